What follows belongs to an exercise in optimizing a design on an open flow for small area; a production flow would make more cautious choices.
RTL that was checked went through simulation tests only; none was proved equivalent to the original.
Order is by start time. A run may have started before the one above it ended, and the first run may already hold edits.
Not every run is shown, and edits may drop behaviour that the tests do not exercise.
Function not checked in runs 1 to 5: the RTL went through the layout flow alone.
Power is estimated from default activity; no workload was simulated. The flow treats the clock pin as an ideal source, which a real chip does not have.

## design.v

```verilog
`timescale 1ns / 1ps
module ring_bank #(parameter L = 16, parameter RH = 120, parameter IB = 7) (
    input           clk,
    input  [7:0]    wdata,
    input  [IB-1:0] wr_idx,
    input           wr_hi,
    input  [IB-1:0] rd_idx,
    output [7:0]    mux_a,
    output [7:0]    mux_b
);
    wire [7:0] port_a [0:RH-1];
    wire [7:0] port_b [0:RH-1];
    genvar i;
    generate
        for (i = 0; i < RH; i = i + 1) begin : g_ring
            reg [8*L-1:0] ra, rb;
            wire we_a = !wr_hi && wr_idx == i;
            wire we_b =  wr_hi && wr_idx == i;
            always @(posedge clk) begin
                ra <= {we_a ? wdata : ra[7:0], ra[8*L-1:8]};
                rb <= {we_b ? wdata : rb[7:0], rb[8*L-1:8]};
            end
            assign port_a[i] = ra[7:0];
            assign port_b[i] = rb[7:0];
        end
    endgenerate
    assign mux_a = port_a[rd_idx];
    assign mux_b = port_b[rd_idx];
endmodule
`timescale 1ns / 1ps
module rgb2grey (
    input  [23:0] rgb,
    output [7:0]  grey
);
    wire [9:0] sum = rgb[23:16] + rgb[15:8] + rgb[7:0];
    assign grey = sum / 2'd3;
endmodule
`timescale 1ns / 1ps
module sobel (
    input         aclk,
    input         aresetn,
    input         v,
    input  [7:0]  p0,
    input  [7:0]  l1,
    input  [7:0]  l2,
    input         tuser,
    input         tlast,
    input  [31:0] threshold,
    output reg    m_axis_tvalid,
    output [23:0] m_axis_tdata,
    output reg    m_axis_tuser,
    output reg    m_axis_tlast
);
    reg [7:0] a0, a1, a2;    
    reg [7:0] b0, b1, b2;    
    reg [7:0] c0, c1, c2;    
    always @(posedge aclk) begin
        if (!aresetn) begin
            a0 <= 0; a1 <= 0; a2 <= 0;
            b0 <= 0; b1 <= 0; b2 <= 0;
            c0 <= 0; c1 <= 0; c2 <= 0;
        end else if (v) begin
            a0 <= p0; a1 <= a0; a2 <= a1;
            b0 <= l1; b1 <= b0; b2 <= b1;
            c0 <= l2; c1 <= c0; c2 <= c1;
        end
    end
    always @(posedge aclk) begin
        m_axis_tvalid <= v;
        m_axis_tuser  <= tuser;
        m_axis_tlast  <= tlast;
    end
    wire [9:0] hv0 = a0 + {a1, 1'b0} + a2;
    wire [9:0] hv1 = c0 + {c1, 1'b0} + c2;
    wire [9:0] hh0 = a0 + {b0, 1'b0} + c0;
    wire [9:0] hh1 = a2 + {b2, 1'b0} + c2;
    wire [9:0] t10 = threshold[9:0];
    wire big = |threshold[30:10];
    wire [10:0] dv = (hv0 > hv1) ? hv0 - hv1 : hv1 - hv0;
    wire [10:0] dh = (hh0 > hh1) ? hh0 - hh1 : hh1 - hh0;
    wire edge_v = dv > t10;
    wire edge_h = dh > t10;
    wire is_edge = threshold[31] | (~big & (edge_v | edge_h));
    assign m_axis_tdata = {24{is_edge}};
endmodule
`timescale 1ns / 1ps
module edge_detect (
    input         aclk,
    input         aresetn,
    input  [23:0] s_axis_tdata,
    input         s_axis_tvalid,
    output        s_axis_tready,
    input         s_axis_tuser,
    input         s_axis_tlast,
    output        m_axis_tvalid,
    output [23:0] m_axis_tdata,
    input         m_axis_tready,
    output        m_axis_tuser,
    output        m_axis_tlast,
    input  [31:0] threshold
);
    localparam LB = 4;                  
    localparam L  = 1 << LB;            
    localparam R  = 3840 / L;           
    localparam RH = R / 2;              
    localparam IB = $clog2(RH);
    assign s_axis_tready = m_axis_tready;
    wire       v = s_axis_tvalid;
    wire [7:0] grey;
    rgb2grey u_grey (.rgb(s_axis_tdata), .grey(grey));
    reg [LB-1:0] n_lo;
    reg [IB-1:0] n_idx;
    reg          n_hi;
    reg [LB-1:0] dlt;
    reg          f1, f2;                
    always @(posedge aclk) begin
        if (!aresetn) begin
            n_lo <= 0; n_idx <= 0; n_hi <= 1'b0; dlt <= 0;
            f1 <= 1'b0; f2 <= 1'b0;
        end else if (v) begin
            n_lo <= n_lo + 1'b1;
            if (&n_lo) begin
                if (n_idx == RH - 1) begin
                    n_idx <= 0;
                    n_hi  <= ~n_hi;
                    if (n_hi) f2 <= 1'b1; else f1 <= 1'b1;
                end else
                    n_idx <= n_idx + 1'b1;
            end
        end else
            dlt <= dlt + 1'b1;
    end
    wire [LB:0]  ph_sum = {1'b0, n_lo} + {1'b0, dlt};
    wire [LB-1:0] ph = ph_sum[LB-1:0];
    wire         cb = ph_sum[LB];
    wire [IB-1:0] rb_idx = (cb && n_idx == RH - 1) ? {IB{1'b0}} : n_idx + cb;
    wire          rb_hi  = (cb && n_idx == RH - 1) ? ~n_hi : n_hi;
    wire [IB-1:0] wr_idx = (rb_idx == 0) ? RH - 1 : rb_idx - 1'b1;
    wire          wr_hi  = (rb_idx == 0) ? ~rb_hi : rb_hi;
    reg [7:0] wbuf [0:L-1];
    genvar k;
    generate
        for (k = 0; k < L; k = k + 1) begin : g_wb
            always @(posedge aclk)
                if (v && n_lo == k) wbuf[k] <= grey;
        end
    endgenerate
    wire [7:0] wdata = wbuf[ph];
    wire [7:0] mux_a, mux_b;
    ring_bank #(.L(L), .RH(RH), .IB(IB)) u_bank (
        .clk(aclk), .wdata(wdata), .wr_idx(wr_idx), .wr_hi(wr_hi),
        .rd_idx(rb_idx), .mux_a(mux_a), .mux_b(mux_b));
    wire [7:0] port1 = rb_hi ? mux_a : mux_b;    
    wire [7:0] port2 = rb_hi ? mux_b : mux_a;    
    reg [7:0] pf1 [0:L-2];
    reg [7:0] pf2 [0:L-2];
    integer j;
    always @(posedge aclk) begin
        pf1[0] <= port1;
        pf2[0] <= port2;
        for (j = 1; j < L - 1; j = j + 1) begin
            pf1[j] <= pf1[j-1];
            pf2[j] <= pf2[j-1];
        end
    end
    wire [LB-1:0] dm1 = dlt - 1'b1;
    wire [7:0] line1 = (dlt == 0) ? port1 : pf1[dm1];
    wire [7:0] line2 = (dlt == 0) ? port2 : pf2[dm1];
    sobel u_sobel (
        .aclk(aclk), .aresetn(aresetn), .v(v),
        .p0(grey), .l1(f1 ? line1 : 8'd0), .l2(f2 ? line2 : 8'd0),
        .tuser(s_axis_tuser), .tlast(s_axis_tlast), .threshold(threshold),
        .m_axis_tvalid(m_axis_tvalid), .m_axis_tdata(m_axis_tdata),
        .m_axis_tuser(m_axis_tuser), .m_axis_tlast(m_axis_tlast));
endmodule
```

## run.sh

```bash
#!/bin/bash
# synth_recipe.tcl (not shown) runs the flow's synth.tcl, then flattens the netlist and writes it again
# the make line also repeats each setting of config.mk as NAME=value (left out here)
make -C /OpenROAD-flow-scripts/flow DESIGN_CONFIG=/design/flow/config.mk WORK_HOME=/design/flow/orfs CLKGATE_MAP_FILE= SYNTH_SCRIPT=/design/flow/synth_recipe.tcl finish
```

## config.mk

```make
export PLATFORM = sky130hd
export DESIGN_NAME = edge_detect
export DESIGN_NICKNAME = edge_detect
export VERILOG_FILES = /design/flow/design.v
export SDC_FILE = /design/flow/constraint.sdc
export NUM_CORES = 8
export LEC_CHECK = 0
export CAP_MARGIN = 20
export CORE_MARGIN = 2
export CORE_UTILIZATION = 50
export PLACE_DENSITY = 0.6
export SLEW_MARGIN = 20
```

## constraint.sdc

```tcl
create_clock -name core_clock -period 6.0 [get_ports {aclk}]
set_input_delay 1.2000 -clock core_clock [delete_from_list [all_inputs] [get_ports {aclk}]]
set_output_delay 1.2000 -clock core_clock [all_outputs]
set_load 0.01 [all_outputs]
```

==> flow_summary_export.csv, run 1 <==
group,metric,value,unit
outcome,status,"complete, but fails checks",
outcome,check.faults,"negative setup slack",
min_path,min_to,"u_bank.g_ring[80].ra[119]",
global_route,grt-busiest-layer,"met2",
floorplanning,dieWidth,1160,um
clock_network,clock_path_buffers,6,
layout,areaGrowthSynthToFinish,21.5,%
critical_path,timing.rr.end,"u_sobel.c0[5]",
clock_network,root_buffer,"clkbuf_16",
yosys,synth.distinct_cells,97,
sta,slew_violations,0,
floorplanning,die_h,1160,um
yosys,synthArstFlopShare,0,
sta,fmax,114,MHz
critical_path,critPathLaunchType,"register",
placed_design,place_area,718000,um2
floorplanning,core-area,1340000,um2
critical_path,ff2ff_setup_slack,-520,ps
layout,stdcell_area,813000,um2
global_route,grt_pass1_vias,286000,
global_route,grt_overflow_total,0,
critical_path,path_common_cell,"buf_4",
yosys,synth.cell_area,669000,um2
route,wl_per_cell,25.0,um
critical_path,startpoint,"u_sobel.c0[1]",
critical_path,r2r_cells,32,
yosys,yosys.area.top_type,"dfxtp_1",
sta,skew,122,ps
floorplanning,start_util,0.501,
route,via_count,291000,
placed_design,gp_congestion,0.914,
layout,final_nets,44200,
sta,finalSetupViolCount,57,
sta,final_hold_viol_count,0,
critical_path,crit_fanout,6,
floorplanning,io_pins,90,
route,avgViaCountPerCell,4.55,
floorplanning,dieArea,1350000,um2
sta,fin_crit,8780,ps
power,ir_drop,0.376,mV
global_route,antenna_found_initial,233,
clock_network,cts_buffers,2747,
power,power.leakage,325,nW
route,first_pass_iters,9,
layout,drive_above_1_share,0.164,
sta,setup_ws,-2780,ps
clock_network,clock_sinks,31200,
layout,fin_util,0.608,
sta,tns,-75540,ps
route,first_iter_violations,23400,
yosys,ys_seq_elements,31200,
clock_network,insertion_delay,1340,ps
global_route,global_route.usage.met1,0.325,
placed_design,dp_hpwl,1090000,um
sta,max-slew-margin-rel,0.199,
sta,hold_slack,212,ps
yosys,syn_nets,39500,
critical_path,crit_slowest_cell,"fa_1",
route,wirelength,1600000,um
global_route,grt_max_degree,65,
min_path,hp-class,"reg2reg",
sta,tightest_slew,1200,ps
critical_path,worstSetupPathType,"reg2out",
critical_path,arrival,7580,ps
yosys,yosysMostFrequentCell,"dfxtp_1",
critical_path,max_stage_delay,470,ps
yosys,synth_top_area_share,0.929,
critical_path,crit_path_end_kind,"primary output",
global_route,use_met2,0.354,
critical_path,critical_path_required,4800,ps
yosys,ys_warn_count,6,
clock_network,cts_max_level,8,
sta,rsz0062_at_grt,"yes",
yosys,synth_edf_count,128,
placed_design,io_buffers,87,
yosys,postSynthAreaPerCell,17.1,um2
clock_network,clkTransAtPathRegs,70,ps
yosys,synth_cells,39200,
critical_path,r2r-start,"dlt[0]",
yosys,synth_area_leaders,"dfxtp_1 (93%), o21ai_0 (1.5%), nand2_1 (1.3%)",
yosys,ys.flop_type,"dfxtp_1",
clock_network,cts_tree,"built",
yosys,synth_common_cells,"dfxtp_1 (31,100), nand2_1 (2,376), o21ai_0 (1,991)",
flow_run,maxCapViolCount,0,
power,pwr_density_cell,485,nW/um2
global_route,grtUsageTotal,0.231,
min_path,holdPathStages,0,
route,drc,0,
sta,finalCritPeriodShare,1.46,
min_path,hold_start,"u_bank.g_ring[80].ra[127]",
floorplanning,num_rows,425,
global_route,grt_pass1_wl,2170000,um
yosys,synth-seq-area-share,0.935,
global_route,met3_usage,0.0395,
route,detail-route-antenna-nets,0,
[metrics by stage]
step | instances | total power [mW] | setup WS, ps
2_1_floorplan | 39200 | 217 | -1050
3_3_place_gp | 58800 | 225 | -3000
3_5_place_dp | 58800 | 225 | -2360
4_1_cts | 63700 | 396 | -3000
5_1_grt | 63800 | 405 | -3120
6_report | 63900 | 394 | -2780
[critical path, delay by kind of cell (launching register included)]
kind / cells / cell delay (ps)
compound gates: 15 / 2590
fa+ha+maj: 5 / 1590
buf+inv: 7 / 1040
flops: 1 / 360
mux: 1 / 310
simple gates: 2 / 210
xor+xnor: 1 / 170
[kinds of logic (layout without fill, tap and decap cells)]
group,count (synthesis),after routing,share of synthesized area
xor+xnor,79,79,0.00106
fa+ha+maj,170,170,0.00362
buf+inv,907,7730,0.00536
simple gates,3230,3230,0.0204
compound gates,3570,3573,0.0331
flops,31200,31200,0.935
other cells,0,123,0
mux,106,106,0.00162
[routing by layer]
layer  wire length, um  part of all wire
met1            726000              0.45
met4             79700             0.050
met2            698000              0.44
met5               144          0.000090
met3             93100             0.058
[sequential cells by signal, indices dropped and copies added (netlist names), 4 cells and up]
| name | flops |
|---|---|
| u_sobel.c2 | 8 |
| dlt | 4 |
| u_sobel.b0 | 8 |
| u_bank.g_ring.rb | 15360 |
| u_sobel.a2 | 8 |
| pf2 | 120 |
| u_sobel.c0 | 8 |
| u_sobel.a1 | 8 |
| u_sobel.b2 | 8 |
| u_sobel.b1 | 8 |
| wbuf | 128 |
| u_bank.g_ring.ra | 15360 |
| pf1 | 120 |
| n_lo | 4 |
| n_idx | 7 |
| u_sobel.a0 | 8 |
| u_sobel.c1 | 8 |
[what timing repair did]
| item | in CTS | in global routing |
|---|---|---|
| pin swaps | 174 | 167 |
| setup endpoints to repair | 122 | 93 |
| setup buffers | 138 | 84 |
| gates cloned | 3 | 0 |
| hold buffers | 0 | 0 |
| gates resized for setup | 562 | 217 |
[cell usage in the layout (no fill, tap or decap), types with 32 or more instances in the layout]
| cell | Yosys | routed |
|---|---|---|
| a21o_1 | 36 | 36 |
| a21oi_1 | 214 | 131 |
| a21oi_2 | 1 | 38 |
| a21oi_4 | 0 | 46 |
| a221oi_1 | 150 | 119 |
| a222oi_1 | 83 | 83 |
| a22o_1 | 171 | 166 |
| a22oi_1 | 522 | 480 |
| a22oi_2 | 1 | 43 |
| buf_12 | 0 | 681 |
| buf_4 | 32 | 1880 |
| buf_6 | 4 | 138 |
| bufinv_16 | 0 | 149 |
| clkbuf_1 | 683 | 592 |
| clkbuf_16 | 0 | 2782 |
| clkbuf_8 | 0 | 672 |
| clkdlybuf4s50_1 | 0 | 61 |
| clkinv_2 | 0 | 430 |
| clkinv_8 | 0 | 51 |
| clkinvlp_4 | 0 | 39 |
| dfxtp_1 | 31100 | 31000 |
| diode_2 | 0 | 123 |
| edfxtp_1 | 128 | 128 |
| fa_1 | 39 | 33 |
| ha_1 | 131 | 119 |
| inv_1 | 119 | 111 |
| inv_16 | 0 | 32 |
| inv_6 | 0 | 44 |
| mux2i_1 | 88 | 85 |
| nand2_1 | 2376 | 2365 |
| nand3_1 | 124 | 115 |
| nand4_1 | 127 | 127 |
| nor2_1 | 195 | 138 |
| nor2_2 | 2 | 34 |
| nor2b_1 | 93 | 78 |
| nor3_1 | 92 | 58 |
| o21ai_0 | 1991 | 1964 |
| o22ai_1 | 45 | 33 |
| xnor2_1 | 61 | 48 |
[worst max-delay path by stage]
stage                       endpoint  slack (ps)  depth (start not counted)
detailed placement   m_axis_tdata[5]       -2360                         30
CTS                 m_axis_tdata[16]       -3000                         34
global placement     m_axis_tdata[5]       -3000                         30
global route        m_axis_tdata[18]       -3120                         32
floorplan            m_axis_tdata[0]       -1050                         32
finish              m_axis_tdata[18]       -2780                         31
[cell type report]
class / instances / area [um2]
clock inverters: 784 / 9540
diodes: 123 / 308
inverters: 120 / 455
well taps: 17700 / 22200
multi-input cells: 7158 / 44000
repair buffers: 2781 / 30300
fillers: 96700 / 524000
flip-flops and latches: 31200 / 626000
clock buffers: 4045 / 81100
[power by group]
group	leakage [nW]	internal [mW]	total (mW)	switching, mW
Combinational	29.6	3.69	12.4	8.72
Clock	44.8	100	174	73.2
Sequential	251	208	208	0.189
==> run 2, diff against run 1 <==
--- a/design.v
+++ b/design.v
@@ -51,6 +51,7 @@
     output reg    m_axis_tuser,
     output reg    m_axis_tlast
 );
+    reg       v1, u1, l1r, e_r;
     reg [7:0] a0, a1, a2;    
     reg [7:0] b0, b1, b2;    
     reg [7:0] c0, c1, c2;    
@@ -66,9 +67,11 @@
         end
     end
     always @(posedge aclk) begin
-        m_axis_tvalid <= v;
-        m_axis_tuser  <= tuser;
-        m_axis_tlast  <= tlast;
+        v1 <= v; u1 <= tuser; l1r <= tlast;
+        m_axis_tvalid <= v1;
+        m_axis_tuser  <= u1;
+        m_axis_tlast  <= l1r;
+        e_r <= is_edge;
     end
     wire [9:0] hv0 = a0 + {a1, 1'b0} + a2;
     wire [9:0] hv1 = c0 + {c1, 1'b0} + c2;
@@ -81,7 +84,7 @@
     wire edge_v = dv > t10;
     wire edge_h = dh > t10;
     wire is_edge = threshold[31] | (~big & (edge_v | edge_h));
-    assign m_axis_tdata = {24{is_edge}};
+    assign m_axis_tdata = {24{e_r}};
 endmodule
 `timescale 1ns / 1ps
 module edge_detect (
@@ -99,7 +102,7 @@
     output        m_axis_tlast,
     input  [31:0] threshold
 );
-    localparam LB = 4;                  
+    localparam LB = 5;                  
     localparam L  = 1 << LB;            
     localparam R  = 3840 / L;           
     localparam RH = R / 2;              
--- a/config.mk
+++ b/config.mk
@@ -7,6 +7,8 @@
 export LEC_CHECK = 0
 export CAP_MARGIN = 20
 export CORE_MARGIN = 2
-export CORE_UTILIZATION = 50
-export PLACE_DENSITY = 0.6
+export CORE_UTILIZATION = 70
+export CTS_CLUSTER_DIAMETER = 60
+export CTS_CLUSTER_SIZE = 35
+export PLACE_DENSITY = 0.78
 export SLEW_MARGIN = 20
==> flow_summary_export.csv, run 2 <==
group,metric,value,unit
floorplanning,dieWidth,980,um
yosys,ys_seq_elements,31600,
yosys,synthArstFlopShare,0,
yosys,syn_nets,36100,
yosys,yosys.area.top_type,"dfxtp_1",
yosys,yosysMostFrequentCell,"dfxtp_1",
yosys,synth_area_leaders,"dfxtp_1 (94%), mux2_2 (1.7%), edfxtp_1 (1.2%)",
yosys,ys_warn_count,6,
yosys,synth_common_cells,"dfxtp_1 (31,300), mux2_2 (990), a22oi_1 (402)",
floorplanning,die_h,980,um
yosys,ys.flop_type,"dfxtp_1",
yosys,synth_cells,35900,
floorplanning,io_pins,90,
outcome,run.stop_error,"[ERROR DPL-0033] detailed placement checks failed during check placement.",
yosys,synth_top_area_share,0.939,
placed_design,dp_hpwl,985000,um
yosys,synth.distinct_cells,102,
yosys,synth_edf_count,256,
placed_design,io_buffers,87,
placed_design,gp_congestion,0.938,
outcome,status,"did not finish",
yosys,synth-seq-area-share,0.951,
floorplanning,num_rows,358,
yosys,postSynthAreaPerCell,18.6,um2
yosys,synth.cell_area,667000,um2
floorplanning,start_util,0.702,
outcome,haltStage,"3_5_place_dp",
## run 2: changes by cell type after synthesis, sizes merged, moves of 42 or more
cell    change
a22o       -68
a22oi     -121
o21ai    -1902
nor2b      -80
nand2    -2024
nor2      +173
clkbuf    -414
dfxtp     +261
mux2      +972
nand4      -42
a221oi     -51
edfxtp    +128
## run 2: power by group through the flow
stage	Combinational, mW	Sequential, mW	Clock [mW]
after global placement	11.4	216	0
after floorplan	3.98	216	0
## run 2: worst max path at each step
stage	from	endpoint	slack, ps	cells after the start
3_3_place_gp	s_axis_tdata[8]	wbuf[21][0]	-2160	31
2_1_floorplan	s_axis_tdata[8]	wbuf[0][0]	-370	24
## run 2: kinds of logic after synthesis
family | synth area share
adders and majority gates | 0.00370
and+or+nand+nor | 0.00816
buffers and inverters | 0.00302
AOI/OAI and AO/OA | 0.0149
DFF | 0.951
muxes | 0.0182
xor gates and xnor gates | 0.00112
## run 2: through the flow
| stage | worst slack [ps] | cell area, um2 | hold slack, ps | instances | power, mW |
|---|---|---|---|---|---|
| after floorplan | -367 | 668000 | 310 | 35900 | 220 |
| after global placement | -2160 | 696000 | 309 | 49600 | 228 |
==> run 3, diff against run 2 <==
--- a/design.v
+++ b/design.v
@@ -29,10 +29,9 @@
 endmodule
 `timescale 1ns / 1ps
 module rgb2grey (
-    input  [23:0] rgb,
-    output [7:0]  grey
+    input  [9:0] sum,
+    output [7:0] grey
 );
-    wire [9:0] sum = rgb[23:16] + rgb[15:8] + rgb[7:0];
     assign grey = sum / 2'd3;
 endmodule
 `timescale 1ns / 1ps
@@ -79,10 +78,8 @@
     wire [9:0] hh1 = a2 + {b2, 1'b0} + c2;
     wire [9:0] t10 = threshold[9:0];
     wire big = |threshold[30:10];
-    wire [10:0] dv = (hv0 > hv1) ? hv0 - hv1 : hv1 - hv0;
-    wire [10:0] dh = (hh0 > hh1) ? hh0 - hh1 : hh1 - hh0;
-    wire edge_v = dv > t10;
-    wire edge_h = dh > t10;
+    wire edge_v = ({1'b0, hv0} > hv1 + t10) | ({1'b0, hv1} > hv0 + t10);
+    wire edge_h = ({1'b0, hh0} > hh1 + t10) | ({1'b0, hh1} > hh0 + t10);
     wire is_edge = threshold[31] | (~big & (edge_v | edge_h));
     assign m_axis_tdata = {24{e_r}};
 endmodule
@@ -108,9 +105,16 @@
     localparam RH = R / 2;              
     localparam IB = $clog2(RH);
     assign s_axis_tready = m_axis_tready;
-    wire       v = s_axis_tvalid;
+    reg       v, u1, l1;
+    reg [9:0] sum;
+    always @(posedge aclk) begin
+        v   <= s_axis_tvalid;
+        u1  <= s_axis_tuser;
+        l1  <= s_axis_tlast;
+        sum <= s_axis_tdata[23:16] + s_axis_tdata[15:8] + s_axis_tdata[7:0];
+    end
     wire [7:0] grey;
-    rgb2grey u_grey (.rgb(s_axis_tdata), .grey(grey));
+    rgb2grey u_grey (.sum(sum), .grey(grey));
     reg [LB-1:0] n_lo;
     reg [IB-1:0] n_idx;
     reg          n_hi;
@@ -172,7 +176,7 @@
     sobel u_sobel (
         .aclk(aclk), .aresetn(aresetn), .v(v),
         .p0(grey), .l1(f1 ? line1 : 8'd0), .l2(f2 ? line2 : 8'd0),
-        .tuser(s_axis_tuser), .tlast(s_axis_tlast), .threshold(threshold),
+        .tuser(u1), .tlast(l1), .threshold(threshold),
         .m_axis_tvalid(m_axis_tvalid), .m_axis_tdata(m_axis_tdata),
         .m_axis_tuser(m_axis_tuser), .m_axis_tlast(m_axis_tlast));
 endmodule
==> flow_summary_export.csv, run 3 <==
group,metric,value,unit
yosys,synth-seq-area-share,0.953,
outcome,status,"did not finish",
floorplanning,die_h,979,um
yosys,synthArstFlopShare,0,
yosys,ys_seq_elements,31600,
yosys,yosys.area.top_type,"dfxtp_1",
floorplanning,num_rows,358,
yosys,ys_warn_count,6,
yosys,synth_cells,36900,
yosys,synth.distinct_cells,105,
floorplanning,start_util,0.702,
outcome,run.stop_error,"Error: detail_place.tcl, 38 bad optional access",
floorplanning,io_pins,90,
floorplanning,dieWidth,979,um
placed_design,io_buffers,87,
yosys,yosysMostFrequentCell,"dfxtp_1",
yosys,synth_common_cells,"dfxtp_1 (31,300), nand2_1 (1,251), o21ai_0 (1,037)",
yosys,synth_area_leaders,"dfxtp_1 (94%), edfxtp_1 (1.2%), o21ai_0 (0.78%)",
yosys,synth_top_area_share,0.942,
outcome,haltStage,"3_5_place_dp",
yosys,syn_nets,37200,
yosys,synth_edf_count,256,
yosys,ys.flop_type,"dfxtp_1",
placed_design,gp_congestion,0.948,
yosys,synth.cell_area,666000,um2
yosys,postSynthAreaPerCell,18.0,um2
## run 3: changes by cell type after synthesis, sizes merged, moves of 16 or more
cell | before | now
nor3 | 90 | 69
clkbuf | 269 | 408
nor2b | 13 | 35
a22oi | 402 | 340
o21a | 26 | 8
o21ai | 97 | 1040
a21oi | 183 | 147
nor2 | 371 | 256
nand2 | 353 | 1252
a211oi | 49 | 29
nand3 | 103 | 167
a22o | 103 | 87
and2 | 19 | 54
mux2 | 990 | 25
## run 3: per-stage QoR
stage	total power, mW	hold WS (ps)
after floorplan	219	310
after global placement	224	309
## run 3: worst max-delay path by stage
stage	from	to	cells past startpoint
global placement	n_lo[1]	u_sobel.c0[2]	25
floorplan	dlt[1]	u_sobel.b0[5]	21
## run 3: logic make-up after synthesis
family / Yosys count / share of synthesized area
multiplexers: 141 / 0.00219
adder cells (fa/ha/maj): 190 / 0.00409
buffers and inverters: 617 / 0.00386
XOR/XNOR: 86 / 0.00124
AO/OA/AOI/OAI: 2166 / 0.0211
AND/OR/NAND/NOR: 2119 / 0.0141
flip-flops: 31600 / 0.953
## run 3: power groups by stage
stage | sequential [mW] | clock, mW | combinational [mW]
floorplan | 216 | 0 | 2.23
global placement | 217 | 0 | 7.21
==> run 4, diff against run 3 <==
--- a/config.mk
+++ b/config.mk
@@ -7,8 +7,8 @@
 export LEC_CHECK = 0
 export CAP_MARGIN = 20
 export CORE_MARGIN = 2
-export CORE_UTILIZATION = 70
-export CTS_CLUSTER_DIAMETER = 60
+export CORE_UTILIZATION = 50
+export CTS_CLUSTER_DIAMETER = 80
 export CTS_CLUSTER_SIZE = 35
-export PLACE_DENSITY = 0.78
+export PLACE_DENSITY = 0.6
 export SLEW_MARGIN = 20
==> flow_summary_export.csv, run 4 <==
group,metric,value,unit
outcome,status,"complete, but fails checks",
outcome,check.faults,"negative setup slack",
yosys,synth.cell_area,666000,um2
power,pwr_density_cell,426,nW/um2
floorplanning,start_util,0.500,
flow_run,maxCapViolCount,0,
layout,multiInputGateArea,30300,um2
power,total_power,312,mW
route,drc,0,
layout,seq_area,635000,um2
yosys,synth-seq-area-share,0.953,
sta,rsz0062_at_grt,"yes",
critical_path,critPathLaunchType,"register",
yosys,postSynthAreaPerCell,18.0,um2
yosys,synth_common_cells,"dfxtp_1 (31,300), nand2_1 (1,251), o21ai_0 (1,037)",
global_route,grt_overflow_total,0,
layout,areaGrowthSynthToFinish,10.0,%
critical_path,cpLargestDelayFamily,"simple AND/OR/NAND/NOR gates",
critical_path,crit_slowest_cell,"nor4bb_4",
placed_design,io_buffers,87,
global_route,grt_pass1_vias,235000,
sta,tightest_slew,1280,ps
sta,fin_crit,6310,ps
clock_network,cts_hold_buf,0,
yosys,ys_warn_count,6,
layout,n_fill_cell,103000,
critical_path,crit_path_end_kind,"register",
route,wl_per_cell,23.8,um
floorplanning,io_pins,90,
yosys,syn_nets,37200,
floorplanning,num_rows,424,
yosys,synthArstFlopShare,0,
floorplanning,core-area,1330000,um2
global_route,antenna_found_initial,203,
clock_network,clock_sinks,31600,
layout,final_nets,39200,
yosys,yosys.area.top_type,"dfxtp_1",
placed_design,gp_congestion,0.885,
min_path,hp-class,"reg2reg",
power,ir_drop,0.309,mV
yosys,synth_area_leaders,"dfxtp_1 (94%), edfxtp_1 (1.2%), o21ai_0 (0.78%)",
critical_path,max_stage_delay,750,ps
layout,layout_common_cells,"dfxtp_1 (31,300), nand2_1 (1,242), clkbuf_16 (1,162), buf_4 (1,077), o21ai_0 (1,022)",
clock_network,cts_tree,"built",
sta,skew,138,ps
sta,max-slew-margin-rel,0.144,
clock_network,insertion_delay,1350,ps
clock_network,root_buffer,"clkbuf_16",
yosys,ys_seq_elements,31600,
critical_path,crit_fanout,7,
layout,stdcell_area,732000,um2
route,via_count,244000,
critical_path,worstSetupPathType,"reg2reg",
route,avgViaCountPerCell,4.29,
layout,drive_above_1_share,0.0744,
yosys,synth_cells,36900,
route,first_iter_violations,15500,
power,power.leakage,288,nW
yosys,synth.distinct_cells,105,
sta,final_hold_viol_count,0,
sta,fmax,159,MHz
sta,finalCritPeriodShare,1.05,
clock_network,clkTransAtPathRegs,120,ps
route,first_pass_iters,6,
clock_network,cts_buffers,1135,
critical_path,crit_path_cell_trace,"ha_4 -> a211oi_2 -> buf_4 -> nor2_2 -> o21ai_2 -> nand2b_4 -> ha_4 -> ha_4 -> buf_12 -> and3_4 -> xnor2_4 -> buf_6 -> nor4_4 -> buf_4 -> and2_4 -> buf_12 -> a221oi_2 -> nand4_1 -> clkbuf_16 -> and4b_2 -> nor4bb_4 -> buf_4 -> o32ai_2 -> a221o_1",
global_route,grtUsageTotal,0.198,
critical_path,cp.buffers_inverters,7,
layout,largestRegisters,"u_bank.g_ring.ra: 15360 flops, u_bank.g_ring.rb: 15360 flops, wbuf: 256 flops",
route,detail-route-antenna-nets,0,
critical_path,arrival,7500,ps
floorplanning,dieArea,1340000,um2
layout,final_common_cell,"dfxtp_1",
global_route,grt_pass1_wl,1830000,um
sta,setup_ws,-308,ps
sta,slew_violations,0,
yosys,synth_top_area_share,0.942,
placed_design,place_area,700000,um2
yosys,yosysMostFrequentCell,"dfxtp_1",
floorplanning,dieWidth,1160,um
clock_network,clock_path_buffers,6,
floorplanning,die_h,1160,um
global_route,grt_max_degree,46,
yosys,ys.flop_type,"dfxtp_1",
route,wirelength,1360000,um
yosys,synth_edf_count,256,
critical_path,critical_path_required,7200,ps
sta,finalSetupViolCount,11,
placed_design,dp_hpwl,972000,um
clock_network,cts_max_level,7,
-- run 4: cell counts after synthesis --
No cell type changed its count.
-- run 4: what timing repair did --
action,4_1_cts,5_1_grt
resized for setup,168,94
endpoints found under the setup margin,95,27
buffers inserted,45,14
pin swaps,46,61
gates cloned,0,0
-- run 4: metal layers --
layer / vias to the layer above / track usage / wire, um
met5: - / 0 / 27
met4: 4 / 0.0700 / 58000
li1: 120000 / - / -
met3: 1748 / 0.0222 / 42400
met2: 3398 / 0.323 / 618000
met1: 119000 / 0.275 / 637000
-- run 4: area by class of cell --
type / count / area share
diodes: 125 / 0.000427
clock inverters: 70 / 0.00154
repair buffers: 1444 / 0.0195
flip-flops and latches: 31600 / 0.867
well taps: 17700 / 0.0302
multi-input cells: 4702 / 0.0413
clock buffers: 1169 / 0.0397
inverters: 104 / 0.000533
-- run 4: report_power, final --
group	leakage (nW)	internal, mW	switching [mW]
Sequential	255	212	0.491
Combinational	18.4	1.59	5.76
Clock	14.8	35.7	57.3
Total	288	249	63.6
-- run 4: worst reg2reg max path, stage by stage, from the launching register on --
cell,delay [ps]
dfxtp_2,360
ha_4,240
a211oi_2,210
buf_4,160
nor2_2,40
o21ai_2,150
nand2b_4,180
ha_4,280
ha_4,190
buf_12,150
and3_4,220
xnor2_4,270
buf_6,150
nor4_4,40
buf_4,160
and2_4,160
buf_12,140
a221oi_2,260
nand4_1,630
clkbuf_16,410
and4b_2,320
nor4bb_4,750
buf_4,290
o32ai_2,120
a221o_1,320
-- run 4: cell families (layout without fill, tap and decap cells) --
family,Yosys count,after routing,synth area share
other,0,125,0
XOR/XNOR,86,86,0.00124
AO/OA/AOI/OAI,2166,2166,0.0211
multiplexers,141,141,0.00219
adder cells (fa/ha/maj),190,190,0.00409
buffers and inverters,617,2787,0.00386
flip-flops,31600,31600,0.953
AND/OR/NAND/NOR,2119,2119,0.0141
-- run 4: path summary, 6_finish.rpt --
check,startpoint,end,slack (ps),cells past startpoint
max,dlt[1],u_sobel.c0[4],-310,24
min,u_bank.g_ring[4].rb[190],u_bank.g_ring[4].rb[182],260,0
max reg2reg,dlt[1],u_sobel.c0[4],-310,24
min reg2reg,u_bank.g_ring[4].rb[190],u_bank.g_ring[4].rb[182],260,0
-- run 4: per-stage QoR --
stage	cells	hold slack [ps]	TNS (ps)	worst slack (ps)	utilization
final	56900	261	-1390	-308	0.551
after global routing	56800	234	-1490	-323	0.550
after CTS	56700	192	-1090	-175	0.550
after detailed placement	55500	312	-49850	-1700	0.526
after global placement	55500	309	-83740	-2680	0.526
after floorplan	36900	310	0	1160	-
==> run 5, diff against run 4 <==
--- a/config.mk
+++ b/config.mk
@@ -7,8 +7,8 @@
 export LEC_CHECK = 0
 export CAP_MARGIN = 20
 export CORE_MARGIN = 2
-export CORE_UTILIZATION = 50
-export CTS_CLUSTER_DIAMETER = 80
+export CORE_UTILIZATION = 60
+export CTS_CLUSTER_DIAMETER = 60
 export CTS_CLUSTER_SIZE = 35
-export PLACE_DENSITY = 0.6
+export PLACE_DENSITY = 0.68
 export SLEW_MARGIN = 20
==> flow_summary_export.csv, run 5 <==
group,metric,value,unit
layout,fin_util,0.666,
yosys,ys_warn_count,6,
sta,fmax,164,MHz
global_route,antenna_found_initial,210,
yosys,synth_edf_count,256,
placed_design,io_buffers,87,
critical_path,critical_path_required,7160,ps
route,via_count,247000,
yosys,yosys.area_share.adder,0.00409,
critical_path,critPathLaunchType,"register",
outcome,status,"complete, but fails checks",
yosys,ys_seq_elements,31600,
clock_network,clock_path_buffers,6,
placed_design,gp_congestion,0.901,
global_route,grt_overflow_total,0,
clock_network,cts_buffers,1275,
yosys,synth_compound_area_frac,0.0211,
min_path,hp-class,"reg2reg",
global_route,grtUsageTotal,0.238,
global_route,grt_max_degree,55,
route,wirelength,1350000,um
floorplanning,core-area,1110000,um2
yosys,synth_common_cells,"dfxtp_1 (31,300), nand2_1 (1,251), o21ai_0 (1,037)",
yosys,syn_nets,37200,
yosys,synth.distinct_cells,105,
layout,final_common_cell,"dfxtp_1",
sta,slew_violations,0,
floorplanning,start_util,0.601,
clock_network,cts_tree,"built",
critical_path,crit_fanout,5,
floorplanning,dieArea,1120000,um2
clock_network,cts_max_level,7,
layout,final_nets,39300,
sta,max-slew-margin-rel,0.0830,
layout,largestRegisters,"u_bank.g_ring.ra: 15360 flops, u_bank.g_ring.rb: 15360 flops, wbuf: 256 flops",
yosys,synth.cell_area,666000,um2
sta,hold_slack,256,ps
sta,fin_crit,6110,ps
yosys,yosys.area_share.simple,0.0141,
yosys,synth_area_leaders,"dfxtp_1 (94%), edfxtp_1 (1.2%), o21ai_0 (0.78%)",
power,pwr_density_cell,441,nW/um2
power,power.leakage,292,nW
yosys,synth_top_area_share,0.942,
sta,skew,177,ps
sta,finalSetupViolCount,7,
global_route,grt_pass1_vias,240000,
yosys,synth_top_family_by_area,"compound AO/OA/AOI/OAI gates",
floorplanning,io_pins,90,
yosys,synthMuxAreaShare,0.00219,
yosys,ys.flop_type,"dfxtp_1",
critical_path,cp.buffers_inverters,9,
layout,areaGrowthSynthToFinish,10.8,%
placed_design,dp_hpwl,961000,um
power,ir_drop,0.370,mV
clock_network,clock_sinks,31600,
sta,setup_ws,-107,ps
clock_network,root_buffer,"clkbuf_16",
global_route,grt_pass1_wl,1830000,um
floorplanning,dieWidth,1060,um
yosys,synthArstFlopShare,0,
clock_network,insertion_delay,1350,ps
route,drc,0,
route,first_iter_violations,17800,
critical_path,path_common_cell,"buf_12",
sta,finalCritPeriodShare,1.02,
floorplanning,die_h,1060,um
power,total_power,325,mW
layout,drive_above_1_share,0.0842,
route,avgViaCountPerCell,4.52,
route,detail-route-antenna-nets,0,
outcome,check.faults,"negative setup slack",
route,first_pass_iters,6,
yosys,synth-seq-area-share,0.953,
critical_path,crit_path_end_kind,"register",
sta,rsz0062_at_grt,"yes",
yosys,synth_cells,36900,
sta,final_hold_viol_count,0,
route,wl_per_cell,24.8,um
layout,layout_common_cells,"dfxtp_1 (31,300), clkbuf_16 (1,294), nand2_1 (1,242), o21ai_0 (1,025), buf_4 (972)",
critical_path,worstSetupPathType,"reg2reg",
yosys,yosysMostFrequentCell,"dfxtp_1",
critical_path,crit_slowest_cell,"a2111oi_4",
flow_run,maxCapViolCount,0,
yosys,postSynthAreaPerCell,18.0,um2
critical_path,max_stage_delay,980,ps
critical_path,cpLargestDelayFamily,"compound AO/OA/AOI/OAI gates",
floorplanning,num_rows,387,
layout,n_fill_cell,73000,
sta,tightest_slew,1360,ps
yosys,synth_xor_area_frac,0.00124,
critical_path,arrival,7270,ps
yosys,yosys.area.top_type,"dfxtp_1",
clock_network,clkTransAtPathRegs,120,ps
run 5: kinds of logic (layout without fill, tap and decap cells):
group	after synthesis	after routing
other cells	0	145
fa+ha+maj	190	190
mux	141	141
simple gates	2119	2119
xor+xnor	86	86
buf+inv	617	3287
compound gates	2166	2166
flops	31600	31600
run 5: through the flow:
step           area, um2  TNS [ps]  instances  setup slack, ps
2_1_floorplan     666000         0      36900             1160
5_1_grt           738000     -1510      54400             -225
6_report          738000      -363      54500             -107
3_3_place_gp      696000    -31430      52500            -2190
4_1_cts           737000         0      54300             6.69
3_5_place_dp      696000    -18830      52500            -1040
run 5: timing repair:
item | 4_1_cts | 5_1_grt
setup endpoints to repair | 34 | 25
pin swaps | 23 | 40
resized for setup | 90 | 96
buffers inserted | 15 | 33
hold buffers | 0 | 0
run 5: final cells by class:
class / instances / area [um2] / area share
repair buffers: 1345 / 13700 / 0.0185
clock buffers: 1340 / 32700 / 0.0443
well taps: 14800 / 18500 / 0.0251
flip-flops and latches: 31600 / 635000 / 0.860
diodes: 145 / 363 / 0.000492
clock inverters: 498 / 7530 / 0.0102
inverters: 104 / 390 / 0.000529
multi-input cells: 4702 / 29900 / 0.0405
run 5: final timing paths:
| path | slack, ps | startpoint | depth (start not counted) | to |
|---|---|---|---|---|
| min | 260 | u_bank.g_ring[1].rb[59] | 0 | u_bank.g_ring[1].rb[51] |
| max reg2reg | -110 | n_lo[1] | 26 | u_sobel.c0[5] |
| min reg2reg | 260 | u_bank.g_ring[1].rb[59] | 0 | u_bank.g_ring[1].rb[51] |
| max | -110 | n_lo[1] | 26 | u_sobel.c0[5] |
run 5: metal layers:
| layer | share of wire | wire length [um] | global-route usage | vias to the layer above |
|---|---|---|---|---|
| met5 | 0.000044 | 59 | 0 | - |
| met4 | 0.040 | 54400 | 0.0794 | 10 |
| met3 | 0.035 | 47400 | 0.0263 | 1810 |
| met2 | 0.46 | 624000 | 0.390 | 3994 |
| met1 | 0.46 | 627000 | 0.335 | 120000 |
| li1 | - | - | - | 121000 |
run 5: report_power, final:
group | switching [mW] | total (mW) | internal, mW
registers | 0.547 | 212 | 212
logic | 5.67 | 7.28 | 1.61
clock network | 62.9 | 106 | 42.9
==> run 6, diff against run 5 <==
--- a/design.v
+++ b/design.v
@@ -56,15 +56,33 @@
     reg [7:0] c0, c1, c2;    
     always @(posedge aclk) begin
         if (!aresetn) begin
-            a0 <= 0; a1 <= 0; a2 <= 0;
-            b0 <= 0; b1 <= 0; b2 <= 0;
-            c0 <= 0; c1 <= 0; c2 <= 0;
+            a0 <= 0; a1 <= 0;
+            b0 <= 0; b1 <= 0;
+            c0 <= 0; c1 <= 0;
         end else if (v) begin
-            a0 <= p0; a1 <= a0; a2 <= a1;
-            b0 <= l1; b1 <= b0; b2 <= b1;
-            c0 <= l2; c1 <= c0; c2 <= c1;
+            a0 <= p0; a1 <= a0;
+            b0 <= l1; b1 <= b0;
+            c0 <= l2; c1 <= c0;
+        end
+        if (v) begin
+            a2 <= a1; b2 <= b1; c2 <= c1;
         end
     end
+    wire [9:0] hv0 = a0 + {a1, 1'b0} + a2;
+    wire [9:0] hv1 = c0 + {c1, 1'b0} + c2;
+    wire [9:0] hh0 = a0 + {b0, 1'b0} + c0;
+    wire [9:0] hh1 = a2 + {b2, 1'b0} + c2;
+    wire [9:0] t10 = threshold[9:0];
+    wire big = |threshold[30:10];
+    wire signed [10:0] dv = $signed({1'b0, hv0}) - $signed({1'b0, hv1});
+    wire signed [10:0] dh = $signed({1'b0, hh0}) - $signed({1'b0, hh1});
+    wire [9:0] xv = dv[9:0] ^ {10{dv[10]}};
+    wire [9:0] xh = dh[9:0] ^ {10{dh[10]}};
+    wire [10:0] cv = {1'b0, xv} + {1'b0, ~t10} + dv[10];
+    wire [10:0] ch = {1'b0, xh} + {1'b0, ~t10} + dh[10];
+    wire edge_v = cv[10];
+    wire edge_h = ch[10];
+    wire is_edge = threshold[31] | (~big & (edge_v | edge_h));
     always @(posedge aclk) begin
         v1 <= v; u1 <= tuser; l1r <= tlast;
         m_axis_tvalid <= v1;
@@ -72,15 +90,6 @@
         m_axis_tlast  <= l1r;
         e_r <= is_edge;
     end
-    wire [9:0] hv0 = a0 + {a1, 1'b0} + a2;
-    wire [9:0] hv1 = c0 + {c1, 1'b0} + c2;
-    wire [9:0] hh0 = a0 + {b0, 1'b0} + c0;
-    wire [9:0] hh1 = a2 + {b2, 1'b0} + c2;
-    wire [9:0] t10 = threshold[9:0];
-    wire big = |threshold[30:10];
-    wire edge_v = ({1'b0, hv0} > hv1 + t10) | ({1'b0, hv1} > hv0 + t10);
-    wire edge_h = ({1'b0, hh0} > hh1 + t10) | ({1'b0, hh1} > hh0 + t10);
-    wire is_edge = threshold[31] | (~big & (edge_v | edge_h));
     assign m_axis_tdata = {24{e_r}};
 endmodule
 `timescale 1ns / 1ps
@@ -103,7 +112,7 @@
     localparam L  = 1 << LB;            
     localparam R  = 3840 / L;           
     localparam RH = R / 2;              
-    localparam IB = $clog2(RH);
+    localparam IB = 6;                  
     assign s_axis_tready = m_axis_tready;
     reg       v, u1, l1;
     reg [9:0] sum;
@@ -115,33 +124,34 @@
     end
     wire [7:0] grey;
     rgb2grey u_grey (.sum(sum), .grey(grey));
-    reg [LB-1:0] n_lo;
-    reg [IB-1:0] n_idx;
-    reg          n_hi;
-    reg [LB-1:0] dlt;
+    reg [LB-1:0] n_lo, ph;
+    reg [IB-1:0] n_idx, rb_idx;
+    reg          n_hi, rb_hi;
     reg          f1, f2;                
+    wire          n_wrap  = v && (&n_lo);
+    wire          n_top   = n_idx == RH - 1;
+    wire [LB-1:0] n_lo_nx = n_lo + v;
+    wire [IB-1:0] n_idx_nx = n_wrap ? (n_top ? {IB{1'b0}} : n_idx + 1'b1) : n_idx;
+    wire          n_hi_nx = n_hi ^ (n_wrap && n_top);
+    wire [LB-1:0] ph_nx   = ph + 1'b1;
+    wire          cb_nx   = ph_nx < n_lo_nx;
+    wire          b_top   = cb_nx && n_idx_nx == RH - 1;
+    wire [IB-1:0] rb_idx_nx = b_top ? {IB{1'b0}} : n_idx_nx + cb_nx;
+    wire          rb_hi_nx  = n_hi_nx ^ b_top;
     always @(posedge aclk) begin
         if (!aresetn) begin
-            n_lo <= 0; n_idx <= 0; n_hi <= 1'b0; dlt <= 0;
+            n_lo <= 0; n_idx <= 0; n_hi <= 1'b0;
+            ph <= 0; rb_idx <= 0; rb_hi <= 1'b0;
             f1 <= 1'b0; f2 <= 1'b0;
-        end else if (v) begin
-            n_lo <= n_lo + 1'b1;
-            if (&n_lo) begin
-                if (n_idx == RH - 1) begin
-                    n_idx <= 0;
-                    n_hi  <= ~n_hi;
-                    if (n_hi) f2 <= 1'b1; else f1 <= 1'b1;
-                end else
-                    n_idx <= n_idx + 1'b1;
+        end else begin
+            n_lo <= n_lo_nx; n_idx <= n_idx_nx; n_hi <= n_hi_nx;
+            ph <= ph_nx; rb_idx <= rb_idx_nx; rb_hi <= rb_hi_nx;
+            if (n_wrap && n_top) begin
+                if (n_hi) f2 <= 1'b1; else f1 <= 1'b1;
             end
-        end else
-            dlt <= dlt + 1'b1;
+        end
     end
-    wire [LB:0]  ph_sum = {1'b0, n_lo} + {1'b0, dlt};
-    wire [LB-1:0] ph = ph_sum[LB-1:0];
-    wire         cb = ph_sum[LB];
-    wire [IB-1:0] rb_idx = (cb && n_idx == RH - 1) ? {IB{1'b0}} : n_idx + cb;
-    wire          rb_hi  = (cb && n_idx == RH - 1) ? ~n_hi : n_hi;
+    wire [LB-1:0] dlt = ph - n_lo;      
     wire [IB-1:0] wr_idx = (rb_idx == 0) ? RH - 1 : rb_idx - 1'b1;
     wire          wr_hi  = (rb_idx == 0) ? ~rb_hi : rb_hi;
     reg [7:0] wbuf [0:L-1];
--- a/config.mk
+++ b/config.mk
@@ -7,8 +7,8 @@
 export LEC_CHECK = 0
 export CAP_MARGIN = 20
 export CORE_MARGIN = 2
-export CORE_UTILIZATION = 60
-export CTS_CLUSTER_DIAMETER = 60
-export CTS_CLUSTER_SIZE = 35
-export PLACE_DENSITY = 0.68
+export CORE_UTILIZATION = 50
+export CTS_CLUSTER_DIAMETER = 70
+export CTS_CLUSTER_SIZE = 30
+export PLACE_DENSITY = 0.6
 export SLEW_MARGIN = 20
==> flow_summary_export.csv, run 6 <==
group,metric,value,unit
critical_path,ff2ff_setup_slack,370,ps
yosys,synth_area_leaders,"dfxtp_1 (95%), edfxtp_1 (1.3%), o21ai_0 (0.74%)",
min_path,hp-class,"reg2reg",
placed_design,io_buffers,87,
yosys,synth.cell_area,662000,um2
layout,largestRegisters,"u_bank.g_ring.ra: 15360 flops, u_bank.g_ring.rb: 15360 flops, wbuf: 256 flops",
yosys,ys.flop_type,"dfxtp_1",
power,power.leakage,284,nW
clock_network,root_buffer,"clkbuf_16",
sta,skew,98.5,ps
critical_path,cp.buffers_inverters,7,
placed_design,dp_hpwl,892000,um
layout,multiInputGateArea,25600,um2
yosys,ys_seq_elements,31600,
critical_path,crit_slowest_cell,"fa_1",
floorplanning,die_h,1160,um
layout,layoutNonFillerInstCount,55800,
clock_network,clkTransAtPathRegs,100,ps
yosys,yosysMostFrequentCell,"dfxtp_1",
critical_path,cpLargestDelayFamily,"adder cells",
sta,tns,0,ps
critical_path,critPathLaunchType,"register",
sta,hold_slack,263,ps
yosys,synth_common_cells,"dfxtp_1 (31,300), nand2_1 (1,260), o21ai_0 (985)",
route,via_count,239000,
global_route,grt_pass1_wl,1740000,um
critical_path,timing.rr.end,"u_sobel.e_r",
global_route,grt_pass1_vias,230000,
critical_path,crit_fanout,2,
clock_network,cts_tree,"built",
route,first_iter_violations,17300,
layout,layout_common_cells,"dfxtp_1 (31,300), clkbuf_16 (1,341), nand2_1 (1,236), o21ai_0 (982), a22oi_1 (571)",
sta,fin_crit,5630,ps
critical_path,r2r-start,"u_sobel.a2[2]",
critical_path,worstSetupPathType,"reg2reg",
min_path,hold_start,"u_bank.g_ring[20].ra[138]",
route,detail-route-antenna-nets,0,
layout,areaGrowthSynthToFinish,9.52,%
layout,final_nets,38100,
placed_design,place_area,689000,um2
yosys,synth_top_area_share,0.946,
floorplanning,num_rows,422,
critical_path,max_stage_delay,600,ps
yosys,ys_warn_count,6,
route,drc,0,
yosys,synthArstFlopShare,0,
sta,final_hold_viol_count,0,
floorplanning,dieArea,1330000,um2
critical_path,critical_path_required,7190,ps
global_route,antenna_found_initial,274,
critical_path,crit_path_end_kind,"register",
yosys,yosys.area.top_type,"dfxtp_1",
global_route,grt_max_degree,43,
flow_run,maxCapViolCount,0,
yosys,synth.distinct_cells,84,
sta,finalCritPeriodShare,0.938,
route,wirelength,1290000,um
placed_design,placed_cells,54200,
power,pwr_density_cell,448,nW/um2
sta,setup_ws,371,ps
layout,drive_above_1_share,0.0597,
clock_network,clock_path_buffers,6,
clock_network,clock_sinks,31600,
layout,n_fill_cell,102000,
sta,tightest_slew,1240,ps
clock_network,cts_max_level,7,
power,ir_drop,0.473,mV
yosys,syn_nets,36600,
floorplanning,core-area,1320000,um2
floorplanning,start_util,0.502,
global_route,grtUsageTotal,0.188,
outcome,status,"finished clean",
sta,slew_violations,0,
floorplanning,dieWidth,1160,um
layout,final_common_cell,"dfxtp_1",
critical_path,r2r_cells,27,
placed_design,pre_cts_ws,-357,ps
sta,max-slew-margin-rel,0.170,
placed_design,gp_congestion,0.889,
critical_path,arrival,6820,ps
yosys,synth_cells,36400,
global_route,grt_overflow_total,0,
sta,fmax,178,MHz
yosys,synth-seq-area-share,0.959,
power,total_power,325,mW
sta,finalSetupViolCount,0,
route,wl_per_cell,23.0,um
min_path,holdPathStages,0,
floorplanning,io_pins,90,
sta,rsz0062_at_grt,"no",
yosys,synth_edf_count,280,
min_path,min_to,"u_bank.g_ring[20].ra[130]",
clock_network,cts_buffers,1312,
layout,seq_area,635000,um2
route,avgViaCountPerCell,4.29,
layout,stdcell_area,725000,um2
critical_path,path_common_cell,"buf_4",
route,first_pass_iters,6,
clock_network,insertion_delay,1320,ps
yosys,postSynthAreaPerCell,18.2,um2
layout,fin_util,0.549,
## run 6: cell count changes in the layout (fill, tap and decap cells not counted), moves of 76 or more
cell	previous run	this run
buf_4	972	533
a22oi_1	332	571
nand3_1	162	80
nor2_1	234	121
inv_12	95	19
buf_12	260	45
## run 6: how the worst max path moves through the flow
| stage | from | end | depth (start not counted) |
|---|---|---|---|
| after floorplan | u_sobel.c0[2] | u_sobel.e_r | 22 |
| after global placement | u_sobel.c2[2] | u_sobel.e_r | 27 |
| after detailed placement | u_sobel.c1[1] | u_sobel.e_r | 27 |
| after CTS | u_sobel.c0[0] | u_sobel.e_r | 26 |
| after global routing | u_sobel.a2[2] | u_sobel.e_r | 27 |
| final | u_sobel.a2[2] | u_sobel.e_r | 27 |
## run 6: power breakdown
part | switching [mW] | internal [mW] | total, mW
Sequential | 1.31 | 213 | 214
Combinational | 7.03 | 3.43 | 10.5
Clock | 59.2 | 41.4 | 101
## run 6: timing repair
item                                    CTS  global route
hold buffers                              0             0
gates resized for setup                  15            16
pin swaps                                21            14
buffers inserted                         18             2
endpoints found under the setup margin    1             1
## run 6: area by class of cell
| cell class | count | share of cell area |
|---|---|---|
| Sequential cell | 31600 | 0.876 |
| Clock inverter | 130 | 0.00293 |
| Clock buffer | 1363 | 0.0465 |
| Tap cell | 17600 | 0.0303 |
| Antenna cell | 156 | 0.000538 |
| Inverter | 114 | 0.000590 |
| Multi-Input combinational cell | 4213 | 0.0353 |
| Timing Repair Buffer | 675 | 0.00818 |
## run 6: kinds of logic after synthesis
logic type | count (synthesis) | share of synthesized area
adders and majority gates | 143 | 0.00352
buffers and inverters | 588 | 0.00360
AOI/OAI and AO/OA | 1943 | 0.0185
muxes | 96 | 0.00146
and+or+nand+nor | 1968 | 0.0132
xor gates and xnor gates | 63 | 0.000844
DFF | 31600 | 0.959
## run 6: layer usage
metal | track usage | routed length, um
met4 | 0.0753 | 58400
met5 | 0 | 127
met1 | 0.274 | 619000
met2 | 0.281 | 541000
met3 | 0.0334 | 66500
==> run 7, diff against run 6 <==
==> flow/run.sh (new file) <==
#!/bin/bash
# The standard layout (standard.sh: ORFS synth .. finish), with one
# change: clock tree synthesis runs without dummy loads. Sink clusters of at
# most 32 flip-flops within 80 um, as in config.mk.
set -euo pipefail
export CTS_ARGS="-sink_clustering_enable -repair_clock_nets -sink_clustering_size 32 -sink_clustering_max_diameter 80 -dont_use_dummy_load"
bash standard.sh finish > standard_finish.log 2>&1
==> standard.sh (new file) <==
#!/bin/bash
# synth_recipe.tcl (not shown) runs the flow's synth.tcl, then flattens the netlist and writes it again
# the make line also repeats each setting of config.mk as NAME=value (left out here)
make -C /OpenROAD-flow-scripts/flow DESIGN_CONFIG=/design/flow/config.mk WORK_HOME=/design/flow/orfs CLKGATE_MAP_FILE= SYNTH_SCRIPT=/design/flow/synth_recipe.tcl "${@:-finish}"
--- a/config.mk
+++ b/config.mk
@@ -7,8 +7,8 @@
 export LEC_CHECK = 0
 export CAP_MARGIN = 20
 export CORE_MARGIN = 2
-export CORE_UTILIZATION = 50
-export CTS_CLUSTER_DIAMETER = 70
-export CTS_CLUSTER_SIZE = 30
-export PLACE_DENSITY = 0.6
+export CORE_UTILIZATION = 60
+export CTS_CLUSTER_DIAMETER = 80
+export CTS_CLUSTER_SIZE = 32
+export PLACE_DENSITY = 0.68
 export SLEW_MARGIN = 20
removed: run.sh
==> flow_summary_export.csv, run 7 <==
group,metric,value,unit
floorplanning,dieWidth,1050,um
yosys,synth.distinct_cells,84,
yosys,ys_seq_elements,31600,
clock_network,clock_sinks,31600,
critical_path,crit_fanout,19,
floorplanning,die_h,1050,um
clock_network,clock_path_buffers,6,
flow_run,maxCapViolCount,0,
yosys,synth_edf_count,280,
yosys,ys.flop_type,"dfxtp_1",
yosys,yosysMostFrequentCell,"dfxtp_1",
yosys,postSynthAreaPerCell,18.2,um2
yosys,ys_warn_count,6,
yosys,synth_cells,36400,
power,swShare,0.203,
sta,tightest_slew,1310,ps
sta,finalSetupViolCount,1,
yosys,synth_top_area_share,0.946,
power,pwr_density_cell,443,nW/um2
route,avgViaCountPerCell,4.56,
floorplanning,num_rows,386,
sta,rsz0062_at_grt,"no",
layout,areaGrowthSynthToFinish,8.16,%
clock_network,cts_buffers,1220,
route,detail-route-antenna-nets,0,
yosys,synth.cell_area,662000,um2
floorplanning,core-area,1100000,um2
layout,final_nets,38000,
power,clkPwrFrac,0.294,
outcome,status,"complete, but fails checks",
placed_design,pre_cts_ws,-463,ps
min_path,hp-class,"reg2reg",
critical_path,crit_path_end_kind,"register",
outcome,check.faults,"negative setup slack",
yosys,syn_nets,36600,
route,first_pass_iters,8,
global_route,grtUsageTotal,0.225,
clock_network,cts_max_level,7,
route,wirelength,1280000,um
sta,final_hold_viol_count,0,
sta,fmax,166,MHz
global_route,grt_overflow_total,0,
power,power.leakage,282,nW
clock_network,cts_tree,"built",
layout,drive_above_1_share,0.0528,
layout,layout_common_cells,"dfxtp_1 (31,300), nand2_1 (1,245), clkbuf_16 (1,220), o21ai_0 (980), a22oi_1 (571)",
power,comb_power_share,0.032,
clock_network,clkTransAtPathRegs,110,ps
sta,slew_violations,0,
layout,stdcell_area,716000,um2
clock_network,insertion_delay,1320,ps
power,net-switching-power,64.6,mW
yosys,yosys.area.top_type,"dfxtp_1",
global_route,grt_max_degree,51,
yosys,synth-seq-area-share,0.959,
sta,fin_crit,6010,ps
floorplanning,dieArea,1110000,um2
placed_design,gp_congestion,0.957,
route,drc,0,
power,ir_drop,0.366,mV
layout,fin_util,0.650,
sta,setup_ws,-12.4,ps
layout,n_fill_cell,73600,
sta,skew,176,ps
sta,finalCritPeriodShare,1.00,
sta,max-slew-margin-rel,0.118,
route,first_iter_violations,18400,
power,internal-power,253,mW
route,wl_per_cell,24.3,um
global_route,grt_pass1_vias,231000,
layout,final_common_cell,"dfxtp_1",
yosys,synth_area_leaders,"dfxtp_1 (95%), edfxtp_1 (1.3%), o21ai_0 (0.74%)",
placed_design,dp_hpwl,893000,um
sta,tns,-12.4,ps
placed_design,io_buffers,87,
critical_path,critPathLaunchType,"register",
layout,largestRegisters,"u_bank.g_ring.ra: 15360 flops, u_bank.g_ring.rb: 15360 flops, wbuf: 256 flops",
route,via_count,240000,
clock_network,cts_hold_buf,0,
global_route,grt_pass1_wl,1730000,um
global_route,antenna_found_initial,244,
critical_path,worstSetupPathType,"reg2reg",
yosys,synth_common_cells,"dfxtp_1 (31,300), nand2_1 (1,260), o21ai_0 (985)",
power,pwr-share-seq,0.675,
yosys,synthArstFlopShare,0,
floorplanning,start_util,0.601,
floorplanning,io_pins,90,
placed_design,place_area,685000,um2
critical_path,critical_path_required,7060,ps
clock_network,root_buffer,"clkbuf_16",
power,total_power,318,mW
critical_path,arrival,7070,ps
run 7: cell counts after synthesis:
No cell type changed its count.
run 7: final timing paths:
| path | start | endpoint | slack, ps | depth (start not counted) |
|---|---|---|---|---|
| worst max-delay path | rb_idx[3] | u_sobel.b0[3] | -10 | 12 |
| worst min-delay path | u_bank.g_ring[52].rb[223] | u_bank.g_ring[52].rb[215] | 250 | 0 |
| worst max register to register | rb_idx[3] | u_sobel.b0[3] | -10 | 12 |
| worst min register to register | u_bank.g_ring[52].rb[223] | u_bank.g_ring[52].rb[215] | 250 | 0 |
run 7: power by group through the flow:
stage | clock [mW] | combinational [mW] | sequential (mW)
after floorplan | 0 | 3.83 | 218
after global placement | 0 | 10.2 | 219
after detailed placement | 0 | 9.95 | 219
after CTS | 95.2 | 10.1 | 214
after global routing | 102 | 10.6 | 214
final | 93.3 | 10.0 | 214
run 7: critical path, cell delays in order (launching register included):
cell	delay, ps
dfxtp_1	830
and4bb_1	390
and2_1	610
a22oi_1	350
nand2_1	200
nor4_1	1050
nand4_1	860
buf_4	410
o21ai_0	170
buf_4	190
mux2i_1	250
buf_4	260
a221o_1	300
run 7: through the flow:
| step | hold slack [ps] | cells |
|---|---|---|
| floorplan | 310 | 36400 |
| global placement | 309 | 51300 |
| detailed placement | 312 | 51300 |
| CTS | 247 | 52600 |
| global route | 246 | 52600 |
| finish | 253 | 52700 |
run 7: logic make-up (layout without fill, tap and decap cells):
| family | Yosys count | count (layout) | share of synthesized area |
|---|---|---|---|
| other cells | 0 | 171 | 0 |
| xor+xnor | 63 | 63 | 0.000844 |
| flops | 31600 | 31600 | 0.959 |
| compound gates | 1943 | 1943 | 0.0185 |
| buf+inv | 588 | 2011 | 0.00360 |
| fa+ha+maj | 143 | 143 | 0.00352 |
| simple gates | 1968 | 1968 | 0.0132 |
| mux | 96 | 96 | 0.00146 |
run 7: layer usage:
layer  vias to the layer above  global-route usage  share of wire
met1                    117000               0.324           0.47
met2                      5011               0.331           0.42
met4                        20               0.117          0.060
met3                      2187              0.0421          0.056
met5                         -                   0       0.000095
li1                     116000                   -              -
run 7: cell type report:
class | instances | area (um2) | area share
flip-flops and latches | 31600 | 635000 | 0.887
clock buffers | 1220 | 30500 | 0.0426
multi-input cells | 4213 | 25500 | 0.0355
well taps | 14700 | 18400 | 0.0257
repair buffers | 677 | 5960 | 0.00832
inverters | 114 | 428 | 0.000597
diodes | 171 | 428 | 0.000597
run 7: what timing repair did:
| item | CTS | global route |
|---|---|---|
| gates resized for setup | 21 | 6 |
| pin swaps | 25 | 13 |
| buffers inserted | 8 | 3 |
| hold endpoints to repair | 0 | 0 |
| endpoints found under the setup margin | 1 | 1 |
==> run 8, diff against run 7 <==
--- a/config.mk
+++ b/config.mk
@@ -7,8 +7,8 @@
 export LEC_CHECK = 0
 export CAP_MARGIN = 20
 export CORE_MARGIN = 2
-export CORE_UTILIZATION = 60
+export CORE_UTILIZATION = 50
 export CTS_CLUSTER_DIAMETER = 80
 export CTS_CLUSTER_SIZE = 32
-export PLACE_DENSITY = 0.68
+export PLACE_DENSITY = 0.6
 export SLEW_MARGIN = 20
==> flow_summary_export.csv, run 8 <==
group,metric,value,unit
outcome,status,"finished clean",
floorplanning,start_util,0.502,
yosys,ys_seq_elements,31600,
clock_network,root_buffer,"clkbuf_16",
route,first_iter_violations,17500,
placed_design,pre_cts_ws,-357,ps
clock_network,insertion_delay,1320,ps
global_route,grtUsageTotal,0.188,
placed_design,gp_congestion,0.889,
placed_design,place_area,689000,um2
clock_network,clock_path_buffers,6,
min_path,hp-class,"reg2reg",
yosys,synth-seq-area-share,0.959,
power,total_power,319,mW
clock_network,clock_sinks,31600,
sta,tightest_slew,1250,ps
sta,skew,124,ps
yosys,synth.cell_area,662000,um2
yosys,postSynthAreaPerCell,18.2,um2
sta,hold_slack,254,ps
yosys,synthArstFlopShare,0,
route,wl_per_cell,23.1,um
sta,finalCritPeriodShare,0.940,
layout,final_common_cell,"dfxtp_1",
yosys,synth_common_cells,"dfxtp_1 (31,300), nand2_1 (1,260), o21ai_0 (985)",
route,detail-route-antenna-nets,0,
power,pwr_density_cell,442,nW/um2
clock_network,cts_buffers,1232,
global_route,grt_overflow_total,0,
yosys,synth_edf_count,280,
sta,fin_crit,5640,ps
floorplanning,dieWidth,1160,um
layout,n_fill_cell,102000,
critical_path,critPathLaunchType,"register",
yosys,yosysMostFrequentCell,"dfxtp_1",
global_route,grt_pass1_vias,228000,
critical_path,crit_fanout,4,
critical_path,critical_path_required,7120,ps
floorplanning,core-area,1320000,um2
layout,largestRegisters,"u_bank.g_ring.ra: 15360 flops, u_bank.g_ring.rb: 15360 flops, wbuf: 256 flops",
route,drc,0,
route,first_pass_iters,8,
yosys,ys.flop_type,"dfxtp_1",
sta,rsz0062_at_grt,"no",
sta,slew_violations,0,
yosys,yosys.area.top_type,"dfxtp_1",
sta,fmax,177,MHz
placed_design,placed_cells,54200,
layout,layoutNonFillerInstCount,55600,
yosys,syn_nets,36600,
layout,drive_above_1_share,0.0537,
layout,areaGrowthSynthToFinish,8.77,%
yosys,synth_area_leaders,"dfxtp_1 (95%), edfxtp_1 (1.3%), o21ai_0 (0.74%)",
yosys,synth_cells,36400,
layout,fin_util,0.546,
flow_run,maxCapViolCount,0,
global_route,grt_pass1_wl,1730000,um
yosys,ys_warn_count,6,
clock_network,cts_tree,"built",
clock_network,cts_hold_buf,0,
route,via_count,238000,
route,avgViaCountPerCell,4.29,
clock_network,cts_max_level,7,
global_route,grt_max_degree,43,
critical_path,crit_path_end_kind,"register",
global_route,antenna_found_initial,275,
critical_path,arrival,6760,ps
layout,layout_common_cells,"dfxtp_1 (31,300), nand2_1 (1,235), clkbuf_16 (1,232), o21ai_0 (981), a22oi_1 (571)",
yosys,synth.distinct_cells,84,
sta,max-slew-margin-rel,0.168,
layout,final_nets,38000,
floorplanning,io_pins,90,
sta,final_hold_viol_count,0,
clock_network,clkTransAtPathRegs,110,ps
power,power.leakage,282,nW
power,ir_drop,0.465,mV
route,wirelength,1280000,um
sta,finalSetupViolCount,0,
layout,stdcell_area,720000,um2
floorplanning,num_rows,422,
sta,tns,0,ps
yosys,synth_top_area_share,0.946,
critical_path,worstSetupPathType,"reg2reg",
sta,setup_ws,359,ps
placed_design,io_buffers,87,
floorplanning,die_h,1160,um
floorplanning,dieArea,1330000,um2
placed_design,dp_hpwl,892000,um
==> run 8: changes by cell type in the layout (fill, tap and decap cells not counted), moves of 6 or more <==
| cell | previous run | this run |
|---|---|---|
| nand2_1 | 1245 | 1235 |
| and2_2 | 10 | 4 |
| nand2_2 | 15 | 25 |
| diode_2 | 171 | 157 |
| clkbuf_16 | 1220 | 1232 |
==> run 8: area by class of cell <==
type                       count  area [um2]  area share
inverter                     114         428    0.000594
tap                        17600       22000      0.0306
multi-input combinational   4213       25600      0.0356
clock buffer                1232       30800      0.0428
timing repair buffer         676        5940     0.00825
sequential                 31600      635000       0.882
antenna                      157         393    0.000545
==> run 8: cell families (layout without fill, tap and decap cells) <==
family / after synthesis / in the layout / share of synthesized area
other: 0 / 157 / 0
XOR/XNOR: 63 / 63 / 0.000844
flip-flops: 31600 / 31600 / 0.959
adder cells (fa/ha/maj): 143 / 143 / 0.00352
AND/OR/NAND/NOR: 1968 / 1968 / 0.0132
multiplexers: 96 / 96 / 0.00146
buffers and inverters: 588 / 2022 / 0.00360
AO/OA/AOI/OAI: 1943 / 1943 / 0.0185
==> run 8: per-layer routing <==
layer	up-vias	part of all wire	GRT usage
met3	1712	0.050	0.0315
met5	-	0.000070	0
li1	116000	-	-
met4	12	0.044	0.0714
met1	116000	0.48	0.274
met2	4464	0.42	0.282
==> run 8: final timing paths <==
path	from	endpoint	slack [ps]	depth (start not counted)
setup reg to reg	u_sobel.a2[2]	u_sobel.e_r	360	23
hold / removal	u_bank.g_ring[20].ra[138]	u_bank.g_ring[20].ra[130]	250	0
hold reg to reg	u_bank.g_ring[20].ra[138]	u_bank.g_ring[20].ra[130]	250	0
setup / recovery	u_sobel.a2[2]	u_sobel.e_r	360	23
==> run 8: power by group <==
part           total [mW]  switching (mW)  internal (mW)
combinational        10.5            7.03           3.45
sequential            214            1.31            213
clock                94.1            56.9           37.2
total                 319            65.2            253
==> run 8: what timing repair did <==
item                                    4_1_cts  5_1_grt
endpoints found under the setup margin        1        1
pin swaps                                    24       17
cloned                                        0        0
resized for setup                            19       17
buffers inserted                             18        3
==> run 8: worst max-delay path, stage by stage (launching register included) <==
cell and delay [ps]:
edfxtp_1 430, fa_1 570, fa_1 470, fa_1 580
ha_1 230, a21o_1 170, a21oi_2 180, nor2b_2 70
o21a_1 210, o41a_1 410, a21o_1 220, a21oi_4 220
buf_6 160, xor2_2 150, ha_1 260, nand4_1 170
nor4_2 80, nor4_2 160, buf_4 180, nand3_4 90
nor2_4 130, o21ai_1 70, a21oi_1 140, a21oi_1 90
==> run 9, diff against run 8 <==
--- a/config.mk
+++ b/config.mk
@@ -10,5 +10,6 @@
 export CORE_UTILIZATION = 50
 export CTS_CLUSTER_DIAMETER = 80
 export CTS_CLUSTER_SIZE = 32
+export GPL_TIMING_DRIVEN = 0
 export PLACE_DENSITY = 0.6
 export SLEW_MARGIN = 20
==> flow_summary_export.csv, run 9 <==
group,metric,value,unit
outcome,status,"complete, but fails checks",
outcome,check.faults,"negative setup slack",
yosys,synth.cell_area,662000,um2
sta,slew_violations,0,
sta,setup_ws,-370,ps
placed_design,io_buffers,88,
floorplanning,io_pins,90,
sta,tightest_slew,1340,ps
route,drc,0,
yosys,ys.flop_type,"dfxtp_1",
yosys,yosys.area_share.adder,0.00352,
floorplanning,dieWidth,1160,um
sta,max-slew-margin-rel,0.110,
clock_network,clock_path_buffers,6,
layout,final_common_cell,"dfxtp_1",
route,via_count,243000,
layout,fin_util,0.547,
yosys,synth_top_area_share,0.946,
floorplanning,num_rows,422,
sta,final_hold_viol_count,0,
global_route,grt_overflow_total,0,
critical_path,critical_path_required,7160,ps
route,first_iter_violations,19200,
global_route,grtUsageTotal,0.192,
yosys,syn_nets,36600,
clock_network,cts_tree,"built",
global_route,grt_pass1_vias,230000,
yosys,postSynthAreaPerCell,18.2,um2
global_route,grt_pass1_wl,1770000,um
placed_design,place_area,691000,um2
min_path,hp-class,"reg2reg",
yosys,synth_edf_count,280,
layout,final_nets,38200,
placed_design,gp_congestion,0.913,
yosys,synthMuxAreaShare,0.00146,
floorplanning,start_util,0.502,
layout,layout_common_cells,"dfxtp_1 (31,300), nand2_1 (1,249), clkbuf_16 (1,228), o21ai_0 (929), a22oi_1 (547)",
critical_path,arrival,7530,ps
layout,largestRegisters,"u_bank.g_ring.ra: 15360 flops, u_bank.g_ring.rb: 15360 flops, wbuf: 256 flops",
route,wirelength,1310000,um
yosys,synth_common_cells,"dfxtp_1 (31,300), nand2_1 (1,260), o21ai_0 (985)",
clock_network,clock_sinks,31600,
global_route,grt_max_degree,34,
yosys,synthArstFlopShare,0,
clock_network,root_buffer,"clkbuf_16",
clock_network,cts_max_level,7,
sta,finalSetupViolCount,19,
sta,fmax,157,MHz
floorplanning,die_h,1160,um
yosys,synth_area_leaders,"dfxtp_1 (95%), edfxtp_1 (1.3%), o21ai_0 (0.74%)",
power,pwr_density_cell,441,nW/um2
layout,n_fill_cell,102000,
power,power.leakage,282,nW
yosys,ys_warn_count,6,
critical_path,crit_fanout,10,
yosys,synth_top_family_by_area,"compound AO/OA/AOI/OAI gates",
route,wl_per_cell,23.6,um
yosys,synth_compound_area_frac,0.0185,
sta,fin_crit,6370,ps
flow_run,maxCapViolCount,0,
clock_network,cts_buffers,1228,
clock_network,insertion_delay,1330,ps
power,ir_drop,0.335,mV
route,avgViaCountPerCell,4.37,
floorplanning,dieArea,1330000,um2
layout,areaGrowthSynthToFinish,9.07,%
critical_path,crit_path_end_kind,"register",
layout,seq_area,635000,um2
critical_path,worstSetupPathType,"reg2reg",
yosys,ys_seq_elements,31600,
yosys,yosysMostFrequentCell,"dfxtp_1",
sta,skew,117,ps
route,detail-route-antenna-nets,0,
clock_network,cts_hold_buf,0,
yosys,synth_cells,36400,
placed_design,dp_hpwl,930000,um
yosys,yosys.area.top_type,"dfxtp_1",
layout,multiInputGateArea,25800,um2
yosys,yosys.area_share.simple,0.0132,
layout,drive_above_1_share,0.0537,
yosys,synth.distinct_cells,84,
clock_network,clkTransAtPathRegs,110,ps
yosys,synth_xor_area_frac,0.000844,
floorplanning,core-area,1320000,um2
yosys,synth-seq-area-share,0.959,
layout,stdcell_area,722000,um2
sta,finalCritPeriodShare,1.06,
critical_path,critPathLaunchType,"register",
sta,rsz0062_at_grt,"yes",
global_route,antenna_found_initial,283,
route,first_pass_iters,5,
placed_design,pre_cts_ws,-1150,ps
-- run 9: cell counts after synthesis --
Identical to the previous run, type by type.
-- run 9: where the power goes --
group | internal (mW) | switching, mW
combinational | 2.97 | 7.35
clock | 37.1 | 57.1
sequential | 213 | 1.03
-- run 9: per-stage QoR --
| step | setup TNS [ps] | cells | power, mW | hold slack [ps] |
|---|---|---|---|---|
| final | -2480 | 55700 | 318 | 217 |
| after global routing | -298 | 55600 | 329 | 213 |
| after CTS | -115 | 55600 | 321 | 217 |
| after detailed placement | -55690 | 54300 | 229 | 312 |
| after global placement | -2796710 | 54100 | 228 | 310 |
| after floorplan | 0 | 36400 | 222 | 310 |
-- run 9: final timing paths --
kind | startpoint | endpoint | slack [ps] | cells past startpoint
max reg2reg | rb_idx[0] | u_sobel.b0[3] | -370 | 14
min reg2reg | u_bank.g_ring[53].ra[53] | u_bank.g_ring[53].ra[45] | 220 | 0
min | u_bank.g_ring[53].ra[53] | u_bank.g_ring[53].ra[45] | 220 | 0
max | rb_idx[0] | u_sobel.b0[3] | -370 | 14
-- run 9: area by class of cell --
type | instances | area share
inverter | 114 | 0.000592
tap | 17600 | 0.0305
clock buffer | 1228 | 0.0425
sequential | 31600 | 0.879
antenna | 184 | 0.000637
buffer | 468 | 0.00327
timing repair buffer | 346 | 0.00751
multi-input combinational | 4213 | 0.0358
-- run 9: logic make-up (layout without fill, tap and decap cells) --
kind of cell / count (synthesis) / count (layout)
xor+xnor: 63 / 63
compound gates: 1943 / 1943
fa+ha+maj: 143 / 143
flops: 31600 / 31600
other cells: 0 / 184
buf+inv: 588 / 2156
simple gates: 1968 / 1968
mux: 96 / 96
-- run 9: repair_timing --
action / CTS / global route
endpoints found under the hold margin: 0 / 0
setup endpoints to repair: 241 / 46
pin swaps: 5 / 3
buffers inserted: 1 / 0
resized for setup: 83 / 35
-- run 9: metal layers --
layer	track usage	up-vias	part of all wire
met5	0	-	0.00010
met4	0.0912	20	0.055
met3	0.0316	2133	0.056
met1	0.277	119000	0.47
li1	-	117000	-
met2	0.284	5804	0.42
-- run 9: worst max-delay path, stage by stage, from the launching register on --
cell	delay (ps)
dfxtp_2	540
clkbuf_2	300
nor2b_1	120
clkbuf_1	350
and2_0	250
clkbuf_2	430
clkbuf_2	550
buf_16	310
a22oi_1	590
nand4_1	390
nor3_1	290
nand4_1	710
o21ai_0	590
mux2i_4	310
a221o_1	380
==> run 10, diff against run 9 <==
--- a/config.mk
+++ b/config.mk
@@ -10,6 +10,5 @@
 export CORE_UTILIZATION = 50
 export CTS_CLUSTER_DIAMETER = 80
 export CTS_CLUSTER_SIZE = 32
-export GPL_TIMING_DRIVEN = 0
-export PLACE_DENSITY = 0.6
+export PLACE_DENSITY = 0.72
 export SLEW_MARGIN = 20
==> flow_summary_export.csv, run 10 <==
group,metric,value,unit
global_route,grtUsageTotal,0.191,
placed_design,dp_hpwl,860000,um
clock_network,cts_tree,"built",
global_route,global_route.usage.met1,0.263,
power,clkPwrFrac,0.297,
floorplanning,dieArea,1330000,um2
global_route,use_met2,0.293,
floorplanning,core-area,1320000,um2
critical_path,worstSetupPathType,"reg2reg",
global_route,antenna_found_initial,251,
global_route,grt_max_degree,57,
global_route,grt_pass1_vias,243000,
clock_network,clock_sinks,31600,
yosys,yosysMostFrequentCell,"dfxtp_1",
outcome,status,"complete, but fails checks",
power,comb_power_share,0.031,
layout,n_fill_cell,96800,
clock_network,clock_path_buffers,6,
sta,rsz0062_at_grt,"no",
yosys,postSynthAreaPerCell,18.2,um2
route,avgViaCountPerCell,4.38,
min_path,min_to,"u_bank.g_ring[17].ra[230]",
yosys,synth-seq-area-share,0.959,
yosys,synthArstFlopShare,0,
route,first_iter_violations,19500,
clock_network,cts_hold_buf,0,
power,pwr_density_cell,443,nW/um2
min_path,hold_start,"u_bank.g_ring[17].ra[238]",
global_route,grt_pass1_wl,1800000,um
global_route,met3_usage,0.0335,
layout,largestRegisters,"u_bank.g_ring.ra: 15360 flops, u_bank.g_ring.rb: 15360 flops, wbuf: 256 flops",
critical_path,r2r_cells,10,
layout,multiInputGateArea,25500,um2
clock_network,insertion_delay,1320,ps
power,internal-power,253,mW
layout,seq_area,635000,um2
yosys,synth_cells,36400,
sta,tns,-28.7,ps
sta,max-slew-margin-rel,0.144,
yosys,synth_edf_count,280,
floorplanning,dieWidth,1160,um
power,swShare,0.205,
flow_run,maxCapViolCount,0,
placed_design,pre_cts_ws,-187,ps
power,net-switching-power,65.5,mW
power,pwr-share-seq,0.672,
critical_path,crit_fanout,23,
clock_network,cts_max_level,7,
sta,skew,153,ps
yosys,ys.flop_type,"dfxtp_1",
layout,final_nets,37900,
route,first_pass_iters,9,
route,wl_per_cell,23.7,um
sta,tightest_slew,1280,ps
critical_path,timing.rr.end,"u_sobel.b0[6]",
floorplanning,die_h,1160,um
route,wirelength,1310000,um
yosys,synth.cell_area,662000,um2
placed_design,io_buffers,87,
critical_path,r2r-start,"rb_idx[2]",
route,drc,0,
yosys,synth_top_area_share,0.946,
layout,layout_common_cells,"dfxtp_1 (31,300), clkbuf_16 (1,231), nand2_1 (1,226), o21ai_0 (980), a22oi_1 (571)",
floorplanning,num_rows,422,
global_route,grt_overflow_total,0,
sta,finalCritPeriodShare,1.00,
layout,areaGrowthSynthToFinish,8.59,%
placed_design,gp_congestion,0.914,
sta,fin_crit,6030,ps
yosys,ys_seq_elements,31600,
route,detail-route-antenna-nets,0,
clock_network,root_buffer,"clkbuf_16",
critical_path,critPathLaunchType,"register",
floorplanning,io_pins,90,
yosys,syn_nets,36600,
min_path,hp-class,"reg2reg",
critical_path,crit_path_end_kind,"register",
floorplanning,start_util,0.502,
sta,slew_violations,0,
yosys,synth_common_cells,"dfxtp_1 (31,300), nand2_1 (1,260), o21ai_0 (985)",
critical_path,critical_path_required,7140,ps
sta,final_hold_viol_count,0,
critical_path,ff2ff_setup_slack,-30,ps
power,ir_drop,0.313,mV
route,via_count,243000,
yosys,synth.distinct_cells,84,
layout,final_common_cell,"dfxtp_1",
yosys,yosys.area.top_type,"dfxtp_1",
min_path,holdPathStages,0,
layout,drive_above_1_share,0.0503,
outcome,check.faults,"negative setup slack",
power,power.leakage,281,nW
global_route,grt-busiest-layer,"met2",
yosys,synth_area_leaders,"dfxtp_1 (95%), edfxtp_1 (1.3%), o21ai_0 (0.74%)",
clock_network,clkTransAtPathRegs,110,ps
clock_network,cts_buffers,1231,
critical_path,arrival,7170,ps
yosys,ys_warn_count,6,
sta,finalSetupViolCount,1,
sta,setup_ws,-28.7,ps
sta,fmax,166,MHz
[run 10: cell counts after synthesis]
No cell type changed its count.
[run 10: how the worst max path moves through the flow]
| stage | slack [ps] | cells past startpoint | endpoint | start |
|---|---|---|---|---|
| 3_3_place_gp | -630 | 28 | u_sobel.e_r | u_sobel.a2[1] |
| 5_1_grt | 6 | 26 | u_sobel.e_r | u_sobel.c2[2] |
| 6_report | -30 | 10 | u_sobel.b0[6] | rb_idx[2] |
| 2_1_floorplan | 930 | 22 | u_sobel.e_r | u_sobel.c0[2] |
| 4_1_cts | 9 | 27 | u_sobel.e_r | u_sobel.c0[3] |
| 3_5_place_dp | -190 | 26 | u_sobel.e_r | u_sobel.c2[2] |
[run 10: final cells by class]
type	count	area share
multi-input combinational	4213	0.0355
tap	17600	0.0306
clock buffer	1231	0.0428
timing repair buffer	563	0.00701
sequential	31600	0.883
inverter	114	0.000595
antenna	113	0.000393
[run 10: routing by layer]
layer	up-vias	routed length, um
met1	119000	592000
met3	2009	72000
met2	5309	567000
met5	-	98
met4	14	81500
li1	116000	-
[run 10: cell families (layout without fill, tap and decap cells)]
kind of cell,after synthesis,count (layout),synth area share
xor gates and xnor gates,63,63,0.000844
AOI/OAI and AO/OA,1943,1943,0.0185
and+or+nand+nor,1968,1968,0.0132
buffers and inverters,588,1908,0.00360
adders and majority gates,143,143,0.00352
muxes,96,96,0.00146
DFF,31600,31600,0.959
other,0,113,0
[run 10: per-stage QoR]
step	cell area [um2]	power, mW	hold slack [ps]	utilization	cells
after floorplan	662000	222	310	-	36400
after CTS	719000	321	204	0.544	55300
after global routing	719000	328	213	0.545	55300
final	719000	319	210	0.545	55400
after global placement	688000	229	309	0.521	54100
after detailed placement	688000	229	312	0.521	54100
[run 10: critical path, stage by stage, from the launching register on]
cell and delay (ps):
dfxtp_1 990, nor4bb_1 290, and2_1 510, a22oi_1 950, nand4_1 180, or4_1 750
o41ai_2 1140, buf_4 260, mux2i_1 250, o21ai_0 420, o21ai_1 90
[run 10: power groups by stage]
stage                     registers (mW)  clock network (mW)  logic (mW)
final                                214                94.8        9.87
after global routing                 214                 103        10.4
after CTS                            214                96.4        9.97
after detailed placement             219                   0        9.81
after global placement               219                   0        10.1
after floorplan                      218                   0        3.83
[run 10: repair_timing]
action | 4_1_cts | 5_1_grt
gates cloned | 0 | 0
endpoints found under the setup margin | 1 | 1
gates resized for setup | 12 | 8
setup buffers | 7 | 1
pin swaps | 9 | 18
==> run 11, diff against run 10 <==
==> flow/run.sh (replaced) <==
#!/bin/bash
# The standard layout (standard.sh: ORFS synth .. finish), with one
# change: clock tree synthesis runs without dummy loads. Sink clusters of at
# most 32 flip-flops within 80 um, as in config.mk; clock nets get
# non-default (wider-spaced) routing rules.
set -euo pipefail
export CTS_ARGS="-sink_clustering_enable -repair_clock_nets -sink_clustering_size 32 -sink_clustering_max_diameter 80 -dont_use_dummy_load -apply_ndr half"
bash standard.sh finish > standard_finish.log 2>&1
--- a/config.mk
+++ b/config.mk
@@ -10,5 +10,5 @@
 export CORE_UTILIZATION = 50
 export CTS_CLUSTER_DIAMETER = 80
 export CTS_CLUSTER_SIZE = 32
-export PLACE_DENSITY = 0.72
+export PLACE_DENSITY = 0.6
 export SLEW_MARGIN = 20
==> flow_summary_export.csv, run 11 <==
group,metric,value,unit
outcome,status,"finished clean",
route,drc,0,
yosys,ys_warn_count,6,
route,via_count,238000,
critical_path,critical_path_required,7120,ps
sta,finalSetupViolCount,0,
yosys,synth.cell_area,662000,um2
clock_network,cts_max_level,7,
route,first_pass_iters,8,
yosys,synthArstFlopShare,0,
critical_path,crit_fanout,4,
floorplanning,num_rows,422,
sta,fin_crit,5640,ps
sta,rsz0062_at_grt,"no",
power,net-switching-power,65.2,mW
sta,tightest_slew,1250,ps
power,total_power,319,mW
placed_design,gp_congestion,0.889,
sta,slew_violations,0,
clock_network,insertion_delay,1320,ps
power,power.leakage,282,nW
layout,drive_above_1_share,0.0537,
critical_path,startpoint,"u_sobel.a2[2]",
yosys,yosys.area.top_type,"dfxtp_1",
clock_network,root_buffer,"clkbuf_16",
layout,final_nets,38000,
clock_network,clock_path_buffers,6,
layout,areaGrowthSynthToFinish,8.77,%
yosys,synth.distinct_cells,84,
floorplanning,dieArea,1330000,um2
power,clkPwrFrac,0.295,
power,comb_power_share,0.033,
sta,skew,124,ps
yosys,ys_seq_elements,31600,
yosys,synth_cells,36400,
route,wirelength,1280000,um
global_route,antenna_found_initial,275,
flow_run,maxCapViolCount,0,
critical_path,arrival,6760,ps
layout,final_common_cell,"dfxtp_1",
power,internal-power,253,mW
critical_path,critPathLaunchType,"register",
placed_design,dp_hpwl,892000,um
route,wl_per_cell,23.1,um
sta,fmax,177,MHz
floorplanning,start_util,0.502,
sta,max-slew-margin-rel,0.168,
sta,finalCritPeriodShare,0.940,
floorplanning,core-area,1320000,um2
yosys,synth_area_leaders,"dfxtp_1 (95%), edfxtp_1 (1.3%), o21ai_0 (0.74%)",
global_route,grt_pass1_wl,1730000,um
yosys,synth-seq-area-share,0.959,
floorplanning,die_h,1160,um
global_route,grtUsageTotal,0.188,
yosys,yosysMostFrequentCell,"dfxtp_1",
clock_network,cts_buffers,1232,
layout,stdcell_area,720000,um2
critical_path,worstSetupPathType,"reg2reg",
critical_path,ff2ff_setup_slack,360,ps
floorplanning,dieWidth,1160,um
sta,final_hold_viol_count,0,
yosys,postSynthAreaPerCell,18.2,um2
placed_design,pre_cts_ws,-357,ps
critical_path,r2r_cells,23,
sta,setup_ws,359,ps
clock_network,clkTransAtPathRegs,110,ps
sta,hold_slack,254,ps
layout,layout_common_cells,"dfxtp_1 (31,300), nand2_1 (1,235), clkbuf_16 (1,232), o21ai_0 (981), a22oi_1 (571)",
critical_path,timing.rr.end,"u_sobel.e_r",
global_route,grt_overflow_total,0,
global_route,grt_pass1_vias,228000,
yosys,synth_top_area_share,0.946,
power,pwr-share-seq,0.672,
clock_network,cts_tree,"built",
route,detail-route-antenna-nets,0,
yosys,ys.flop_type,"dfxtp_1",
global_route,grt_max_degree,43,
placed_design,io_buffers,87,
yosys,syn_nets,36600,
power,ir_drop,0.465,mV
critical_path,crit_end,"u_sobel.e_r",
clock_network,clock_sinks,31600,
yosys,synth_common_cells,"dfxtp_1 (31,300), nand2_1 (1,260), o21ai_0 (985)",
clock_network,cts_hold_buf,0,
placed_design,place_area,689000,um2
floorplanning,io_pins,90,
route,avgViaCountPerCell,4.29,
power,swShare,0.205,
min_path,hp-class,"reg2reg",
yosys,synth_edf_count,280,
route,first_iter_violations,17500,
critical_path,r2r-start,"u_sobel.a2[2]",
layout,largestRegisters,"u_bank.g_ring.ra: 15360 flops, u_bank.g_ring.rb: 15360 flops, wbuf: 256 flops",
critical_path,crit_path_end_kind,"register",
power,pwr_density_cell,442,nW/um2
==> run 11: layout make-up <==
class | count | area, um2
flip-flops and latches | 31600 | 635000
repair buffers | 676 | 5940
inverters | 114 | 428
fillers | 102000 | 600000
clock buffers | 1232 | 30800
diodes | 157 | 393
multi-input cells | 4213 | 25600
well taps | 17600 | 22000
==> run 11: per-layer routing <==
layer  wire length (um)  GRT usage  share of wire  vias to the layer above
met5                 90          0       0.000070                        -
met1             620000      0.274           0.48                   116000
li1                   -          -              -                   116000
met4              56200     0.0714          0.044                       12
met3              64300     0.0315          0.050                     1712
met2             542000      0.282           0.42                     4464
==> run 11: worst min path at each step <==
stage / start / cells after the start / to / slack, ps
after CTS: u_bank.g_ring[20].ra[138] / 0 / u_bank.g_ring[20].ra[130] / 240
after global placement: u_bank.g_ring[2].rb[252] / 0 / u_bank.g_ring[2].rb[244] / 310
after global routing: u_bank.g_ring[20].ra[138] / 0 / u_bank.g_ring[20].ra[130] / 250
after floorplan: u_bank.g_ring[0].ra[8] / 0 / u_bank.g_ring[0].ra[0] / 310
final: u_bank.g_ring[20].ra[138] / 0 / u_bank.g_ring[20].ra[130] / 250
after detailed placement: u_bank.g_ring[0].ra[18] / 0 / u_bank.g_ring[0].ra[10] / 310
==> run 11: kinds of logic after synthesis <==
group                    synth area share
AND/OR/NAND/NOR                    0.0132
AO/OA/AOI/OAI                      0.0185
adder cells (fa/ha/maj)           0.00352
buffers and inverters             0.00360
multiplexers                      0.00146
XOR/XNOR                         0.000844
flip-flops                          0.959
==> run 11: critical path: stages (launching register included) <==
cell and delay (ps):
edfxtp_1 430, fa_1 570, fa_1 470, fa_1 580
ha_1 230, a21o_1 170, a21oi_2 180, nor2b_2 70
o21a_1 210, o41a_1 410, a21o_1 220, a21oi_4 220
buf_6 160, xor2_2 150, ha_1 260, nand4_1 170
nor4_2 80, nor4_2 160, buf_4 180, nand3_4 90
nor2_4 130, o21ai_1 70, a21oi_1 140, a21oi_1 90
==> run 11: through the flow <==
step,TNS (ps),cells,util
after floorplan,0,36400,-
after global placement,-2600,54200,0.521
after detailed placement,-357,54200,0.522
after CTS,0,55400,0.545
after global routing,0,55400,0.545
final,0,55600,0.546
==> run 11: repair_timing <==
| item | in CTS | in global routing |
|---|---|---|
| gates cloned | 0 | 0 |
| endpoints found under the setup margin | 1 | 1 |
| gates resized for setup | 19 | 17 |
| pin swaps | 24 | 17 |
| buffers inserted | 18 | 3 |
==> run 11: power by group through the flow <==
stage	combinational (mW)	clock, mW	sequential [mW]
2_1_floorplan	3.83	0	218
3_3_place_gp	10.7	0	219
3_5_place_dp	10.4	0	219
4_1_cts	10.7	96.6	214
5_1_grt	11.2	104	214
6_report	10.5	94.1	214

-- separate check: timing with driven ports --
No port has a modelled driver above. Below, the same layouts with a new extraction and two added sets of constraints. Step 1: set_driving_cell puts a clkbuf_16 on aclk and a buf_2 on each other input, an assumption about the parent block. Step 2 adds t to the input delays and takes it off the output delays; t is the mean of the earliest and latest rising clock arrival at the registers after step 1. Input paths then give back, and output paths get back, about the clock's delay inside the block. Three values: ideal, step 1, step 2; two values: the first two.
run	shift t [ns]	setup WS [ns]	hold slack, ns	latest minus earliest clock arrival (ns)
run 1	1.475	-2.785 / -2.952 / -1.477	0.212 / 0.108 / 0.212	0.176 / 0.176
run 4	1.447	-0.308 / -0.308 / -0.308	0.261 / 0.203 / 0.261	0.142 / 0.143
run 5	1.418	-0.107 / -0.107 / -0.107	0.256 / 0.241 / 0.256	0.182 / 0.182
run 6	1.430	0.371 / 0.371 / 0.371	0.263 / 0.219 / 0.263	0.122 / 0.123
run 7	1.387	-0.012 / -0.012 / -0.012	0.253 / 0.246 / 0.253	0.181 / 0.181
run 8	1.417	0.359 / 0.359 / 0.359	0.254 / 0.248 / 0.254	0.156 / 0.156
run 9	1.426	-0.370 / -0.370 / -0.370	0.217 / 0.217 / 0.217	0.158 / 0.158
run 10	1.421	-0.029 / -0.029 / -0.029	0.210 / 0.207 / 0.210	0.174 / 0.173
run 11	1.417	0.359 / 0.359 / 0.359	0.254 / 0.248 / 0.254	0.156 / 0.156
